Context: an optimization exercise on an open-source flow, tuned for small area. The choices shown serve that exercise and are no tape-out recipe. Where RTL was checked, it was by simulation tests only, not by an equivalence proof against the original. Runs are listed by start time; runs that overlapped did not see each other's results, and the first one shown may already differ from the original design. Not every run is shown, and edits may drop behaviour that the tests do not exercise. Only the layout flow was run in run 10; the RTL was not checked for function there. The clock cells of runs 12 to 14 come from the design's own scripts or RTL, not from TritonCTS. The clock input has no modelled driver; a real chip could not lean on it and would need a root buffer or a full tree. Power and IR drop assume default switching activity.

===== design/flow/design.v =====
module baudrate_gen
	(
		input clk, rst,
		output tick,
		output bit_tick
	);
	reg [10:0] cnt;
	reg [1:0] sub;
	assign tick = cnt[10] & cnt[8];    
	always @(posedge clk, posedge rst)
		if (rst)
			cnt <= 11'd0;
		else if (tick)
			cnt <= 11'd0;
		else
			cnt <= cnt + 11'd1;
	always @(posedge clk, posedge rst)
		if (rst)
			sub <= 2'd0;
		else if (tick)
			sub <= sub + 2'd1;
	assign bit_tick = tick & (sub == 2'd3);
endmodule
module fifo
	#(parameter
		WORD = 8,
		SIZE = 8
	)
	(
		input clk, rst,
		input wr,                  
		input [WORD-1:0] wr_data,
		input rd,                  
		output [WORD-1:0] rd_data,
		output full, empty
	);
	reg [WORD-1:0] buf_r [0:SIZE-1];
	reg [SIZE-1:0] valid;
	reg [SIZE-1:0] move;     
	integer i;
	always @(*) begin
		move[0] = ~valid[0] | rd;
		for (i = 1; i < SIZE; i = i + 1)
			move[i] = ~valid[i] | move[i-1];
	end
	always @(posedge clk, posedge rst)
		if (rst)
			valid <= {SIZE{1'b0}};
		else begin
			for (i = 0; i < SIZE-1; i = i + 1)
				valid[i] <= move[i] ? valid[i+1] : 1'b1;
			valid[SIZE-1] <= move[SIZE-1] ? (wr & ~full) : 1'b1;
		end
	always @(posedge clk) begin
		for (i = 0; i < SIZE-1; i = i + 1)
			if (move[i])
				buf_r[i] <= buf_r[i+1];
		if (move[SIZE-1])
			buf_r[SIZE-1] <= wr_data;
	end
	assign rd_data = buf_r[0];
	assign full = &valid;
	assign empty = ~valid[0];
endmodule
module uart_rx
	(
		input clk, rst,
		input tick,
		input rx,
		output ready,
		output [7:0] rd_data
	);
	reg busy;
	reg [1:0] sub;
	reg [9:0] sh;
	wire sample = busy & tick & (sub == 2'd3);
	wire done = sample & ~sh[0];
	always @(posedge clk, posedge rst)
		if (rst) begin
			busy <= 1'b0;
			sub <= 2'd1;
		end else begin
			if (~busy)
				busy <= ~rx;
			else if (done)
				busy <= 1'b0;
			if (~busy)
				sub <= 2'd1;
			else if (tick)
				sub <= sub + 2'd1;
		end
	always @(posedge clk)
		if (~busy | sample)
			sh <= {rx, sh[9:1]};
	assign ready = done;
	assign rd_data = sh[9:2];
endmodule
module uart_tx
	(
		input clk, rst,
		input bit_tick,
		input avail,             
		input [7:0] data,
		output start,            
		output tx
	);
	reg [8:0] sh;
	reg line;
	wire idle = (sh == 9'd0);
	assign start = bit_tick & idle & avail;
	always @(posedge clk, posedge rst)
		if (rst) begin
			sh <= 9'd0;
			line <= 1'b1;
		end else if (bit_tick) begin
			if (idle) begin
				line <= ~avail;
				if (avail)
					sh <= {1'b1, data};
			end else begin
				line <= sh[0];
				sh <= {1'b0, sh[8:1]};
			end
		end
	assign tx = line;
endmodule
module uart
	(
		input clk, rst,
		output rx_ready,
		input rx,  
		output [7:0] rx_data,
		input uart_rx,	 
		input tx,
		input [7:0] tx_data,
		output tx_full,	 
		output uart_tx
	);
	wire tick, bit_tick;
	baudrate_gen baudrate_inst (
		.clk(clk), .rst(rst),
		.tick(tick), .bit_tick(bit_tick)
	);
	wire rx_done;
	wire [7:0] rx_byte;
	wire rx_empty, rx_full;
	uart_rx rx_inst (
		.clk(clk), .rst(rst),
		.tick(tick), .rx(uart_rx),
		.ready(rx_done), .rd_data(rx_byte)
	);
	fifo rx_fifo (
		.clk(clk), .rst(rst),
		.wr(rx_done), .wr_data(rx_byte),
		.rd(rx), .rd_data(rx_data),
		.full(rx_full), .empty(rx_empty)
	);
	assign rx_ready = ~rx_empty;
	wire tx_empty, tx_start;
	wire [7:0] tx_head;
	fifo tx_fifo (
		.clk(clk), .rst(rst),
		.wr(tx), .wr_data(tx_data),
		.rd(tx_start), .rd_data(tx_head),
		.full(tx_full), .empty(tx_empty)
	);
	uart_tx tx_inst (
		.clk(clk), .rst(rst),
		.bit_tick(bit_tick),
		.avail(~tx_empty), .data(tx_head),
		.start(tx_start), .tx(uart_tx)
	);
endmodule

===== design/flow/run.sh =====
#!/bin/bash
# synth_recipe.tcl (not shown) runs the flow's synth.tcl, then flattens the netlist and writes it again
# the make line also repeats each setting of config.mk as NAME=value (left out here)
make -C /OpenROAD-flow-scripts/flow DESIGN_CONFIG=/design/flow/config.mk WORK_HOME=/design/flow/orfs CLKGATE_MAP_FILE= SYNTH_SCRIPT=/design/flow/synth_recipe.tcl finish

===== design/flow/config.mk =====
export PLATFORM = sky130hd
export DESIGN_NAME = uart
export DESIGN_NICKNAME = uart
export VERILOG_FILES = /design/flow/design.v
export SDC_FILE = /design/flow/constraint.sdc
export NUM_CORES = 4
export LEC_CHECK = 0
export CAP_MARGIN = 20
export CORE_MARGIN = 2
export CORE_UTILIZATION = 40
export SLEW_MARGIN = 20

===== design/flow/constraint.sdc =====
create_clock -name core_clock -period 10.0 [get_ports {clk}]
set_input_delay 2.0000 -clock core_clock [delete_from_list [all_inputs] [get_ports {clk}]]
set_output_delay 2.0000 -clock core_clock [all_outputs]
set_load 0.01 [all_outputs]

==> notes.md, run 1 <==
FF+latch area: 5200 µm²
GRT Total Usage: 0.101
period utilisation layout: 0.419
Clock transition at path regs: 0.07 ns
final hold viol count: 0
FFs w/ async S/R, synth: 0.233
CP Launch Type: flip-flop
Clk Latency, worst-skew pair: 0.42 ns
Setup violations, final: 0
CP endpoint kind: output pin
maximum buffer depth of the clock tree: 2
Hold/Removal Path Class: reg -> reg
minimum clock period: 4.19 ns
Reg-to-Reg Start: baudrate_inst.sub[0]
die width: 128 µm
most used flip-flop cell after synthesis: edfxtp_1
crit path max fanout: 11
CP endpoint: tx_full
Worst-Margin Slew: 0.735 ns
max_cap viols: 0
total core area: 15100 µm²
first-pass GRT wire length: 12400 µm
Antenna Violating Nets Remaining: 0
layout filler cell count: 1265
Synth Area in Simple Gates: 0.0822
Final Wtd Congestion: 0.696
IO buf count: 23
vias per cell: 4.80
unrepaired setup endpoints after global routing: false
die area: 16300 µm²
Reg-to-Reg End: tx_fifo.buf_r[4][2]
postcts setup bufs: 0
Yosys reg bits: 180
Die H: 128 µm
total wire length: 7250 µm
Initial Utilization: 0.406
Syn. warnings: 5
mux contribution to synthesized area: 0.0117
Adder-Cell Fraction of Synth Area: 0.00613
1st-iter DRT viols: 194
Cells after Synth: 325
grt ovf: 0
fin. max-slew vios: 0
status: complete, no violations
Worst Skew: 0.00720 ns
H-tree Lvls: 4
FF-to-FF setup slack: 7.95 ns
boundary pin count: 24
CTS Buf Count: 17
drc violations: 0
kind of critical path: reg -> out
CTS tree: built
net count after synthesis: 341
crit path launch: tx_fifo.valid[0]
setup TNS: 0 ns
root buffer cell: clkbuf_16
Req. time, crit path: 8.00 ns
CTS sink count: 180
share of layout cells above drive strength 1: 0.125
largest net degree at the start of global routing: 43
Achievable Freq: 238 MHz
XOR/XNOR Fraction of Synth Area: 0.00716
worst r2r path cells: 4
Rows: 45
vias in the first global route: 2665
CTS Hold Buffers Added: 0
Nets: 378
relative slew slack: 0.510
antenna violations before repair: 0
Syn Std Cell Area: 6120 µm²
Avg WL per Cell: 12.9 µm
sequential element share of the synthesized area: 0.849
Avg Cell Area, Syn: 18.8 µm²
Worst Path Arrival: 2.19 ns
EDFF count, synth: 138
routed via count: 2705
Synth cell types: 43
largest family of logic cells by synthesized area: simple AND/OR/NAND/NOR gates
placed wire-length estimate: 4740 µm
DRT Pass-1 Iters: 4
area delta synth->final: 16.9%
CTS resizes: 0
Multi-input gate area: 872 µm²
# diodes: 0
Hold Startpoint: rx_fifo.buf_r[3][2]
post-synthesis compound-gate area fraction: 0.0354
## worst max-delay path: stages (launching register included)
cell and delay (ns):
dfrtp_1 0.54, and3_1 0.43, and3_1 0.26, clkdlybuf4s50_1 0.55
## synth_stat cells, drive strengths merged (3+ instances only)
cell    count  area (µm²)
edfxtp    138        4140
dfrtp      40        1000
nand2      24        90.1
nor2       13        48.8
nand3      12        65.1
o21ai       9        45.0
a21oi       7        35.0
nand2b      7        43.8
mux2i       6        60.1
nand4b      6        67.6
a31o        5        43.8
and3        5        32.5
inv         5        18.8
nand4       4        25.0
a211oi      3        22.5
a21o        3        22.5
buf         3        20.0
clkbuf      3        11.3
ha          3        37.5
or3         3        18.8
or4         3        22.5
xnor2       3        26.3
## worst min-delay path by stage
stage / depth (start not counted) / end
6_report: 0 / rx_fifo.buf_r[2][2]
3_5_place_dp: 0 / rx_fifo.buf_r[1][2]
2_1_floorplan: 0 / rx_fifo.buf_r[0][0]
5_1_grt: 0 / rx_fifo.buf_r[4][1]
4_1_cts: 0 / rx_fifo.buf_r[2][2]
3_3_place_gp: 0 / rx_fifo.buf_r[1][3]
## through the flow
| stage | setup slack [ns] | cell area, µm² | std cells | hold slack, ns | utilization |
|---|---|---|---|---|---|
| after floorplan | 6.76 | 6120 | 325 | 0.400 | - |
| after global placement | 6.05 | 6560 | 531 | 0.401 | 0.435 |
| after detailed placement | 5.99 | 6560 | 531 | 0.405 | 0.435 |
| after CTS | 5.80 | 7160 | 563 | 0.416 | 0.474 |
| after global routing | 5.63 | 7160 | 563 | 0.419 | 0.474 |
| final | 5.81 | 7160 | 563 | 0.414 | 0.474 |
## cell usage in the layout (no fill, tap or decap), drive strengths merged, types with 2 or more instances in the layout
cell / netlist / routed
xor2: 2 / 2
a211oi: 3 / 3
inv: 5 / 10
a21o: 3 / 3
o31ai: 2 / 2
clkinv: 0 / 5
clkbuf: 3 / 17
edfxtp: 138 / 138
xnor2: 3 / 3
nand4b: 6 / 6
nand4: 4 / 4
nand2: 24 / 24
or4: 3 / 3
ha: 3 / 3
bufinv: 0 / 2
clkinvlp: 0 / 3
nand3: 12 / 12
clkdlybuf4s50: 0 / 23
nor2: 13 / 13
nand2b: 7 / 7
a21oi: 7 / 7
and3: 5 / 5
dfrtp: 40 / 40
dfstp: 2 / 2
a31o: 5 / 5
o21ai: 9 / 9
or3: 3 / 3
mux2i: 6 / 6
nor4: 2 / 2
and2: 2 / 2
## area by class of cell
cell class | instances | area share
Clock inverter | 15 | 0.0238
Multi-Input combinational cell | 134 | 0.122
Clock buffer | 17 | 0.0594
Timing Repair Buffer | 24 | 0.0332
Inverter | 5 | 0.00262
Sequential cell | 180 | 0.726
Tap cell | 188 | 0.0329
## kinds of logic after synthesis
| family | after synthesis |
|---|---|
| muxes | 7 |
| and+or+nand+nor | 86 |
| buffers and inverters | 11 |
| xor gates and xnor gates | 5 |
| adders and majority gates | 3 |
| DFF | 180 |
| AOI/OAI and AO/OA | 33 |
## sequential cells by signal (all words and copies together), names as in the netlist, 2 cells and up
| register | flops |
|---|---|
| baudrate_inst.cnt | 11 |
| baudrate_inst.sub | 2 |
| rx_fifo.buf_r | 64 |
| rx_fifo.valid | 8 |
| rx_inst.sh | 10 |
| rx_inst.sub | 2 |
| tx_fifo.buf_r | 64 |
| tx_fifo.valid | 8 |
| tx_inst.sh | 9 |
## per-layer routing
metal | global-route usage | part of all wire | vias up
met5 | 0 | 0 | -
met4 | 0.0608 | 0.015 | 0
met3 | 0.0438 | 0.041 | 11
met2 | 0.159 | 0.50 | 51
met1 | 0.115 | 0.44 | 1325
li1 | - | - | 1318
Power of run 1 is not shown: the default activity estimate is doubtful for this run.
==> run 2: changes to the inputs <==
--- a/design/flow/config.mk
+++ b/design/flow/config.mk
@@ -9,3 +9,6 @@
 export CORE_MARGIN = 2
-export CORE_UTILIZATION = 40
+export CORE_UTILIZATION = 60
+export CTS_BUF_LIST = sky130_fd_sc_hd__clkbuf_8
+export CTS_CLUSTER_DIAMETER = 100
+export CTS_CLUSTER_SIZE = 40
 export SLEW_MARGIN = 20
==> notes.md, run 2 <==
CP endpoint kind: output pin
GRT Total Usage: 0.147 (+0.0461)
status: complete, no violations
postcts setup bufs: 0 (unchanged)
die width: 105 µm (-18%)
Hold/Removal Path Class: reg -> reg
antenna violations before repair: 0 (unchanged)
FF+latch area: 5200 µm² (unchanged)
root buffer cell: clkbuf_8
Worst Path Arrival: 2.27 ns (+0.08 ns)
Hold Slack: 0.420 ns (+0.00670 ns)
Worst-Margin Slew: 0.730 ns (-0.00450 ns)
Setup violations, final: 0 (unchanged)
cell with the most instances after synthesis: edfxtp_1
Clock transition at path regs: 0.10 ns (+0.03 ns)
first-pass GRT wire length: 12200 µm (-1.1%)
total core area: 9820 µm² (-35%)
Clk Latency, worst-skew pair: 0.44 ns (+0.02 ns)
leading cell type in the layout, fill and taps excluded: edfxtp_1
Hold Crit Depth: 0 (unchanged)
boundary pin count: 24 (unchanged)
placed wire-length estimate: 4710 µm (-0.63%)
vias per cell: 5.31 (+11%)
relative slew slack: 0.513 (+0.00300)
Final Wtd Congestion: 0.749 (+7.6%)
routed via count: 2700 (-0.18%)
kind of critical path: reg -> out
Syn Std Cell Area: 6120 µm² (unchanged)
Yosys reg bits: 180 (unchanged)
final hold viol count: 0 (unchanged)
met2 usage: 0.224 (+0.0647)
area delta synth->final: 12.7%
M3 GR Usage: 0.0543 (+0.0105)
die area: 11000 µm² (-32%)
max_cap viols: 0 (unchanged)
top cells by area, synth: edfxtp_1, dfrtp_1, nand2_1
worst r2r path cells: 4 (unchanged)
setup TNS: 0 ns (unchanged)
CP Launch Type: flip-flop
share of the synthesized area in the top cell type: 0.677 (unchanged)
Cells after Synth: 325 (unchanged)
layout filler cell count: 666 (-47%)
Avg Cell Area, Syn: 18.8 µm² (unchanged)
Rows: 36 (-20%)
total wire length: 7220 µm (-0.47%)
crit path max fanout: 11 (unchanged)
CTS Buf Count: 17 (unchanged)
drc violations: 0 (unchanged)
vias in the first global route: 2652 (-0.49%)
CTS sink count: 180 (unchanged)
share of layout cells above drive strength 1: 0.123 (-0.00267)
Synth top cells by count: edfxtp_1, dfrtp_1, nand2_1, nor2_1, nand3_1
period utilisation layout: 0.427 (+0.00749)
Worst Skew: 0.0179 ns (+0.0107 ns)
GRT met1 Usage: 0.191 (+0.0754)
CTS resizes: 0 (unchanged)
Syn. warnings: 5 (unchanged)
maximum buffer depth of the clock tree: 2 (unchanged)
DRT Pass-1 Iters: 4 (unchanged)
H-tree Lvls: 4 (unchanged)
unrepaired setup endpoints after global routing: false
CTS Hold Buffers Added: 0 (unchanged)
Initial Utilization: 0.623 (+0.218)
Req. time, crit path: 8.00 ns (about the same)
sequential element share of the synthesized area: 0.849 (unchanged)
CTS tree: built
Achievable Freq: 234 MHz (-1.8%)
Antenna Violating Nets Remaining: 0 (unchanged)
minimum clock period: 4.27 ns (+0.0749 ns)
# diodes: 0 (unchanged)
largest registers: rx_fifo.buf_r (64), tx_fifo.buf_r (64), baudrate_inst.cnt (11)
biggest area consumer among synthesized cells: edfxtp_1
grt ovf: 0 (unchanged)
IO buf count: 23 (unchanged)
EDFF count, synth: 138 (unchanged)
busiest grt layer: met2
Nets: 378 (unchanged)
Multi-input gate area: 872 µm² (unchanged)
Avg WL per Cell: 14.2 µm (+10%)
1st-iter DRT viols: 125 (-36%)
most used flip-flop cell after synthesis: edfxtp_1
commonest non-fill, non-tap cells in the layout: edfxtp_1, dfrtp_1, nand2_1, clkdlybuf4s50_1, clkbuf_8
FFs w/ async S/R, synth: 0.233 (unchanged)
largest net degree at the start of global routing: 43 (unchanged)
Die H: 105 µm (-18%)
fin. max-slew vios: 0 (unchanged)
Synth cell types: 43 (unchanged)
net count after synthesis: 341 (unchanged)
[run 2: per-layer routing]
layer	share of wire	wire length [µm]	up-vias
li1	-	-	1313
met1	0.45	3270	1323
met2	0.49	3510	48
met3	0.041	297	16
met4	0.019	135	0
met5	0	0	-
[run 2: area by class of cell]
cell class / instances / area share
inverters: 5 / 0.00272
repair buffers: 24 / 0.0345
well taps: 133 / 0.0241
multi-input cells: 134 / 0.126
flip-flops and latches: 180 / 0.753
clock buffers: 17 / 0.0339
clock inverters: 15 / 0.0249
[run 2: cell families after synthesis]
kind of cell,synth area share
XOR/XNOR,0.00716
AND/OR/NAND/NOR,0.0822
adder cells (fa/ha/maj),0.00613
flip-flops,0.849
AO/OA/AOI/OAI,0.0354
buffers and inverters,0.00818
multiplexers,0.0117
[run 2: final timing paths]
path / startpoint / endpoint / slack, ns
worst max-delay path: tx_fifo.valid[0] / tx_full / 5.73
worst min-delay path: tx_fifo.buf_r[6][3] / tx_fifo.buf_r[5][3] / 0.42
worst max register to register: baudrate_inst.sub[0] / tx_fifo.buf_r[4][4] / 7.94
worst min register to register: tx_fifo.buf_r[6][3] / tx_fifo.buf_r[5][3] / 0.42
max in group asynchronous: rst / tx_inst.line / 7.63
min in group asynchronous: rst / baudrate_inst.cnt[9] / 1.99
[run 2: worst max-delay path, cell delays in order, from the launching register on]
cell             delay [ns]
dfrtp_1                0.55
and3_1                 0.45
and3_1                 0.27
clkdlybuf4s50_1        0.55
[run 2: per-stage QoR]
step                 util  cells  instance area (µm²)  setup slack (ns)
CTS                 0.702    508                 6900              5.74
global placement    0.661    476                 6490              6.05
detailed placement  0.661    476                 6490              6.00
floorplan               -    325                 6120              6.76
global route        0.702    508                 6900              5.59
finish              0.702    508                 6900              5.73
Power of run 2 is not shown: the default activity estimate is doubtful for this run.
==> run 3: changes to the inputs <==
--- a/design/flow/design.v
+++ b/design/flow/design.v
@@ -6,18 +6,16 @@
 	);
-	reg [10:0] cnt;
-	reg [1:0] sub;
-	assign tick = cnt[10] & cnt[8];    
+	reg [9:0] lfsr;    
+	reg [2:0] sub;     
 	always @(posedge clk, posedge rst)
 		if (rst)
-			cnt <= 11'd0;
-		else if (tick)
-			cnt <= 11'd0;
+			lfsr <= 10'd1;
 		else
-			cnt <= cnt + 11'd1;
+			lfsr <= {lfsr[8:0], lfsr[9] ^ lfsr[6]};
+	assign tick = (lfsr == 10'd1);
 	always @(posedge clk, posedge rst)
 		if (rst)
-			sub <= 2'd0;
+			sub <= 3'b000;
 		else if (tick)
-			sub <= sub + 2'd1;
-	assign bit_tick = tick & (sub == 2'd3);
+			sub <= {sub[1:0], ~(sub[2] | sub[1])};
+	assign bit_tick = tick & sub[2] & ~sub[1];
 endmodule
@@ -73,5 +71,5 @@
 	reg busy;
-	reg [1:0] sub;
+	reg [2:0] sub;     
 	reg [9:0] sh;
-	wire sample = busy & tick & (sub == 2'd3);
+	wire sample = busy & tick & sub[2] & ~sub[1];
 	wire done = sample & ~sh[0];
@@ -80,3 +78,3 @@
 			busy <= 1'b0;
-			sub <= 2'd1;
+			sub <= 3'b001;
 		end else begin
@@ -87,5 +85,5 @@
 			if (~busy)
-				sub <= 2'd1;
+				sub <= 3'b001;
 			else if (tick)
-				sub <= sub + 2'd1;
+				sub <= {sub[1:0], ~(sub[2] | sub[1])};
 		end
@@ -106,19 +104,23 @@
 	);
+	reg busy, line;
 	reg [8:0] sh;
-	reg line;
-	wire idle = (sh == 9'd0);
-	assign start = bit_tick & idle & avail;
+	wire free = ~busy | ~|sh;
+	assign start = bit_tick & free & avail;
 	always @(posedge clk, posedge rst)
 		if (rst) begin
-			sh <= 9'd0;
+			busy <= 1'b0;
 			line <= 1'b1;
 		end else if (bit_tick) begin
-			if (idle) begin
+			if (free) begin
+				busy <= avail;
 				line <= ~avail;
-				if (avail)
-					sh <= {1'b1, data};
-			end else begin
+			end else
 				line <= sh[0];
+		end
+	always @(posedge clk)
+		if (bit_tick) begin
+			if (~free)
 				sh <= {1'b0, sh[8:1]};
-			end
+			else if (avail)
+				sh <= {1'b1, data};
 		end
==> design/flow/config.mk (replaced) <==
export PLATFORM = sky130hd
export DESIGN_NAME = uart
export DESIGN_NICKNAME = uart
export VERILOG_FILES = /design/flow/design.v
export SDC_FILE = /design/flow/constraint.sdc
export NUM_CORES = 4
export LEC_CHECK = 0
export CAP_MARGIN = 0
export CORE_MARGIN = 2
export CORE_UTILIZATION = 40
export CTS_BUF_LIST = sky130_fd_sc_hd__clkbuf_8
export SLEW_MARGIN = 0
==> notes.md, run 3 <==
most used flip-flop cell after synthesis: edfxtp_1
period utilisation layout: 0.426 (about the same)
root buffer cell: clkbuf_8
grt ovf: 0 (unchanged)
vias per cell: 4.51 (-15%)
first-pass GRT wire length: 11000 µm (-9.9%)
final instance area: 6780 µm² (-1.7%)
status: complete, no violations
drc violations: 0 (unchanged)
Syn Std Cell Area: 5920 µm² (-3.3%)
postcts setup bufs: 0 (unchanged)
placed wire-length estimate: 4160 µm (-12%)
CTS tree: built
Hold Path End: baudrate_inst.lfsr[2]
post-place setup slack: 6.03 ns (+0.0278 ns)
largest registers: rx_fifo.buf_r (64), tx_fifo.buf_r (64)
DRT Pass-1 Iters: 4 (unchanged)
# diodes: 0 (unchanged)
Achievable Freq: 235 MHz (about the same)
Antenna Violating Nets Remaining: 0 (unchanged)
FFs w/ async S/R, synth: 0.192 (-0.0410)
Nets: 334 (-12%)
Avg WL per Cell: 12.3 µm (-14%)
Initial Utilization: 0.409 (-0.215)
Setup violations, final: 0 (unchanged)
routed via count: 2337 (-13%)
net count after synthesis: 295 (-13%)
final hold viol count: 0 (unchanged)
maximum buffer depth of the clock tree: 2 (unchanged)
Hold Startpoint: baudrate_inst.lfsr[1]
FF-to-FF setup slack: 7.26 ns (-0.68 ns)
biggest area consumer among synthesized cells: edfxtp_1
sequential element share of the synthesized area: 0.895 (+0.0456)
Rows: 44 (+22%)
H-tree Lvls: 4 (unchanged)
Die H: 126 µm (+20%)
share of the synthesized area in the top cell type: 0.746 (+0.0690)
Clk Latency, worst-skew pair: 0.44 ns (about the same)
Layout Utilization: 0.468 (-0.234)
Avg Cell Area, Syn: 21.0 µm² (+11%)
CP cell instances: and4_1, and3_1, and3_1, clkdlybuf4s50_1
GRT Total Usage: 0.0912 (-0.0561)
die width: 126 µm (+20%)
Synth top cells by count: edfxtp_1, dfrtp_1, nand2_1, nand2b_1
CTS resizes: 0 (unchanged)
setup TNS: 0 ns (unchanged)
area delta synth->final: 14.6%
Synth cell types: 37 (-14%)
CTS Hold Buffers Added: 0 (unchanged)
leading cell type in the layout, fill and taps excluded: edfxtp_1
Reg-to-Reg End: tx_fifo.buf_r[2][3]
Syn. warnings: 5 (unchanged)
vias in the first global route: 2381 (-10%)
CP Launch Type: flip-flop
IO buf count: 23 (unchanged)
Worst-Margin Slew: 0.841 ns (+0.111 ns)
total wire length: 6360 µm (-12%)
CP most frequent cell: and3_1
CP endpoint kind: output pin
CTS sink count: 182 (+1.1%)
worst r2r path cells: 4 (unchanged)
placed cell areas: 6360 µm² (-2.0%)
minimum clock period: 4.26 ns (-0.00380 ns)
commonest non-fill, non-tap cells in the layout: edfxtp_1, dfrtp_1, nand2_1, clkdlybuf4s50_1, clkbuf_8
FF+latch area: 5290 µm² (+1.9%)
layout filler cell count: 1224 (+84%)
1st-iter DRT viols: 139 (+11%)
CTS Buf Count: 17 (unchanged)
Clock transition at path regs: 0.08 ns (-0.02 ns)
Cells after Synth: 282 (-13%)
cell with the most instances after synthesis: edfxtp_1
total core area: 14500 µm² (+47%)
max_cap viols: 0 (unchanged)
Yosys reg bits: 182 (+1.1%)
die area: 15800 µm² (+43%)
Req. time, crit path: 8.00 ns (about the same)
kind of critical path: reg -> out
Multi-input gate area: 572 µm² (-34%)
EDFF count, synth: 147 (+6.5%)
largest net degree at the start of global routing: 36 (-16%)
top cells by area, synth: edfxtp_1, dfrtp_1, nand2_1
Worst Skew: 0.0106 ns (-0.00731 ns)
share of layout cells above drive strength 1: 0.141 (+0.0181)
Worst Path Arrival: 2.26 ns (about the same)
critical path's largest stage delay: 0.55 ns (about the same)
Slowest cell on crit path: clkdlybuf4s50_1
Final Wtd Congestion: 0.697 (-6.9%)
Reg-to-Reg Start: tx_inst.sh[2]
unrepaired setup endpoints after global routing: false
Hold Crit Depth: 0 (unchanged)
antenna violations before repair: 0 (unchanged)
boundary pin count: 24 (unchanged)
relative slew slack: 0.440 (-0.0735)
Hold/Removal Path Class: reg -> reg
Worst Slack Setup Final: 5.74 ns (+0.00380 ns)
crit path max fanout: 8 (-3)
fin. max-slew vios: 0 (unchanged)
## run 3: worst max-delay path by stage
stage,startpoint,endpoint,slack [ns]
floorplan,tx_fifo.valid[0],tx_full,6.74
global placement,rx,rx_fifo.buf_r[6][3],6.16
detailed placement,rx,rx_fifo.buf_r[6][1],6.03
CTS,tx_fifo.valid[0],tx_full,5.69
global route,tx_fifo.valid[0],tx_full,5.52
finish,tx_fifo.valid[0],tx_full,5.74
## run 3: layout make-up
class                      count  area share
tap                          184      0.0339
sequential                   182       0.781
timing repair buffer          25      0.0362
inverter                       5     0.00277
clock buffer                  17      0.0345
multi-input combinational     90      0.0843
clock inverter                15      0.0277
## run 3: layer usage
layer | track usage | part of all wire | vias up
met5 | 0 | 0 | -
met4 | 0.0529 | 0.019 | 0
met3 | 0.0391 | 0.043 | 10
met2 | 0.141 | 0.50 | 40
met1 | 0.106 | 0.44 | 1136
li1 | - | - | 1151
## run 3: critical path, delay by kind of cell (launching register included)
family | cells | cell delay [ns]
buffers and inverters | 1 | 0.55
DFF | 1 | 0.47
and+or+nand+nor | 3 | 0.81
## run 3: per-stage QoR
stage	hold slack (ns)	cells
3_3_place_gp	0.362	486
2_1_floorplan	0.354	282
6_report	0.388	518
3_5_place_dp	0.366	486
5_1_grt	0.401	518
4_1_cts	0.384	518
## run 3: logic make-up after synthesis
family / synth area share
AO/OA/AOI/OAI: 0.0256
XOR/XNOR: 0.00148
multiplexers: 0.0146
buffers and inverters: 0.00846
flip-flops: 0.895
AND/OR/NAND/NOR: 0.0550
Power of run 3 is not shown: the default activity estimate is doubtful for this run.
==> run 4: changes to the inputs <==
--- a/design/flow/config.mk
+++ b/design/flow/config.mk
@@ -7,3 +7,3 @@
 export LEC_CHECK = 0
-export CAP_MARGIN = 0
+export CAP_MARGIN = 20
 export CORE_MARGIN = 2
@@ -11,2 +11,2 @@
 export CTS_BUF_LIST = sky130_fd_sc_hd__clkbuf_8
-export SLEW_MARGIN = 0
+export SLEW_MARGIN = 20
==> notes.md, run 4 <==
Nets: 334 (unchanged)
Worst Path Arrival: 2.26 ns (about the same)
net count after synthesis: 295 (unchanged)
Antenna Violating Nets Remaining: 0 (unchanged)
IO buf count: 23 (unchanged)
1st-iter DRT viols: 139 (unchanged)
biggest area consumer among synthesized cells: edfxtp_1
FF-to-FF setup slack: 7.26 ns (about the same)
leading cell type in the layout, fill and taps excluded: edfxtp_1
grt ovf: 0 (unchanged)
metal2 WL: 3170 µm (unchanged)
Slowest cell on crit path: clkdlybuf4s50_1
Synth top cells by count: edfxtp_1, dfrtp_1, nand2_1, nand2b_1
fin. max-slew vios: 0 (unchanged)
CTS sink count: 182 (unchanged)
Final Wtd Congestion: 0.697 (unchanged)
antenna violations before repair: 0 (unchanged)
CP most frequent cell: and3_1
WL met3: 271 µm (unchanged)
Rows: 44 (unchanged)
final hold viol count: 0 (unchanged)
CTS Hold Buffers Added: 0 (unchanged)
largest registers: rx_fifo.buf_r (64), tx_fifo.buf_r (64)
most used flip-flop cell after synthesis: edfxtp_1
Avg Cell Area, Syn: 21.0 µm² (unchanged)
CTS Buf Count: 17 (unchanged)
Hold/Removal Path Class: reg -> reg
# diodes: 0 (unchanged)
total wire length: 6360 µm (unchanged)
vias per cell: 4.51 (unchanged)
Avg WL per Cell: 12.3 µm (unchanged)
Die H: 126 µm (unchanged)
critical path's largest stage delay: 0.55 ns (about the same)
die width: 126 µm (unchanged)
wire length on met1: 2800 µm (unchanged)
setup TNS: 0 ns (unchanged)
kind of critical path: reg -> out
status: complete, no violations
layout filler cell count: 1224 (unchanged)
maximum buffer depth of the clock tree: 2 (unchanged)
cell with the most instances after synthesis: edfxtp_1
max_cap viols: 0 (unchanged)
root buffer cell: clkbuf_8
Initial Utilization: 0.409 (unchanged)
Setup violations, final: 0 (unchanged)
postcts setup bufs: 0 (unchanged)
die area: 15800 µm² (unchanged)
Yosys reg bits: 182 (unchanged)
CTS tree: built
Clock transition at path regs: 0.08 ns (about the same)
top sig layer: met4
total core area: 14500 µm² (unchanged)
Synth cell types: 37 (unchanged)
boundary pin count: 24 (unchanged)
share of the synthesized area in the top cell type: 0.746 (unchanged)
first-pass GRT wire length: 11000 µm (unchanged)
Achievable Freq: 235 MHz (unchanged)
relative slew slack: 0.440 (unchanged)
top cells by area, synth: edfxtp_1, dfrtp_1, nand2_1
routed via count: 2337 (unchanged)
Cells after Synth: 282 (unchanged)
Clk Latency, worst-skew pair: 0.44 ns (about the same)
DRT Pass-1 Iters: 4 (unchanged)
period utilisation layout: 0.426 (unchanged)
commonest non-fill, non-tap cells in the layout: edfxtp_1, dfrtp_1, nand2_1, clkdlybuf4s50_1, clkbuf_8
largest net degree at the start of global routing: 36 (unchanged)
Worst-Margin Slew: 0.841 ns (unchanged)
CP Launch Type: flip-flop
crit path max fanout: 8 (unchanged)
Worst Skew: 0.0106 ns (unchanged)
GRT Total Usage: 0.0912 (unchanged)
CP cell instances: and4_1, and3_1, and3_1, clkdlybuf4s50_1
H-tree Lvls: 4 (unchanged)
placed wire-length estimate: 4160 µm (unchanged)
Syn Std Cell Area: 5920 µm² (unchanged)
unrepaired setup endpoints after global routing: false
FFs w/ async S/R, synth: 0.192 (unchanged)
area delta synth->final: 14.6% (unchanged)
EDFF count, synth: 147 (unchanged)
CTS resizes: 0 (unchanged)
minimum clock period: 4.26 ns (unchanged)
Syn. warnings: 5 (unchanged)
vias in the first global route: 2381 (unchanged)
Req. time, crit path: 8.00 ns (about the same)
drc violations: 0 (unchanged)
CP endpoint kind: output pin
sequential element share of the synthesized area: 0.895 (unchanged)
share of layout cells above drive strength 1: 0.141 (unchanged)
[run 4: cell counts after synthesis]
Identical to the previous run, type by type.
[run 4: worst max-delay path, delay by kind of cell (launching register included)]
family                 cells  cell delay (ns)
AND/OR/NAND/NOR            3             0.81
buffers and inverters      1             0.55
flip-flops                 1             0.47
[run 4: metrics by stage]
stage | cell area, µm² | cells | hold slack, ns | setup slack [ns] | utilization
2_1_floorplan | 5920 | 282 | 0.354 | 6.74 | -
3_3_place_gp | 6360 | 486 | 0.362 | 6.16 | 0.439
3_5_place_dp | 6360 | 486 | 0.366 | 6.03 | 0.439
4_1_cts | 6780 | 518 | 0.384 | 5.69 | 0.468
5_1_grt | 6780 | 518 | 0.401 | 5.52 | 0.468
6_report | 6780 | 518 | 0.388 | 5.74 | 0.468
[run 4: worst paths after layout]
kind,start,endpoint,depth (start not counted)
max,tx_fifo.valid[0],tx_full,4
min,baudrate_inst.lfsr[1],baudrate_inst.lfsr[2],0
max reg2reg,tx_inst.sh[2],tx_fifo.buf_r[2][3],4
min reg2reg,baudrate_inst.lfsr[1],baudrate_inst.lfsr[2],0
max in group asynchronous,rst,tx_inst.line,3
min in group asynchronous,rst,tx_fifo.valid[7],3
[run 4: cell families (layout without fill, tap and decap cells)]
kind of cell    Yosys count  in the layout  synth area share
compound gates           18             18            0.0256
xor+xnor                  1              1           0.00148
buf+inv                  10             62           0.00846
flops                   182            182             0.895
mux                       8              8            0.0146
simple gates             63             63            0.0550
[run 4: cell type report]
type	count	area [µm²]	share of cell area
inverters	5	18.8	0.00277
clock inverters	15	188	0.0277
repair buffers	25	245	0.0362
clock buffers	17	234	0.0345
multi-input cells	90	572	0.0843
flip-flops and latches	182	5290	0.781
well taps	184	230	0.0339
[run 4: metal layers]
layer / GRT usage / vias up
li1: - / 1151
met1: 0.106 / 1136
met2: 0.141 / 40
met3: 0.0391 / 10
met4: 0.0529 / 0
met5: 0 / -
Power of run 4 is not shown: the default activity estimate is doubtful for this run.
==> run 5: changes to the inputs <==
==> design/flow/flow/run.sh (new file) <==
#!/bin/bash
# The standard layout, with two changes: ports are buffered with the smallest
# buffer, and clock tree synthesis adds no dummy loads.
set -euo pipefail
export BUFFER_PORTS_ARGS="-buffer_cell sky130_fd_sc_hd__buf_1"
export CTS_ARGS="-sink_clustering_enable -repair_clock_nets -buf_list sky130_fd_sc_hd__clkbuf_8 -dont_use_dummy_load"
bash standard.sh > standard.log 2>&1
==> design/flow/standard.sh (new file) <==
#!/bin/bash
# synth_recipe.tcl (not shown) runs the flow's synth.tcl, then flattens the netlist and writes it again
# the make line also repeats each setting of config.mk as NAME=value (left out here)
make -C /OpenROAD-flow-scripts/flow DESIGN_CONFIG=/design/flow/config.mk WORK_HOME=/design/flow/orfs CLKGATE_MAP_FILE= SYNTH_SCRIPT=/design/flow/synth_recipe.tcl "${@:-finish}"
removed: design/flow/run.sh
==> notes.md, run 5 <==
unrepaired setup endpoints after global routing: false
postcts setup bufs: 0 (unchanged)
worst r2r path cells: 4 (unchanged)
CP Launch Type: flip-flop
die width: 126 µm (unchanged)
Die H: 126 µm (unchanged)
Setup violations, final: 0 (unchanged)
GRT Total Usage: 0.0948 (+0.00366)
# diodes: 0 (unchanged)
CTS Hold Buffers Added: 0 (unchanged)
routed via count: 2339 (+0.086%)
WL met3: 327 µm (+21%)
top sig layer: met4
Req. time, crit path: 8.00 ns (about the same)
drc violations: 0 (unchanged)
final hold viol count: 0 (unchanged)
boundary pin count: 24 (unchanged)
DRT Pass-1 Iters: 4 (unchanged)
EDFF count, synth: 147 (unchanged)
Worst-Margin Slew: 0.840 ns (-0.000431 ns)
Clock transition at path regs: 0.08 ns (about the same)
largest net degree at the start of global routing: 36 (unchanged)
Achievable Freq: 257 MHz (+9.4%)
die area: 15800 µm² (unchanged)
maximum buffer depth of the clock tree: 2 (unchanged)
Antenna Violating Nets Remaining: 0 (unchanged)
Yosys reg bits: 182 (unchanged)
vias in the first global route: 2423 (+1.8%)
Reg-to-Reg Start: tx_inst.sh[2]
Cells after Synth: 282 (unchanged)
CTS tree: built
total core area: 14500 µm² (unchanged)
crit path launch: tx_fifo.valid[0]
crit path max fanout: 8 (unchanged)
Reg-to-Reg End: tx_fifo.buf_r[2][1]
relative slew slack: 0.440 (about the same)
Synth cell types: 37 (unchanged)
fin. max-slew vios: 0 (unchanged)
IO buf count: 23 (unchanged)
share of the synthesized area in the top cell type: 0.746 (unchanged)
max_cap viols: 0 (unchanged)
H-tree Lvls: 4 (unchanged)
Final Wtd Congestion: 0.720 (+3.2%)
status: complete, no violations
Hold Startpoint: baudrate_inst.lfsr[3]
share of layout cells above drive strength 1: 0.110 (-0.0310)
metal2 WL: 3100 µm (-2.3%)
FF-to-FF setup slack: 7.26 ns (about the same)
CTS Buf Count: 17 (unchanged)
Hold Crit Depth: 0 (unchanged)
wire length on met1: 2850 µm (+1.8%)
FFs w/ async S/R, synth: 0.192 (unchanged)
Worst Path Arrival: 1.90 ns (-0.36 ns)
commonest non-fill, non-tap cells in the layout: edfxtp_1, dfrtp_1, nand2_1, buf_1, clkbuf_8
Avg Cell Area, Syn: 21.0 µm² (unchanged)
cell with the most instances after synthesis: edfxtp_1
root buffer cell: clkbuf_8
Synth top cells by count: edfxtp_1, dfrtp_1, nand2_1, nand2b_1
Final Non-Filler Cells: 503 (-2.9%)
minimum clock period: 3.90 ns (-0.366 ns)
sequential element share of the synthesized area: 0.895 (unchanged)
Hold/Removal Path Class: reg -> reg
setup TNS: 0 ns (unchanged)
biggest area consumer among synthesized cells: edfxtp_1
net count after synthesis: 295 (unchanged)
Syn Std Cell Area: 5920 µm² (unchanged)
CTS sink count: 182 (unchanged)
Clk Latency, worst-skew pair: 0.45 ns (about the same)
placed insts: 486 (unchanged)
Worst Skew: 0.0211 ns (+0.0105 ns)
vias per cell: 4.65 (+3.1%)
Hold Path End: baudrate_inst.lfsr[4]
grt ovf: 0 (unchanged)
largest registers: rx_fifo.buf_r (64), tx_fifo.buf_r (64)
Rows: 44 (unchanged)
kind of critical path: reg -> out
area delta synth->final: 9.03%
period utilisation layout: 0.390 (-0.0366)
Nets: 334 (unchanged)
Syn. warnings: 5 (unchanged)
first-pass GRT wire length: 11300 µm (+2.1%)
leading cell type in the layout, fill and taps excluded: edfxtp_1
top cells by area, synth: edfxtp_1, dfrtp_1, nand2_1
most used flip-flop cell after synthesis: edfxtp_1
Avg WL per Cell: 12.8 µm (+4.0%)
CTS resizes: 0 (unchanged)
placed wire-length estimate: 4150 µm (about the same)
1st-iter DRT viols: 151 (+8.6%)
antenna violations before repair: 0 (unchanged)
CP endpoint kind: output pin
Initial Utilization: 0.409 (unchanged)
total wire length: 6430 µm (+1.0%)
-- run 5: changes by cell type in the layout (fill, tap and decap cells not counted), sizes merged --
cell,before,now
buf,2,25
clkdlybuf4s50,23,0
clkinv,5,0
clkinvlp,5,0
bufinv,4,0
inv,6,5
-- run 5: final cells by class --
cell class | count | area [µm²]
sequential | 182 | 5290
fill | 1231 | 8030
clock buffer | 17 | 234
timing repair buffer | 25 | 101
inverter | 5 | 18.8
multi-input combinational | 90 | 572
tap | 184 | 230
-- run 5: how the worst max path moves through the flow --
stage,end,slack [ns],depth (start not counted)
2_1_floorplan,tx_full,6.74,4
3_3_place_gp,rx_fifo.buf_r[6][2],6.48,5
3_5_place_dp,rx_fifo.buf_r[6][2],6.40,5
4_1_cts,tx_full,6.07,4
5_1_grt,tx_full,5.94,4
6_report,tx_full,6.10,4
-- run 5: metal layers --
layer | up-vias | GRT usage
met4 | 0 | 0.0549
met1 | 1148 | 0.108
li1 | 1134 | -
met2 | 44 | 0.145
met5 | - | 0
met3 | 13 | 0.0476
-- run 5: through the flow --
stage          utilization  hold slack, ns  setup WS (ns)  instance area, µm²
2_1_floorplan            -           0.354           6.74                5920
3_3_place_gp         0.429           0.363           6.48                6220
3_5_place_dp         0.429           0.362           6.40                6220
4_1_cts              0.445           0.375           6.07                6450
5_1_grt              0.445           0.377           5.94                6450
6_report             0.445           0.374           6.10                6450
-- run 5: cells by family (layout without fill, tap and decap cells) --
group                     after synthesis  after routing  share of synthesized area
and+or+nand+nor                        63             63                     0.0550
xor gates and xnor gates                1              1                    0.00148
muxes                                   8              8                     0.0146
buffers and inverters                  10             47                    0.00846
DFF                                   182            182                      0.895
AOI/OAI and AO/OA                      18             18                     0.0256
-- run 5: critical path: stages, from the launching register on --
cell	delay, ns
dfrtp_1	0.48
and4_1	0.33
and3_1	0.27
and3_1	0.22
buf_1	0.16
Power of run 5 is not shown: the default activity estimate is doubtful for this run.
==> run 6: changes to the inputs <==
--- a/design/flow/design.v
+++ b/design/flow/design.v
@@ -76,15 +76,13 @@
 	always @(posedge clk, posedge rst)
-		if (rst) begin
+		if (rst)
 			busy <= 1'b0;
+		else if (~busy)
+			busy <= ~rx;
+		else if (done)
+			busy <= 1'b0;
+	always @(posedge clk)
+		if (~busy)
 			sub <= 3'b001;
-		end else begin
-			if (~busy)
-				busy <= ~rx;
-			else if (done)
-				busy <= 1'b0;
-			if (~busy)
-				sub <= 3'b001;
-			else if (tick)
-				sub <= {sub[1:0], ~(sub[2] | sub[1])};
-		end
+		else if (tick)
+			sub <= {sub[1:0], ~(sub[2] | sub[1])};
 	always @(posedge clk)
==> design/flow/flow/run.sh (replaced) <==
#!/bin/bash
# The standard layout (standard.sh), with three changes:
#  - ports are buffered with the smallest buffer;
#  - clock tree synthesis adds no dummy loads and builds the tree from
#    clkbuf_4 under a clkbuf_8 root;
#  - after clock tree synthesis, flow/post_cts.tcl gives each clock buffer the
#    smallest size that keeps the clock slew at its flip-flops low enough.
# make's output goes to standard.log; each step's own log is under orfs/logs.
set -euo pipefail
here=$(pwd)
export BUFFER_PORTS_ARGS="-buffer_cell sky130_fd_sc_hd__buf_1"
export CTS_ARGS="-sink_clustering_enable -repair_clock_nets -buf_list sky130_fd_sc_hd__clkbuf_4 -root_buf sky130_fd_sc_hd__clkbuf_8 -dont_use_dummy_load"
export POST_CTS_TCL="$here/flow/post_cts.tcl"
bash standard.sh > standard.log 2>&1
==> design/flow/flow/post_cts.tcl (new file) <==
# Resize the leaf clock buffers: for each, the smallest clkbuf whose estimated
# slew at every flip-flop clock pin it drives stays under the limit.
set slew_limit 0.115
set sizes {sky130_fd_sc_hd__clkbuf_2 sky130_fd_sc_hd__clkbuf_4 sky130_fd_sc_hd__clkbuf_8 sky130_fd_sc_hd__clkbuf_16}

proc sink_slew { inst } {
  set out [get_pins -of_objects $inst -filter "direction==output"]
  set worst 0
  foreach p [get_pins -of_objects [get_nets -of_objects $out] -filter "direction==input"] {
    foreach a {max min} {
      foreach e {rise fall} {
        set s [get_property $p slew_${a}_$e]
        if {$s > $worst} { set worst $s }
      }
    }
  }
  return $worst
}

proc drives_registers { inst } {
  set out [get_pins -of_objects $inst -filter "direction==output"]
  foreach p [get_pins -of_objects [get_nets -of_objects $out] -filter "direction==input"] {
    if {[string match "*/CLK" [get_full_name $p]]} { return 1 }
  }
  return 0
}

estimate_parasitics -placement
set changed 0
foreach inst [get_cells clkbuf_*] {
  if {![drives_registers $inst]} { continue }
  set orig [get_property $inst ref_name]
  set chosen ""
  foreach m $sizes {
    replace_cell $inst $m
    estimate_parasitics -placement
    if {[sink_slew $inst] <= $slew_limit} { set chosen $m; break }
  }
  if {$chosen eq ""} { set chosen [lindex $sizes end]; replace_cell $inst $chosen }
  if {$chosen ne $orig} { incr changed }
  puts [format "post_cts: %s %s -> %s (%.1f ps)" [get_name $inst] $orig $chosen [expr {1000.0 * [sink_slew $inst]}]]
}
puts "post_cts: resized $changed clock buffers"
detailed_placement
check_placement -verbose
estimate_parasitics -placement
--- a/design/flow/config.mk
+++ b/design/flow/config.mk
@@ -9,3 +9,3 @@
 export CORE_MARGIN = 2
-export CORE_UTILIZATION = 40
+export CORE_UTILIZATION = 70
 export CTS_BUF_LIST = sky130_fd_sc_hd__clkbuf_8
==> notes.md, run 6 <==
share of layout cells above drive strength 1: 0.110 (unchanged)
CP cell instances: and4_1, and3_1, and3_1, buf_1
Final Wtd Congestion: 0.676 (-6.0%)
Syn Std Cell Area: 5910 µm² (about the same)
XOR/XNOR Fraction of Synth Area: 0.00148 (about the same)
placed wire-length estimate: 4200 µm (+1.2%)
fin. max-slew vios: 0 (unchanged)
layout filler cell count: 443 (-64%)
met2 usage: 0.237 (+0.0925)
FF-to-FF setup slack: 7.27 ns (about the same)
CP endpoint kind: output pin
CTS sink count: 182 (unchanged)
max_cap viols: 0 (unchanged)
CP most frequent cell: and3_1
Synth cell types: 37 (unchanged)
die area: 9200 µm² (-42%)
routed via count: 2337 (-0.086%)
first-pass GRT wire length: 9730 µm (-14%)
drc violations: 0 (unchanged)
vias in the first global route: 2193 (-9.5%)
CP Launch Type: flip-flop
Die H: 95.9 µm (-24%)
family with the most delay on the worst path: simple AND/OR/NAND/NOR gates
total wire length: 6160 µm (-4.2%)
IO buf count: 23 (unchanged)
# diodes: 0 (unchanged)
Clock transition at path regs: 0.10 ns (+0.02 ns)
Hold Startpoint: baudrate_inst.lfsr[3]
Hold Crit Depth: 0 (unchanged)
Final Non-Filler Cells: 424 (-16%)
Yosys reg bits: 182 (unchanged)
share of the synthesized area in the top cell type: 0.747 (about the same)
Req. time, crit path: 8.00 ns (about the same)
Rows: 33 (-25%)
Achievable Freq: 260 MHz (+1.4%)
commonest non-fill, non-tap cells in the layout: edfxtp_1, dfrtp_1, nand2_1, buf_1, clkbuf_4
Critical path buffers and inverters: 1 (unchanged)
CTS tree: built
cell with the most instances after synthesis: edfxtp_1
largest registers: rx_fifo.buf_r (64), tx_fifo.buf_r (64)
status: complete, no violations
EDFF count, synth: 147 (unchanged)
Reg-to-Reg Start: tx_inst.sh[4]
cell count along the critical path: 4 (unchanged)
Adder-Cell Fraction of Synth Area: 0 (unchanged)
critical path's largest stage delay: 0.47 ns (about the same)
FFs w/ async S/R, synth: 0.176 (-0.0165)
Antenna Violating Nets Remaining: 0 (unchanged)
sequential element share of the synthesized area: 0.893 (-0.00218)
vias per cell: 5.51 (+19%)
GRT Total Usage: 0.148 (+0.0537)
Hold/Removal Path Class: reg -> reg
final hold viol count: 0 (unchanged)
Clk Latency, worst-skew pair: 0.41 ns (-0.04 ns)
Cells after Synth: 282 (unchanged)
worst r2r path cells: 4 (unchanged)
GRT met1 Usage: 0.182 (+0.0741)
mux contribution to synthesized area: 0.0146 (about the same)
boundary pin count: 24 (unchanged)
Avg Cell Area, Syn: 21.0 µm² (about the same)
net count after synthesis: 295 (unchanged)
unrepaired setup endpoints after global routing: false
crit path launch: tx_fifo.valid[0]
DRT Pass-1 Iters: 6 (+2)
largest net degree at the start of global routing: 33 (-8.3%)
top cells by area, synth: edfxtp_1, dfrtp_1, nand2_1
post-synthesis compound-gate area fraction: 0.0256 (about the same)
1st-iter DRT viols: 95 (-37%)
Worst Skew: 0.0406 ns (+0.0195 ns)
Synth top cells by count: edfxtp_1, dfrtp_1, nand2_1, nand2b_1
grt ovf: 0 (unchanged)
placed insts: 407 (-16%)
area delta synth->final: 6.01%
largest family of logic cells by synthesized area: simple AND/OR/NAND/NOR gates
Avg WL per Cell: 14.5 µm (+14%)
total core area: 8220 µm² (-43%)
Syn. warnings: 5 (unchanged)
Worst-Margin Slew: 0.793 ns (-0.0472 ns)
period utilisation layout: 0.384 (-0.00541)
setup TNS: 0 ns (unchanged)
Synth Area in Simple Gates: 0.0561 (+0.00109)
biggest area consumer among synthesized cells: edfxtp_1
relative slew slack: 0.471 (+0.0315)
M3 GR Usage: 0.0587 (+0.0112)
Slowest cell on crit path: dfrtp_1
minimum clock period: 3.84 ns (-0.0541 ns)
most used flip-flop cell after synthesis: edfxtp_1
Worst Path Arrival: 1.84 ns (-0.06 ns)
crit path max fanout: 8 (unchanged)
leading cell type in the layout, fill and taps excluded: edfxtp_1
antenna violations before repair: 0 (unchanged)
Initial Utilization: 0.720 (+0.311)
busiest grt layer: met2
kind of critical path: reg -> out
die width: 95.9 µm (-24%)
Setup violations, final: 0 (unchanged)
Nets: 334 (unchanged)
run 6: changes by cell type after synthesis:
cell and delta:
nor4b_2 +1, buf_2 -1, dfxtp_1 +3, dfrtp_1 -2, nor4b_1 -1, buf_6 +1
dfstp_2 -1
run 6: final timing paths:
check | endpoint
max in group asynchronous | tx_inst.line
min reg2reg | baudrate_inst.lfsr[4]
max reg2reg | tx_fifo.buf_r[6][4]
min | baudrate_inst.lfsr[4]
min in group asynchronous | rx_inst.busy
max | tx_full
run 6: cell type report:
class | instances | area [µm²] | area share
Sequential cell | 182 | 5280 | 0.842
Multi-Input combinational cell | 90 | 578 | 0.0922
Clock buffer | 17 | 160 | 0.0256
Timing Repair Buffer | 25 | 101 | 0.0162
Inverter | 5 | 18.8 | 0.00299
Tap cell | 105 | 131 | 0.0210
run 6: cells by family (layout without fill, tap and decap cells):
kind of cell / Yosys count / count (layout)
simple gates: 63 / 63
flops: 182 / 182
xor+xnor: 1 / 1
buf+inv: 10 / 47
compound gates: 18 / 18
mux: 8 / 8
run 6: per-layer routing:
layer / part of all wire / wire [µm] / vias to the layer above
li1: - / - / 1145
met1: 0.45 / 2770 / 1142
met2: 0.50 / 3070 / 46
met3: 0.044 / 271 / 4
met4: 0.0083 / 51 / 0
met5: 0 / 0 / -
run 6: stage by stage:
step / worst slack [ns] / utilization / hold slack [ns] / instance area [µm²]
after floorplan: 6.74 / - / 0.354 / 5910
after global routing: 6.00 / 0.763 / 0.379 / 6270
after detailed placement: 6.40 / 0.743 / 0.361 / 6110
after global placement: 6.48 / 0.743 / 0.358 / 6110
final: 6.16 / 0.763 / 0.358 / 6270
Power of run 6 is not shown: the default activity estimate is doubtful for this run.
==> run 7: changes to the inputs <==
--- a/design/flow/flow/post_cts.tcl
+++ b/design/flow/flow/post_cts.tcl
@@ -2,4 +2,4 @@
 # slew at every flip-flop clock pin it drives stays under the limit.
-set slew_limit 0.115
-set sizes {sky130_fd_sc_hd__clkbuf_2 sky130_fd_sc_hd__clkbuf_4 sky130_fd_sc_hd__clkbuf_8 sky130_fd_sc_hd__clkbuf_16}
+set slew_limit 0.110
+set sizes {sky130_fd_sc_hd__clkbuf_4 sky130_fd_sc_hd__clkbuf_8 sky130_fd_sc_hd__clkbuf_16}
 
==> notes.md, run 7 <==
status: complete, no violations
vias in the first global route: 2195 (+0.091%)
Achievable Freq: 260 MHz (-0.14%)
Clock transition at path regs: 0.10 ns (about the same)
Clk Latency, worst-skew pair: 0.41 ns (about the same)
IO buf count: 23 (unchanged)
placed wire-length estimate: 4200 µm (unchanged)
die area: 9200 µm² (unchanged)
commonest non-fill, non-tap cells in the layout: edfxtp_1, dfrtp_1, nand2_1, buf_1, clkbuf_4
CP cell instances: and4_1, and3_1, and3_1, buf_1
CTS tree: built
share of the synthesized area in the top cell type: 0.747 (unchanged)
# diodes: 0 (unchanged)
top sig layer: met4
Final Wtd Congestion: 0.676 (unchanged)
1st-iter DRT viols: 84 (-12%)
period utilisation layout: 0.385 (+0.000524)
crit path max fanout: 8 (unchanged)
kind of critical path: reg -> out
Synth top cells by count: edfxtp_1, dfrtp_1, nand2_1, nand2b_1
largest registers: rx_fifo.buf_r (64), tx_fifo.buf_r (64)
Synth cell types: 37 (unchanged)
most used flip-flop cell after synthesis: edfxtp_1
Initial Utilization: 0.720 (unchanged)
die width: 95.9 µm (unchanged)
grt ovf: 0 (unchanged)
FFs w/ async S/R, synth: 0.176 (unchanged)
DRT Pass-1 Iters: 4 (-2)
Worst Path Arrival: 1.85 ns (about the same)
setup TNS: 0 ns (unchanged)
Nets: 334 (unchanged)
GRT Total Usage: 0.148 (-0.000175)
Worst Skew: 0.0278 ns (-0.0127 ns)
Reg-to-Reg Start: tx_inst.sh[4]
EDFF count, synth: 147 (unchanged)
Rows: 33 (unchanged)
cell with the most instances after synthesis: edfxtp_1
total core area: 8220 µm² (unchanged)
Slowest cell on crit path: dfrtp_1
share of layout cells above drive strength 1: 0.110 (unchanged)
crit path launch: tx_fifo.valid[0]
vias per cell: 5.53 (+0.34%)
first-pass GRT wire length: 9710 µm (-0.22%)
family with the most delay on the worst path: simple AND/OR/NAND/NOR gates
CP Launch Type: flip-flop
wire length on met1: 2760 µm (-0.36%)
Worst-Margin Slew: 0.793 ns (unchanged)
Critical path buffers and inverters: 1 (unchanged)
relative slew slack: 0.471 (unchanged)
antenna violations before repair: 0 (unchanged)
Antenna Violating Nets Remaining: 0 (unchanged)
sequential element share of the synthesized area: 0.893 (unchanged)
WL met3: 313 µm (+15%)
max_cap viols: 0 (unchanged)
largest net degree at the start of global routing: 33 (unchanged)
CP most frequent cell: and3_1
Req. time, crit path: 8.00 ns (about the same)
Die H: 95.9 µm (unchanged)
Hold Startpoint: baudrate_inst.lfsr[3]
Setup violations, final: 0 (unchanged)
area delta synth->final: 6.20%
Avg WL per Cell: 14.6 µm (+0.23%)
biggest area consumer among synthesized cells: edfxtp_1
Yosys reg bits: 182 (unchanged)
Hold/Removal Path Class: reg -> reg
CTS sink count: 182 (unchanged)
boundary pin count: 24 (unchanged)
minimum clock period: 3.85 ns (+0.00524 ns)
Syn Std Cell Area: 5910 µm² (unchanged)
fin. max-slew vios: 0 (unchanged)
top cells by area, synth: edfxtp_1, dfrtp_1, nand2_1
final hold viol count: 0 (unchanged)
unrepaired setup endpoints after global routing: false
total wire length: 6170 µm (+0.23%)
Cells after Synth: 282 (unchanged)
leading cell type in the layout, fill and taps excluded: edfxtp_1
Syn. warnings: 5 (unchanged)
metal2 WL: 3060 µm (-0.26%)
CP endpoint kind: output pin
Avg Cell Area, Syn: 21.0 µm² (unchanged)
routed via count: 2345 (+0.34%)
net count after synthesis: 295 (unchanged)
critical path's largest stage delay: 0.47 ns (about the same)
drc violations: 0 (unchanged)
[run 7: logic make-up (layout without fill, tap and decap cells)]
family                 count (synthesis)  in the layout  synth area share
buffers and inverters                 10             47           0.00952
AO/OA/AOI/OAI                         18             18            0.0256
multiplexers                           8              8            0.0146
flip-flops                           182            182             0.893
AND/OR/NAND/NOR                       63             63            0.0561
XOR/XNOR                               1              1           0.00148
[run 7: worst register-to-register path: stages, from the launching register on]
cell and delay [ns]:
edfxtp_1 0.42, or4_4 0.58, o31ai_4 0.49, nand2b_1 0.46, nand3_1 0.47
[run 7: metal layers]
layer	global-route usage	up-vias
met5	0	-
met4	0.0643	0
met3	0.0587	4
met2	0.238	49
met1	0.181	1145
li1	-	1147
[run 7: path summary, 6_finish.rpt]
| kind | end | slack [ns] | cells past startpoint |
|---|---|---|---|
| hold / removal | baudrate_inst.lfsr[4] | 0.35 | 0 |
| min in group asynchronous | tx_fifo.valid[7] | 1.62 | 3 |
| hold reg to reg | baudrate_inst.lfsr[4] | 0.35 | 0 |
| setup reg to reg | tx_fifo.buf_r[6][4] | 7.27 | 4 |
| max in group asynchronous | tx_inst.line | 8.06 | 3 |
| setup / recovery | tx_full | 6.15 | 4 |
[run 7: metrics by stage]
stage / hold slack [ns] / cells / worst slack (ns) / utilization / instance area (µm²)
finish: 0.354 / 424 / 6.15 / 0.764 / 6280
floorplan: 0.354 / 282 / 6.74 / - / 5910
detailed placement: 0.361 / 407 / 6.40 / 0.743 / 6110
global placement: 0.358 / 407 / 6.48 / 0.743 / 6110
global route: 0.360 / 424 / 6.00 / 0.764 / 6280
[run 7: final cells by class]
cell class | count | area [µm²]
well taps | 105 | 131
flip-flops and latches | 182 | 5280
fillers | 440 | 1940
multi-input cells | 90 | 578
clock buffers | 17 | 171
repair buffers | 25 | 101
inverters | 5 | 18.8
Power of run 7 is not shown: the default activity estimate is doubtful for this run.
==> run 8: changes to the inputs <==
--- a/design/flow/flow/run.sh
+++ b/design/flow/flow/run.sh
@@ -6,3 +6,4 @@
 #  - after clock tree synthesis, flow/post_cts.tcl gives each clock buffer the
-#    smallest size that keeps the clock slew at its flip-flops low enough.
+#    smallest size that keeps the clock slew at its flip-flops low enough, and
+#    each logic cell the smallest size that keeps timing, slew and load limits.
 # make's output goes to standard.log; each step's own log is under orfs/logs.
--- a/design/flow/flow/post_cts.tcl
+++ b/design/flow/flow/post_cts.tcl
@@ -46 +46,54 @@
 estimate_parasitics -placement
+
+# Downsize logic cells: give each non-register, non-clock cell the smallest
+# cell of the same function whose use adds no slew or capacitance violation
+# and keeps setup and hold slack.
+proc is_dont_use { name } {
+  if {![info exists ::env(DONT_USE_CELLS)]} { return 0 }
+  foreach pat $::env(DONT_USE_CELLS) {
+    if {[string match $pat $name]} { return 1 }
+  }
+  return 0
+}
+
+proc timing_ok { } {
+  if {[sta::max_slew_violation_count] > $::ds_slew0} { return 0 }
+  if {[sta::max_capacitance_violation_count] > $::ds_cap0} { return 0 }
+  if {[sta::worst_slack_cmd max] < 2.0e-9} { return 0 }
+  if {[sta::worst_slack_cmd min] < $::ds_hold0} { return 0 }
+  return 1
+}
+
+set ::ds_slew0 [sta::max_slew_violation_count]
+set ::ds_cap0 [sta::max_capacitance_violation_count]
+set ::ds_hold0 [expr {min(0.1e-9, [sta::worst_slack_cmd min])}]
+set saved 0.0
+foreach inst [get_cells *] {
+  set m [get_property $inst ref_name]
+  if {![regexp {^(sky130_fd_sc_hd__[a-z0-9]+)_([0-9]+)$} $m -> base drive]} { continue }
+  if {[regexp {df|dl|clk|tap|fill|decap|conb} $base]} { continue }
+  set cur_area [get_property [lindex [get_lib_cells */$m] 0] area]
+  set cands {}
+  foreach lc [get_lib_cells */${base}_*] {
+    set n [get_name $lc]
+    if {![regexp "^${base}_\[0-9\]+\$" $n]} { continue }
+    if {[is_dont_use $n]} { continue }
+    set a [get_property $lc area]
+    if {$a < $cur_area} { lappend cands [list $a $n] }
+  }
+  foreach c [lsort -real -index 0 $cands] {
+    replace_cell $inst [lindex $c 1]
+    estimate_parasitics -placement
+    if {[timing_ok]} {
+      set saved [expr {$saved + $cur_area - [lindex $c 0]}]
+      puts "post_cts: $inst $m -> [lindex $c 1]"
+      break
+    }
+    replace_cell $inst $m
+    estimate_parasitics -placement
+  }
+}
+puts [format "post_cts: downsizing saved %.1f um2" $saved]
+detailed_placement
+check_placement -verbose
+estimate_parasitics -placement
--- a/design/flow/config.mk
+++ b/design/flow/config.mk
@@ -9,3 +9,3 @@
 export CORE_MARGIN = 2
-export CORE_UTILIZATION = 70
+export CORE_UTILIZATION = 80
 export CTS_BUF_LIST = sky130_fd_sc_hd__clkbuf_8
==> notes.md, run 8 <==
status: complete, no violations
unrepaired setup endpoints after global routing: false
post-synthesis compound-gate area fraction: 0.0256 (unchanged)
net count after synthesis: 295 (unchanged)
Setup violations, final: 0 (unchanged)
Antenna Violating Nets Remaining: 0 (unchanged)
CP most frequent cell: and3_1
CP cell instances: and4_1, and3_1, and3_1, buf_1
commonest non-fill, non-tap cells in the layout: edfxtp_1, dfrtp_1, nand2_1, buf_1, clkbuf_4
cell with the most instances after synthesis: edfxtp_1
Layout Utilization: 0.865 (+0.101)
most used flip-flop cell after synthesis: edfxtp_1
Rows: 31 (-6.1%)
top cells by area, synth: edfxtp_1, dfrtp_1, nand2_1
Cells after Synth: 282 (unchanged)
Final Wtd Congestion: 0.689 (+1.8%)
CTS sink count: 182 (unchanged)
# diodes: 0 (unchanged)
FFs w/ async S/R, synth: 0.176 (unchanged)
GRT Total Usage: 0.234 (+0.0857)
Syn. warnings: 5 (unchanged)
period utilisation layout: 0.402 (+0.0174)
Synth Area in Simple Gates: 0.0561 (unchanged)
Worst Path Arrival: 2.02 ns (+0.17 ns)
die width: 90.0 µm (-6.2%)
Worst-Margin Slew: 0.878 ns (+0.0850 ns)
Initial Utilization: 0.819 (+0.100)
total wire length: 8510 µm (+38%)
total core area: 7210 µm² (-12%)
max_cap viols: 0 (unchanged)
CP endpoint kind: output pin
die area: 8090 µm² (-12%)
Avg Cell Area, Syn: 21.0 µm² (unchanged)
setup TNS: 0 ns (unchanged)
area delta synth->final: 5.57%
Adder-Cell Fraction of Synth Area: 0 (unchanged)
largest net degree at the start of global routing: 33 (unchanged)
IO buf count: 23 (unchanged)
Final Non-Filler Cells: 417 (-1.7%)
mux contribution to synthesized area: 0.0146 (unchanged)
fin. max-slew vios: 0 (unchanged)
largest family of logic cells by synthesized area: simple AND/OR/NAND/NOR gates
Yosys reg bits: 182 (unchanged)
share of layout cells above drive strength 1: 0.101 (-0.00909)
share of the synthesized area in the top cell type: 0.747 (unchanged)
routed via count: 2500 (+6.6%)
Clock transition at path regs: 0.11 ns (about the same)
Nets: 333 (-0.30%)
EDFF count, synth: 147 (unchanged)
drc violations: 0 (unchanged)
kind of critical path: reg -> out
boundary pin count: 24 (unchanged)
largest registers: rx_fifo.buf_r (64), tx_fifo.buf_r (64)
Critical path buffers and inverters: 1 (unchanged)
Req. time, crit path: 8.00 ns (about the same)
Synth cell types: 37 (unchanged)
CP Launch Type: flip-flop
sequential element share of the synthesized area: 0.893 (unchanged)
Slowest cell on crit path: dfrtp_1
Hold/Removal Path Class: reg -> reg
placed insts: 400 (-1.7%)
final hold viol count: 0 (unchanged)
first-pass GRT wire length: 13500 µm (+39%)
1st-iter DRT viols: 211 (+150%)
crit path max fanout: 8 (unchanged)
antenna violations before repair: 0 (unchanged)
family with the most delay on the worst path: simple AND/OR/NAND/NOR gates
biggest area consumer among synthesized cells: edfxtp_1
critical path's largest stage delay: 0.54 ns (+0.07 ns)
Avg WL per Cell: 20.4 µm (+40%)
minimum clock period: 4.02 ns (+0.174 ns)
Synth top cells by count: edfxtp_1, dfrtp_1, nand2_1, nand2b_1
Die H: 90.0 µm (-6.2%)
DRT Pass-1 Iters: 4 (unchanged)
CTS tree: built
Worst Skew: 0.0274 ns (-0.000383 ns)
vias per cell: 6.00 (+8.4%)
vias in the first global route: 2606 (+19%)
Clk Latency, worst-skew pair: 0.41 ns (about the same)
grt ovf: 0 (unchanged)
placed wire-length estimate: 5280 µm (+26%)
layout filler cell count: 286 (-35%)
relative slew slack: 0.411 (-0.0602)
Syn Std Cell Area: 5910 µm² (unchanged)
XOR/XNOR Fraction of Synth Area: 0.00148 (unchanged)
leading cell type in the layout, fill and taps excluded: edfxtp_1
Achievable Freq: 249 MHz (-4.3%)
-- run 8: cell counts after synthesis --
Identical to the previous run, type by type.
-- run 8: cell families (layout without fill, tap and decap cells) --
logic type                count (synthesis)  in the layout
buffers and inverters                    10             46
xor gates and xnor gates                  1              1
AOI/OAI and AO/OA                        18             18
and+or+nand+nor                          63             63
DFF                                     182            182
muxes                                     8              8
-- run 8: path summary, 6_finish.rpt --
check	from	depth (start not counted)	slack, ns	endpoint
worst max-delay path	tx_fifo.valid[0]	4	5.98	tx_full
worst min-delay path	rx_fifo.buf_r[7][2]	0	0.40	rx_fifo.buf_r[6][2]
worst max register to register	tx_inst.sh[4]	4	6.73	tx_fifo.buf_r[1][4]
worst min register to register	rx_fifo.buf_r[7][2]	0	0.40	rx_fifo.buf_r[6][2]
max in group asynchronous	rst	2	7.84	baudrate_inst.lfsr[3]
min in group asynchronous	rst	2	1.67	rx_fifo.valid[6]
-- run 8: routing by layer --
layer / part of all wire / GRT usage
met4: 0.022 / 0.114
met5: 0 / 0
met3: 0.046 / 0.0712
met2: 0.54 / 0.388
met1: 0.40 / 0.288
-- run 8: layout make-up --
type / count / area [µm²] / share of cell area
inverters: 5 / 18.8 / 0.00301
clock buffers: 17 / 171 / 0.0275
multi-input cells: 90 / 559 / 0.0896
repair buffers: 24 / 90.1 / 0.0144
flip-flops and latches: 182 / 5280 / 0.846
well taps: 99 / 124 / 0.0198
-- run 8: through the flow --
step / worst slack (ns) / hold WS (ns) / instance area [µm²]
global placement: 6.50 / 0.358 / 6090
global route: 5.85 / 0.399 / 6240
detailed placement: 6.36 / 0.390 / 6090
finish: 5.98 / 0.399 / 6240
floorplan: 6.74 / 0.354 / 5910
Power of run 8 is not shown: the default activity estimate is doubtful for this run.
==> run 9: changes to the inputs <==
--- a/design/flow/config.mk
+++ b/design/flow/config.mk
@@ -9,3 +9,3 @@
 export CORE_MARGIN = 2
-export CORE_UTILIZATION = 80
+export CORE_UTILIZATION = 70
 export CTS_BUF_LIST = sky130_fd_sc_hd__clkbuf_8
==> notes.md, run 9 <==
status: complete, no violations
first-pass GRT wire length: 9700 µm (-28%)
final instance area: 6250 µm² (+0.20%)
vias per cell: 5.53 (-7.8%)
Cells after Synth: 282 (unchanged)
cell with the most instances after synthesis: edfxtp_1
Rows: 33 (+6.5%)
share of layout cells above drive strength 1: 0.100 (-0.000315)
Nets: 334 (+0.30%)
family with the most delay on the worst path: simple AND/OR/NAND/NOR gates
CP most frequent cell: and3_1
Synth cell types: 37 (unchanged)
Hold Startpoint: baudrate_inst.lfsr[3]
Worst Skew: 0.0281 ns (+0.000631 ns)
kind of critical path: reg -> out
relative slew slack: 0.467 (+0.0555)
net count after synthesis: 295 (unchanged)
1st-iter DRT viols: 89 (-58%)
Yosys reg bits: 182 (unchanged)
IO buf count: 23 (unchanged)
crit path max fanout: 8 (unchanged)
# diodes: 0 (unchanged)
GRT Total Usage: 0.148 (-0.0859)
largest net degree at the start of global routing: 33 (unchanged)
Req. time, crit path: 8.00 ns (about the same)
Reg-to-Reg Start: tx_inst.sh[4]
antenna violations before repair: 0 (unchanged)
crit path launch: tx_fifo.valid[0]
Slowest cell on crit path: dfrtp_1
commonest non-fill, non-tap cells in the layout: edfxtp_1, dfrtp_1, nand2_1, buf_1, clkbuf_4
fin. max-slew vios: 0 (unchanged)
Final Wtd Congestion: 0.676 (-1.8%)
routed via count: 2344 (-6.2%)
CP Launch Type: flip-flop
CTS sink count: 182 (unchanged)
placed cell areas: 6110 µm² (+0.25%)
Initial Utilization: 0.720 (-0.100)
grt ovf: 0 (unchanged)
die area: 9200 µm² (+14%)
Layout Utilization: 0.761 (-0.104)
Hold/Removal Path Class: reg -> reg
Avg Cell Area, Syn: 21.0 µm² (unchanged)
largest registers: rx_fifo.buf_r (64), tx_fifo.buf_r (64)
Critical path buffers and inverters: 1 (unchanged)
max_cap viols: 0 (unchanged)
Avg WL per Cell: 14.5 µm (-29%)
EDFF count, synth: 147 (unchanged)
Worst-Margin Slew: 0.795 ns (-0.0828 ns)
Worst Path Arrival: 1.85 ns (-0.17 ns)
most used flip-flop cell after synthesis: edfxtp_1
CP cell instances: and4_1, and3_1, and3_1, buf_1
vias in the first global route: 2195 (-16%)
Clock transition at path regs: 0.10 ns (about the same)
Syn. warnings: 5 (unchanged)
biggest area consumer among synthesized cells: edfxtp_1
CTS tree: built
CP endpoint kind: output pin
leading cell type in the layout, fill and taps excluded: edfxtp_1
FFs w/ async S/R, synth: 0.176 (unchanged)
total core area: 8220 µm² (+14%)
top cells by area, synth: edfxtp_1, dfrtp_1, nand2_1
total wire length: 6160 µm (-28%)
minimum clock period: 3.85 ns (-0.174 ns)
Setup violations, final: 0 (unchanged)
Synth top cells by count: edfxtp_1, dfrtp_1, nand2_1, nand2b_1
period utilisation layout: 0.385 (-0.0174)
final hold viol count: 0 (unchanged)
layout filler cell count: 443 (+55%)
Syn Std Cell Area: 5910 µm² (unchanged)
sequential element share of the synthesized area: 0.893 (unchanged)
die width: 95.9 µm (+6.6%)
Antenna Violating Nets Remaining: 0 (unchanged)
setup TNS: 0 ns (unchanged)
Clk Latency, worst-skew pair: 0.41 ns (about the same)
placed wire-length estimate: 4200 µm (-20%)
area delta synth->final: 5.78%
share of the synthesized area in the top cell type: 0.747 (unchanged)
critical path's largest stage delay: 0.47 ns (-0.07 ns)
drc violations: 0 (unchanged)
DRT Pass-1 Iters: 4 (unchanged)
Die H: 95.9 µm (+6.6%)
unrepaired setup endpoints after global routing: false
boundary pin count: 24 (unchanged)
Achievable Freq: 260 MHz (+4.5%)
-- run 9: cell counts after synthesis --
Identical to the previous run, type by type.
-- run 9: layout make-up --
class	instances	area [µm²]	share of cell area
flip-flops and latches	182	5280	0.844
multi-input cells	90	559	0.0894
clock buffers	17	171	0.0274
inverters	5	18.8	0.00300
well taps	105	131	0.0210
repair buffers	25	95.1	0.0152
-- run 9: logic make-up after synthesis --
family / share of synthesized area
XOR/XNOR: 0.00148
flip-flops: 0.893
AO/OA/AOI/OAI: 0.0256
AND/OR/NAND/NOR: 0.0561
buffers and inverters: 0.00952
multiplexers: 0.0146
-- run 9: worst paths after layout --
check	endpoint	slack, ns	cells after the start
worst min-delay path	baudrate_inst.lfsr[4]	0.35	0
worst max register to register	tx_fifo.buf_r[6][4]	6.95	4
min in group asynchronous	tx_fifo.valid[7]	1.73	3
worst min register to register	baudrate_inst.lfsr[4]	0.35	0
worst max-delay path	tx_full	6.15	4
max in group asynchronous	baudrate_inst.lfsr[3]	7.80	3
-- run 9: per-stage QoR --
step / hold slack [ns] / instances / setup slack [ns]
global placement: 0.358 / 407 / 6.48
finish: 0.352 / 424 / 6.15
global route: 0.360 / 424 / 6.00
detailed placement: 0.361 / 407 / 6.40
floorplan: 0.354 / 282 / 6.74
-- run 9: worst register-to-register path: stages, from the launching register on --
cell and delay, ns:
edfxtp_1 0.42, or4_1 0.59, o31ai_2 0.71, nand2b_1 0.53, nand3_1 0.49
-- run 9: per-layer routing --
layer,vias up,share of wire,GRT usage
met2,50,0.50,0.237
met4,0,0.0075,0.0643
met5,-,0,0
li1,1147,-,-
met1,1142,0.44,0.181
met3,5,0.053,0.0587
Power of run 9 is not shown: the default activity estimate is doubtful for this run.
==> run 10: changes to the inputs <==
--- a/design/flow/design.v
+++ b/design/flow/design.v
@@ -104,3 +104,3 @@
 	reg [8:0] sh;
-	wire free = ~busy | ~|sh;
+	wire free = ~|sh;
 	assign start = bit_tick & free & avail;
@@ -118,8 +118,4 @@
 	always @(posedge clk)
-		if (bit_tick) begin
-			if (~free)
-				sh <= {1'b0, sh[8:1]};
-			else if (avail)
-				sh <= {1'b1, data};
-		end
+		if (bit_tick | ~busy)
+			sh <= {start, sh[8:1] | ({8{start}} & data)};
 	assign tx = line;
==> notes.md, run 10 <==
Worst-Margin Slew: 0.758 ns (-0.0369 ns)
routed via count: 2353 (+0.38%)
kind of critical path: reg -> out
status: complete, no violations
Reg-to-Reg End: tx_fifo.buf_r[4][0]
max_cap viols: 0 (unchanged)
largest net degree at the start of global routing: 33 (unchanged)
Clk Latency, worst-skew pair: 0.41 ns (about the same)
Nets: 324 (-3.0%)
EDFF count, synth: 147 (unchanged)
first-pass GRT wire length: 10200 µm (+5.5%)
Initial Utilization: 0.722 (+0.00241)
Hold Crit Depth: 0 (unchanged)
Die H: 95.8 µm (about the same)
CTS tree: built
Hold Slack: 0.367 ns (+0.0157 ns)
largest registers: rx_fifo.buf_r (64), tx_fifo.buf_r (64)
Avg WL per Cell: 15.4 µm (+5.8%)
Synth cell types: 39 (+5.4%)
area delta synth->final: 5.51%
most used flip-flop cell after synthesis: edfxtp_1
Synth top cells by count: edfxtp_1, dfrtp_1, nand2_1, a31o_2, nand2b_1
share of the synthesized area in the top cell type: 0.748 (+0.00127)
Syn. warnings: 5 (unchanged)
net count after synthesis: 286 (-3.1%)
Achievable Freq: 256 MHz (-1.6%)
Worst Slack Setup Final: 6.09 ns (-0.0614 ns)
vias in the first global route: 2266 (+3.2%)
metal2 WL: 3160 µm (+3.2%)
DRT Pass-1 Iters: 4 (unchanged)
die area: 9180 µm² (-0.17%)
crit path max fanout: 16 (+8)
worst r2r path cells: 4 (unchanged)
unrepaired setup endpoints after global routing: false
Yosys reg bits: 182 (unchanged)
Syn Std Cell Area: 5900 µm² (-0.17%)
total wire length: 6360 µm (+3.3%)
sequential element share of the synthesized area: 0.894 (+0.00151)
Final Wtd Congestion: 0.708 (+4.8%)
CTS sink count: 182 (unchanged)
final hold viol count: 0 (unchanged)
top cells by area, synth: edfxtp_1, dfrtp_1, a31o_2
die width: 95.8 µm (about the same)
wire length on met1: 2760 µm (+1.2%)
Rows: 33 (unchanged)
# diodes: 0 (unchanged)
Antenna Violating Nets Remaining: 0 (unchanged)
placed wire-length estimate: 4360 µm (+3.6%)
IO buf count: 23 (unchanged)
leading cell type in the layout, fill and taps excluded: edfxtp_1
FF-to-FF setup slack: 7.26 ns (+0.31 ns)
CP Launch Type: flip-flop
drc violations: 0 (unchanged)
Reg-to-Reg Start: baudrate_inst.lfsr[0]
grt ovf: 0 (unchanged)
cell with the most instances after synthesis: edfxtp_1
GRT Total Usage: 0.156 (+0.00827)
Worst Skew: 0.0352 ns (+0.00713 ns)
Hold Path End: baudrate_inst.lfsr[5]
Layout Utilization: 0.762 (about the same)
period utilisation layout: 0.391 (+0.00614)
setup TNS: 0 ns (unchanged)
relative slew slack: 0.491 (+0.0244)
minimum clock period: 3.91 ns (+0.0614 ns)
FFs w/ async S/R, synth: 0.176 (unchanged)
fin. max-slew vios: 0 (unchanged)
boundary pin count: 24 (unchanged)
WL met3: 360 µm (+10%)
Hold/Removal Path Class: reg -> reg
total core area: 8180 µm² (-0.50%)
biggest area consumer among synthesized cells: edfxtp_1
crit path launch: tx_fifo.valid[0]
antenna violations before repair: 0 (unchanged)
commonest non-fill, non-tap cells in the layout: edfxtp_1, dfrtp_1, buf_1, nand2_1, clkbuf_4
Worst Path Arrival: 1.91 ns (+0.06 ns)
Setup violations, final: 0 (unchanged)
vias per cell: 5.68 (+2.8%)
Req. time, crit path: 8.00 ns (about the same)
Clock transition at path regs: 0.11 ns (about the same)
Hold Startpoint: baudrate_inst.lfsr[4]
CP endpoint kind: output pin
Avg Cell Area, Syn: 21.6 µm² (+3.1%)
Cells after Synth: 273 (-3.2%)
share of layout cells above drive strength 1: 0.113 (+0.0130)
1st-iter DRT viols: 124 (+39%)
post-place setup slack: 6.39 ns (-0.00175 ns)
top sig layer: met4
layout filler cell count: 466 (+5.2%)
[run 10: cell types whose count changed after synthesis, moves of 2 or more]
cell,change
nand2_1,-15
nor2_1,+2
a31o_2,+7
nor4b_1,+2
a21oi_1,-2
[run 10: area by class of cell]
class	count	area [µm²]	share of cell area
multi-input cells	81	543	0.0872
clock buffers	17	165	0.0265
repair buffers	24	91.3	0.0147
inverters	5	18.8	0.00301
flip-flops and latches	182	5280	0.847
well taps	105	131	0.0211
[run 10: worst max path at each step]
| stage | slack (ns) | depth (start not counted) | end |
|---|---|---|---|
| 3_5_place_dp | 6.39 | 5 | rx_fifo.buf_r[6][4] |
| 3_3_place_gp | 6.49 | 5 | rx_fifo.buf_r[6][2] |
| 5_1_grt | 5.91 | 4 | tx_full |
| 6_report | 6.09 | 4 | tx_full |
| 2_1_floorplan | 6.81 | 4 | rx_fifo.buf_r[6][0] |
[run 10: cells by family after synthesis]
family                    share of synthesized area
DFF                                           0.894
AOI/OAI and AO/OA                            0.0301
and+or+nand+nor                              0.0524
xor gates and xnor gates                    0.00148
buffers and inverters                       0.00912
muxes                                        0.0127
[run 10: metal layers]
metal | up-vias | GRT usage
li1 | 1127 | -
met1 | 1155 | 0.204
met2 | 62 | 0.240
met3 | 9 | 0.0611
met4 | 0 | 0.0643
met5 | - | 0
[run 10: worst max-delay path, stage by stage, from the launching register on]
cell and delay, ns:
dfrtp_1 0.64, and3_1 0.43, nand2_1 0.09, nor2_1 0.18, buf_1 0.17
[run 10: per-stage QoR]
stage                     instances  instance area, µm²
after floorplan                 273                5900
after global placement          397                6090
after detailed placement        397                6090
after global routing            414                6230
final                           414                6230
Power of run 10 is not shown: the default activity estimate is doubtful for this run.
==> run 11: changes to the inputs <==
--- a/design/flow/design.v
+++ b/design/flow/design.v
@@ -13,3 +13,3 @@
 			lfsr <= {lfsr[8:0], lfsr[9] ^ lfsr[6]};
-	assign tick = (lfsr == 10'd1);
+	assign tick = ~|lfsr[9:1];    
 	always @(posedge clk, posedge rst)
==> notes.md, run 11 <==
Clock transition at path regs: 0.09 ns (-0.02 ns)
fin. max-slew vios: 0 (unchanged)
GRT Total Usage: 0.163 (+0.00644)
commonest non-fill, non-tap cells in the layout: edfxtp_1, dfrtp_1, buf_1, a31o_2
leading cell type in the layout, fill and taps excluded: edfxtp_1
routed via count: 2315 (-1.6%)
vias per cell: 5.61 (-1.4%)
1st-iter DRT viols: 135 (+8.9%)
largest registers: rx_fifo.buf_r (64), tx_fifo.buf_r (64)
cell leakage power: 2.23 nW
unrepaired setup endpoints after global routing: false
die area: 9160 µm² (-0.28%)
CTS tree: built
DRT Pass-1 Iters: 4 (unchanged)
FFs w/ async S/R, synth: 0.176 (unchanged)
area delta synth->final: 5.49% (about the same)
sequential element share of the synthesized area: 0.897 (+0.00266)
Die H: 95.7 µm (-0.14%)
period utilisation layout: 0.391 (about the same)
CP Launch Type: flip-flop
Synth top cells by count: edfxtp_1, dfrtp_1, a31o_2, nand2_1
Power Total: 1.45 mW
P_int: 1.16 mW
grt ovf: 0 (unchanged)
largest net degree at the start of global routing: 33 (unchanged)
Syn. warnings: 5 (unchanged)
placed cell areas: 6070 µm² (-0.29%)
Rows: 33 (unchanged)
top cells by area, synth: edfxtp_1, dfrtp_1, a31o_2
vias in the first global route: 2278 (+0.53%)
Achievable Freq: 256 MHz (about the same)
status: complete, no violations
Worst-Margin Slew: 0.729 ns (-0.0297 ns)
Avg WL per Cell: 16.0 µm (+4.1%)
Worst Path Arrival: 1.91 ns (about the same)
Hold/Removal Path Class: reg -> reg
IO buf count: 23 (unchanged)
P_sw: 0.285 mW
minimum clock period: 3.91 ns (+0.00150 ns)
Nets: 323 (-0.31%)
Yosys reg bits: 182 (unchanged)
Antenna Violating Nets Remaining: 0 (unchanged)
relative slew slack: 0.514 (+0.0232)
drc violations: 0 (unchanged)
P per Cell Area: 233 nW/µm²
die width: 95.7 µm (-0.14%)
placed wire-length estimate: 4550 µm (+4.3%)
Multi-input gate area: 517 µm² (-4.8%)
# diodes: 0 (unchanged)
sequential share of power: 0.752
final hold viol count: 0 (unchanged)
FF+latch area: 5280 µm² (unchanged)
Cells after Synth: 272 (-0.37%)
EDFF count, synth: 147 (unchanged)
kind of critical path: reg -> out
crit path max fanout: 15 (-1)
Clk Latency, worst-skew pair: 0.40 ns (about the same)
antenna violations before repair: 0 (unchanged)
share of the synthesized area in the top cell type: 0.750 (+0.00223)
maximum VDD drop: 0.169 mV
combinational cell fraction of total power: 0.044
max_cap viols: 0 (unchanged)
most used flip-flop cell after synthesis: edfxtp_1
final instance area: 6210 µm² (-0.32%)
setup TNS: 0 ns (unchanged)
Initial Utilization: 0.720 (-0.00214)
Clk pwr share: 0.204
first-pass GRT wire length: 10600 µm (+3.4%)
boundary pin count: 24 (unchanged)
share of layout cells above drive strength 1: 0.117 (+0.00361)
layout filler cell count: 459 (-1.5%)
total wire length: 6610 µm (+3.9%)
Setup violations, final: 0 (unchanged)
CTS sink count: 182 (unchanged)
total core area: 8180 µm² (unchanged)
Final Wtd Congestion: 0.688 (-2.9%)
CP endpoint kind: output pin
Avg Cell Area, Syn: 21.6 µm² (about the same)
net count after synthesis: 285 (-0.35%)
Syn Std Cell Area: 5880 µm² (-0.30%)
Worst Skew: 0.0209 ns (-0.0143 ns)
Layout Utilization: 0.759 (-0.00245)
biggest area consumer among synthesized cells: edfxtp_1
cell with the most instances after synthesis: edfxtp_1
Hold Slack: 0.379 ns (+0.0112 ns)
Synth cell types: 36 (-7.7%)
Switching Share: 0.197
Req. time, crit path: 8.00 ns (about the same)
[run 11: cell types whose count changed after synthesis, sizes merged, moves of 2 or more]
cell,change
nor2,+3
nor4b,-3
a21o,-2
a31o,+2
and3,+2
nor2b,-2
[run 11: critical path, cell delays in order (launching register included)]
cell	delay, ns
dfrtp_1	0.63
and3_1	0.45
and3_1	0.27
buf_1	0.17
[run 11: final cells by class]
class                   instances  share of cell area
well taps                     105              0.0212
repair buffers                 24              0.0147
inverters                       5             0.00302
clock buffers                  17              0.0276
multi-input cells              80              0.0832
flip-flops and latches        182               0.850
[run 11: stage by stage]
| step | setup slack (ns) | cells |
|---|---|---|
| floorplan | 6.81 | 272 |
| global placement | 6.49 | 396 |
| detailed placement | 6.37 | 396 |
| global route | 5.88 | 413 |
| finish | 6.09 | 413 |
[run 11: logic make-up after synthesis]
family	after synthesis	synth area share
AO/OA/AOI/OAI	22	0.0317
multiplexers	6	0.0108
XOR/XNOR	1	0.00149
buffers and inverters	10	0.00914
flip-flops	182	0.897
AND/OR/NAND/NOR	51	0.0500
[run 11: final timing paths]
check | from | end | slack, ns | cells past startpoint
max | tx_fifo.valid[0] | tx_full | 6.09 | 3
min | baudrate_inst.lfsr[4] | baudrate_inst.lfsr[5] | 0.38 | 0
max reg2reg | baudrate_inst.lfsr[1] | tx_fifo.buf_r[3][0] | 7.33 | 4
min reg2reg | baudrate_inst.lfsr[4] | baudrate_inst.lfsr[5] | 0.38 | 0
max in group asynchronous | rst | baudrate_inst.lfsr[3] | 7.75 | 3
min in group asynchronous | rst | rx_fifo.valid[0] | 1.77 | 3
[run 11: power by group through the flow]
stage / registers [mW] / logic (mW) / clock network, mW
final: 1.09 / 0.0635 / 0.295
after global placement: 1.09 / 0.0649 / 0
after detailed placement: 1.11 / 0.0684 / 0
after floorplan: 1.09 / 0.0352 / 0
after global routing: 1.11 / 0.0731 / 0.335
[run 11: layer usage]
metal,global-route usage,vias up,part of all wire
li1,-,1118,-
met5,0,-,0
met1,0.208,1142,0.44
met4,0.0643,0,0.0080
met2,0.263,51,0.51
met3,0.0545,4,0.039
==> run 12: changes to the inputs <==
--- a/design/flow/flow/run.sh
+++ b/design/flow/flow/run.sh
@@ -5,3 +5,5 @@
 #    clkbuf_4 under a clkbuf_8 root;
-#  - after clock tree synthesis, flow/post_cts.tcl gives each clock buffer the
+#  - after clock tree synthesis, flow/post_cts.tcl rebuilds the clock tree as
+#    one root buffer and 16 leaf buffers over equal groups of flip-flops
+#    (flow/manual_cts.tcl), then gives each clock buffer the
 #    smallest size that keeps the clock slew at its flip-flops low enough, and
==> design/flow/flow/manual_cts.tcl (new file) <==
# Replace the clock tree that CTS built by one level of buffers: the flip-flops
# are split into groups by placement (k-means), and each group is driven by
# one buffer placed at its centre and fed straight from the clock net.
proc mcts_build { nclusters bufmaster rootmaster } {
  set block [ord::get_db_block]
  set db [ord::get_db]
  set port_net [$block findNet clk]
  # sinks: clock pins of all flip-flops
  set sinks {}
  foreach inst [$block getInsts] {
    set it [$inst findITerm CLK]
    if {$it eq "NULL" || $it eq ""} { continue }
    set bb [$inst getBBox]
    lappend sinks [list $it [expr {([$bb xMin] + [$bb xMax]) / 2.0}] [expr {([$bb yMin] + [$bb yMax]) / 2.0}]]
  }
  set n [llength $sinks]
  # k-means, seeded along a diagonal sweep
  set sorted [lsort -real -index 1 $sinks]
  set cents {}
  for {set k 0} {$k < $nclusters} {incr k} {
    set s [lindex $sorted [expr {int(($k + 0.5) * $n / $nclusters)}]]
    lappend cents [list [lindex $s 1] [lindex $s 2]]
  }
  set cap [expr {int(ceil(double($n) / $nclusters))}]
  for {set iter 0} {$iter < 30} {incr iter} {
    # balanced assignment: sinks in order of their best distance, each to the
    # nearest centre that still has room
    set cand {}
    foreach s $sinks {
      set ds {}
      for {set k 0} {$k < $nclusters} {incr k} {
        set c [lindex $cents $k]
        lappend ds [list $k [expr {abs([lindex $s 1] - [lindex $c 0]) + abs([lindex $s 2] - [lindex $c 1])}]]
      }
      set ds [lsort -real -index 1 $ds]
      lappend cand [list $s $ds [lindex $ds 0 1]]
    }
    set cand [lsort -real -index 2 $cand]
    set count {}
    for {set k 0} {$k < $nclusters} {incr k} { lappend count 0 }
    set assign {}
    foreach c $cand {
      foreach kd [lindex $c 1] {
        set k [lindex $kd 0]
        if {[lindex $count $k] < $cap} {
          lset count $k [expr {[lindex $count $k] + 1}]
          lappend assign [list [lindex $c 0] $k]
          break
        }
      }
    }
    set sx {}; set sy {}
    for {set k 0} {$k < $nclusters} {incr k} { lappend sx 0.0; lappend sy 0.0 }
    foreach a $assign {
      set k [lindex $a 1]; set s [lindex $a 0]
      lset sx $k [expr {[lindex $sx $k] + [lindex $s 1]}]
      lset sy $k [expr {[lindex $sy $k] + [lindex $s 2]}]
    }
    set newc {}
    for {set k 0} {$k < $nclusters} {incr k} {
      set m [lindex $count $k]
      if {$m == 0} { lappend newc [lindex $cents $k] } else {
        lappend newc [list [expr {[lindex $sx $k] / $m}] [expr {[lindex $sy $k] / $m}]]
      }
    }
    set cents $newc
  }
  # remove the tree CTS built
  set old_insts {}
  set old_nets {}
  foreach inst [$block getInsts] {
    set name [$inst getName]
    if {[string match "clkbuf_*" $name] || [string match "clkload*" $name]} { lappend old_insts $inst }
  }
  foreach inst $old_insts {
    set out [$inst findITerm X]
    if {$out ne "NULL" && $out ne ""} {
      set net [$out getNet]
      if {$net ne "NULL" && $net ne "" && [$net getName] ne "clk"} { lappend old_nets $net }
    }
  }
  foreach a $assign { [lindex $a 0 0] disconnect }
  foreach inst $old_insts { odb::dbInst_destroy $inst }
  foreach net $old_nets { odb::dbNet_destroy $net }
  # a root buffer, so that the clock port drives one cell
  set root [odb::dbInst_create $block [$db findMaster $rootmaster] "clkbuf_root"]
  set root_net [odb::dbNet_create $block "clknet_root"]
  $root_net setSigType CLOCK
  [$root findITerm A] connect $port_net
  [$root findITerm X] connect $root_net
  set rx 0.0; set ry 0.0
  foreach c $cents { set rx [expr {$rx + [lindex $c 0]}]; set ry [expr {$ry + [lindex $c 1]}] }
  $root setLocation [expr {int($rx / $nclusters)}] [expr {int($ry / $nclusters)}]
  $root setPlacementStatus PLACED
  # the leaf buffers
  set master [$db findMaster $bufmaster]
  set bufs {}
  for {set k 0} {$k < $nclusters} {incr k} {
    set inst [odb::dbInst_create $block $master "clkbuf_leaf_$k"]
    set net [odb::dbNet_create $block "clknet_leaf_$k"]
    $net setSigType CLOCK
    [$inst findITerm A] connect $root_net
    [$inst findITerm X] connect $net
    set c [lindex $cents $k]
    $inst setLocation [expr {int([lindex $c 0])}] [expr {int([lindex $c 1])}]
    $inst setPlacementStatus PLACED
    lappend bufs $inst
  }
  foreach a $assign {
    set k [lindex $a 1]
    [lindex $a 0 0] connect [$block findNet "clknet_leaf_$k"]
  }
  puts "mcts: $n sinks in $nclusters groups of [join $count { }]"
  return $bufs
}
--- a/design/flow/flow/post_cts.tcl
+++ b/design/flow/flow/post_cts.tcl
@@ -1 +1,8 @@
+# Rebuild the clock tree as a clkbuf_8 root feeding 16 clkbuf_4 leaves, each
+# driving an equal share of the flip-flops grouped by placement.
+source [file join [file dirname [info script]] manual_cts.tcl]
+mcts_build 16 sky130_fd_sc_hd__clkbuf_4 sky130_fd_sc_hd__clkbuf_8
+detailed_placement
+check_placement -verbose
+
 # Resize the leaf clock buffers: for each, the smallest clkbuf whose estimated
==> notes.md, run 12 <==
maximum VDD drop: 0.157 mV (-7.2%)
top cells by area, synth: edfxtp_1, dfrtp_1, a31o_2
Worst-Margin Slew: 0.726 ns (-0.00294 ns)
Clock transition at path regs: 0.11 ns (+0.02 ns)
first-pass GRT wire length: 10600 µm (unchanged)
status: complete, no violations
crit path max fanout: 15 (unchanged)
cell leakage power: 2.23 nW (-0.12%)
Avg WL per Cell: 16.2 µm (+1.3%)
antenna violations before repair: 0 (unchanged)
sequential element share of the synthesized area: 0.897 (unchanged)
Synth cell types: 36 (unchanged)
P per Cell Area: 233 nW/µm² (about the same)
Die H: 95.7 µm (unchanged)
final hold viol count: 0 (unchanged)
CP Launch Type: flip-flop
unrepaired setup endpoints after global routing: false
largest registers: rx_fifo.buf_r (64), tx_fifo.buf_r (64)
largest net degree at the start of global routing: 33 (unchanged)
Syn Std Cell Area: 5880 µm² (unchanged)
FFs w/ async S/R, synth: 0.176 (unchanged)
Worst Path Arrival: 1.97 ns (+0.06 ns)
Req. time, crit path: 8.00 ns (about the same)
GRT Total Usage: 0.153 (-0.00990)
1st-iter DRT viols: 100 (-26%)
DRT Pass-1 Iters: 4 (unchanged)
FF-to-FF setup slack: 7.29 ns (-0.04 ns)
leading cell type in the layout, fill and taps excluded: edfxtp_1
Final Wtd Congestion: 0.688 (unchanged)
drc violations: 0 (unchanged)
# diodes: 0 (unchanged)
Initial Utilization: 0.720 (unchanged)
net count after synthesis: 285 (unchanged)
CP endpoint kind: output pin
total core area: 8180 µm² (unchanged)
Syn. warnings: 5 (unchanged)
Cells after Synth: 272 (unchanged)
EDFF count, synth: 147 (unchanged)
Setup violations, final: 0 (unchanged)
kind of critical path: reg -> out
share of layout cells above drive strength 1: 0.117 (unchanged)
vias in the first global route: 2271 (-0.31%)
Synth top cells by count: edfxtp_1, dfrtp_1, a31o_2, nand2_1
placed wire-length estimate: 4550 µm (unchanged)
vias per cell: 5.61 (about the same)
minimum clock period: 3.97 ns (+0.0552 ns)
period utilisation layout: 0.397 (+0.00552)
CTS sink count: 182 (unchanged)
Yosys reg bits: 182 (unchanged)
routed via count: 2316 (+0.043%)
setup TNS: 0 ns (unchanged)
commonest non-fill, non-tap cells in the layout: edfxtp_1, dfrtp_1, buf_1, a31o_2, clkbuf_4
die area: 9160 µm² (unchanged)
IO buf count: 23 (unchanged)
Worst Skew: 0.0403 ns (+0.0194 ns)
biggest area consumer among synthesized cells: edfxtp_1
fin. max-slew vios: 0 (unchanged)
Clk Latency, worst-skew pair: 0.44 ns (+0.04 ns)
most used flip-flop cell after synthesis: edfxtp_1
Achievable Freq: 252 MHz (-1.4%)
max_cap viols: 0 (unchanged)
share of the synthesized area in the top cell type: 0.750 (unchanged)
boundary pin count: 24 (unchanged)
Hold/Removal Path Class: reg -> reg
Rows: 33 (unchanged)
area delta synth->final: 5.38%
Layout Utilization: 0.758 (-0.000765)
die width: 95.7 µm (unchanged)
total wire length: 6700 µm (+1.3%)
Antenna Violating Nets Remaining: 0 (unchanged)
Power Total: 1.44 mW (about the same)
cell with the most instances after synthesis: edfxtp_1
Nets: 323 (unchanged)
relative slew slack: 0.516 (+0.00196)
grt ovf: 0 (unchanged)
Avg Cell Area, Syn: 21.6 µm² (unchanged)
run 12: cells by family after synthesis:
family          share of synthesized area
xor+xnor                          0.00149
flops                               0.897
compound gates                     0.0317
mux                                0.0108
simple gates                       0.0500
buf+inv                           0.00914
run 12: worst max-delay path: stages (launching register included):
cell and delay [ns]:
dfrtp_1 0.63, and3_1 0.46, and3_1 0.27, buf_1 0.17
run 12: final cells by class:
class                      instances  area [µm²]
sequential                       182        5280
tap                              105         131
fill                             456        1970
inverter                           5        18.8
timing repair buffer              24        91.3
multi-input combinational         80         517
buffer                            17         165
run 12: power breakdown:
part | leakage (nW) | switching (mW) | internal, mW
Sequential | 1.85 | 0.0571 | 1.03
Clock | 0.0937 | 0.190 | 0.104
Combinational | 0.284 | 0.0415 | 0.0217
Total | 2.23 | 0.288 | 1.16
run 12: routing by layer:
layer / wire [µm] / vias up / part of all wire / track usage
met1: 2890 / 1150 / 0.43 / 0.201
met2: 3430 / 41 / 0.51 / 0.264
met5: 0 / - / 0 / 0
li1: - / 1116 / - / -
met3: 280 / 9 / 0.042 / 0.0356
met4: 94 / 0 / 0.014 / 0.0369
run 12: per-stage QoR:
step           area, µm²  hold slack (ns)  cells  setup slack (ns)
2_1_floorplan       5880            0.354    272              6.81
3_3_place_gp        6070            0.363    396              6.49
3_5_place_dp        6070            0.387    396              6.37
5_1_grt             6200            0.381    413              5.82
6_report            6200            0.380    413              6.03
run 12: path summary, 6_finish.rpt:
check | from | endpoint | cells after the start
min in group asynchronous | rst | tx_fifo.valid[7] | 3
setup / recovery | tx_fifo.valid[0] | tx_full | 3
setup reg to reg | baudrate_inst.lfsr[1] | tx_fifo.buf_r[3][4] | 4
max in group asynchronous | rst | rx_fifo.valid[3] | 3
hold / removal | tx_fifo.buf_r[6][6] | tx_fifo.buf_r[5][6] | 0
hold reg to reg | tx_fifo.buf_r[6][6] | tx_fifo.buf_r[5][6] | 0
==> run 13: changes to the inputs <==
--- a/design/flow/flow/run.sh
+++ b/design/flow/flow/run.sh
@@ -6,3 +6,3 @@
 #  - after clock tree synthesis, flow/post_cts.tcl rebuilds the clock tree as
-#    one root buffer and 16 leaf buffers over equal groups of flip-flops
+#    one root buffer and 18 leaf buffers over equal groups of flip-flops
 #    (flow/manual_cts.tcl), then gives each clock buffer the
--- a/design/flow/flow/post_cts.tcl
+++ b/design/flow/flow/post_cts.tcl
@@ -1,5 +1,5 @@
-# Rebuild the clock tree as a clkbuf_8 root feeding 16 clkbuf_4 leaves, each
+# Rebuild the clock tree as a clkbuf_8 root feeding 18 clkbuf_4 leaves, each
 # driving an equal share of the flip-flops grouped by placement.
 source [file join [file dirname [info script]] manual_cts.tcl]
-mcts_build 16 sky130_fd_sc_hd__clkbuf_4 sky130_fd_sc_hd__clkbuf_8
+mcts_build 18 sky130_fd_sc_hd__clkbuf_4 sky130_fd_sc_hd__clkbuf_8
 detailed_placement
==> notes.md, run 13 <==
top cells by area, synth: edfxtp_1, dfrtp_1, a31o_2
Synth top cells by count: edfxtp_1, dfrtp_1, a31o_2, nand2_1
P_int: 1.14 mW (-1.1%)
Worst Skew: 0.0273 ns (-0.0130 ns)
# diodes: 0 (unchanged)
final instance area: 6180 µm² (-0.26%)
P_sw: 0.288 mW (about the same)
GRT Total Usage: 0.154 (+0.000881)
max_cap viols: 0 (unchanged)
share of layout cells above drive strength 1: 0.123 (+0.00570)
net count after synthesis: 285 (unchanged)
biggest area consumer among synthesized cells: edfxtp_1
Nets: 325 (+0.62%)
1st-iter DRT viols: 92 (-8.0%)
die width: 95.7 µm (unchanged)
placed cell areas: 6070 µm² (unchanged)
Req. time, crit path: 8.00 ns (about the same)
status: complete, no violations
sequential element share of the synthesized area: 0.897 (unchanged)
Worst-Margin Slew: 0.716 ns (-0.00982 ns)
FF+latch area: 5280 µm² (unchanged)
vias in the first global route: 2285 (+0.62%)
total core area: 8180 µm² (unchanged)
Avg WL per Cell: 16.2 µm (-0.38%)
cell with the most instances after synthesis: edfxtp_1
placed insts: 396 (unchanged)
Syn Std Cell Area: 5880 µm² (unchanged)
vias per cell: 5.64 (+0.59%)
Achievable Freq: 253 MHz (+0.20%)
most used flip-flop cell after synthesis: edfxtp_1
Setup violations, final: 0 (unchanged)
FF-to-FF setup slack: 7.30 ns (about the same)
P per Cell Area: 232 nW/µm² (-0.58%)
Avg Cell Area, Syn: 21.6 µm² (unchanged)
grt ovf: 0 (unchanged)
IO buf count: 23 (unchanged)
sequential share of power: 0.759 (+0.006)
Hold/Removal Path Class: reg -> reg
largest registers: rx_fifo.buf_r (64), tx_fifo.buf_r (64)
crit path max fanout: 15 (unchanged)
Hold Slack: 0.384 ns (+0.00403 ns)
cell leakage power: 2.22 nW (-0.17%)
share of the synthesized area in the top cell type: 0.750 (unchanged)
area delta synth->final: 5.10%
Worst Path Arrival: 1.96 ns (about the same)
largest net degree at the start of global routing: 33 (unchanged)
total wire length: 6710 µm (+0.10%)
relative slew slack: 0.523 (+0.00654)
DRT Pass-1 Iters: 4 (unchanged)
EDFF count, synth: 147 (unchanged)
Yosys reg bits: 182 (unchanged)
Hold Startpoint: baudrate_inst.lfsr[4]
Rows: 33 (unchanged)
Power Total: 1.43 mW (-0.84%)
Final Wtd Congestion: 0.688 (unchanged)
Clk Latency, worst-skew pair: 0.43 ns (about the same)
Hold Path End: baudrate_inst.lfsr[5]
maximum VDD drop: 0.169 mV (+7.6%)
crit path launch: tx_fifo.valid[0]
setup TNS: 0 ns (unchanged)
commonest non-fill, non-tap cells in the layout: edfxtp_1, dfrtp_1, buf_1, clkbuf_4, a31o_2
Clock transition at path regs: 0.10 ns (about the same)
unrepaired setup endpoints after global routing: false
drc violations: 0 (unchanged)
Reg-to-Reg End: tx_fifo.buf_r[3][4]
die area: 9160 µm² (unchanged)
Synth cell types: 36 (unchanged)
minimum clock period: 3.96 ns (-0.00782 ns)
final hold viol count: 0 (unchanged)
Cells after Synth: 272 (unchanged)
first-pass GRT wire length: 10600 µm (+0.33%)
FFs w/ async S/R, synth: 0.176 (unchanged)
worst r2r path cells: 4 (unchanged)
Die H: 95.7 µm (unchanged)
Multi-input gate area: 517 µm² (unchanged)
post-place setup slack: 6.37 ns (unchanged)
combinational cell fraction of total power: 0.044 (about the same)
Worst Slack Setup Final: 6.04 ns (+0.00782 ns)
Syn. warnings: 5 (unchanged)
CP Launch Type: flip-flop
fin. max-slew vios: 0 (unchanged)
layout filler cell count: 460 (+0.88%)
Layout Utilization: 0.757 (-0.00199)
routed via count: 2341 (+1.1%)
Reg-to-Reg Start: baudrate_inst.lfsr[1]
Final Non-Filler Cells: 415 (+0.48%)
leading cell type in the layout, fill and taps excluded: edfxtp_1
Clk pwr share: 0.197 (-0.007)
Switching Share: 0.201 (+0.00181)
kind of critical path: reg -> out
Initial Utilization: 0.720 (unchanged)
Antenna Violating Nets Remaining: 0 (unchanged)
placed wire-length estimate: 4550 µm (unchanged)
CTS sink count: 182 (unchanged)
period utilisation layout: 0.396 (-0.000782)
CP endpoint kind: output pin
boundary pin count: 24 (unchanged)
Hold Crit Depth: 0 (unchanged)
antenna violations before repair: 0 (unchanged)
[run 13: power by group through the flow]
stage | Sequential (mW) | Clock, mW | Combinational (mW)
2_1_floorplan | 1.09 | 0 | 0.0352
3_3_place_gp | 1.09 | 0 | 0.0649
3_5_place_dp | 1.11 | 0 | 0.0684
5_1_grt | 1.11 | 0.321 | 0.0731
6_report | 1.09 | 0.281 | 0.0634
[run 13: worst max-delay path, cell delays in order (launching register included)]
cell and delay [ns]:
dfrtp_1 0.63, and3_1 0.46, and3_1 0.27, buf_1 0.17
[run 13: worst max path at each step]
| stage | end | slack (ns) | cells after the start |
|---|---|---|---|
| 2_1_floorplan | rx_fifo.buf_r[6][0] | 6.81 | 4 |
| 3_3_place_gp | rx_fifo.buf_r[6][2] | 6.49 | 5 |
| 3_5_place_dp | rx_fifo.buf_r[6][4] | 6.37 | 5 |
| 5_1_grt | tx_full | 5.83 | 3 |
| 6_report | tx_full | 6.04 | 3 |
[run 13: cell type report]
class,instances,area share
Tap cell,105,0.0212
Inverter,5,0.00303
Buffer,19,0.0241
Multi-Input combinational cell,80,0.0836
Sequential cell,182,0.853
Timing Repair Buffer,24,0.0148
[run 13: kinds of logic after synthesis]
family          after synthesis  synth area share
xor+xnor                      1           0.00149
flops                       182             0.897
mux                           6            0.0108
simple gates                 51            0.0500
compound gates               22            0.0317
buf+inv                      10           0.00914
[run 13: routing by layer]
layer  share of wire  track usage  up-vias
li1                -            -     1124
met1            0.42        0.203     1138
met4           0.014       0.0381        0
met5               0            0        -
met2            0.51        0.261       66
met3           0.052       0.0395       13
==> run 14: changes to the inputs <==
--- a/design/flow/config.mk
+++ b/design/flow/config.mk
@@ -9,3 +9,3 @@
 export CORE_MARGIN = 2
-export CORE_UTILIZATION = 70
+export CORE_UTILIZATION = 80
 export CTS_BUF_LIST = sky130_fd_sc_hd__clkbuf_8
==> notes.md, run 14 <==
status: complete, no violations
drc violations: 0 (unchanged)
Worst Slack Setup Final: 5.94 ns (-0.103 ns)
cell with the most instances after synthesis: edfxtp_1
Clock transition at path regs: 0.11 ns (about the same)
1st-iter DRT viols: 110 (+20%)
Critical path buffers and inverters: 1 (unchanged)
family with the most delay on the worst path: simple AND/OR/NAND/NOR gates
Setup violations, final: 0 (unchanged)
maximum VDD drop: 0.175 mV (+3.5%)
biggest area consumer among synthesized cells: edfxtp_1
FF+latch area: 5280 µm² (unchanged)
kind of critical path: reg -> out
P per Cell Area: 233 nW/µm² (+0.57%)
die area: 8060 µm² (-12%)
Clk Latency, worst-skew pair: 0.43 ns (about the same)
commonest non-fill, non-tap cells in the layout: edfxtp_1, dfrtp_1, buf_1, clkbuf_4, a31o_2
CP Launch Type: flip-flop
Hold/Removal Path Class: reg -> reg
fin. max-slew vios: 0 (unchanged)
share of the synthesized area in the top cell type: 0.750 (unchanged)
period utilisation layout: 0.406 (+0.0103)
CP most frequent cell: and3_1
total core area: 7180 µm² (-12%)
IO buf count: 23 (unchanged)
Yosys reg bits: 182 (unchanged)
first-pass GRT wire length: 12600 µm (+18%)
share of layout cells above drive strength 1: 0.123 (unchanged)
Avg WL per Cell: 19.4 µm (+20%)
largest registers: rx_fifo.buf_r (64), tx_fifo.buf_r (64)
# diodes: 0 (unchanged)
Cells after Synth: 272 (unchanged)
Worst Path Arrival: 2.06 ns (+0.10 ns)
Final Wtd Congestion: 0.728 (+5.8%)
Nets: 325 (unchanged)
cell leakage power: 2.22 nW (unchanged)
Worst-Margin Slew: 0.722 ns (+0.00594 ns)
routed via count: 2458 (+5.0%)
critical path's largest stage delay: 0.69 ns (+0.06 ns)
crit path max fanout: 15 (unchanged)
most used flip-flop cell after synthesis: edfxtp_1
CTS sink count: 182 (unchanged)
FFs w/ async S/R, synth: 0.176 (unchanged)
relative slew slack: 0.519 (-0.00396)
largest net degree at the start of global routing: 33 (unchanged)
EDFF count, synth: 147 (unchanged)
grt ovf: 0 (unchanged)
Synth top cells by count: edfxtp_1, dfrtp_1, a31o_2, nand2_1
top cells by area, synth: edfxtp_1, dfrtp_1, a31o_2
placed wire-length estimate: 5540 µm (+22%)
post-place setup slack: 6.35 ns (-0.0191 ns)
Worst Skew: 0.0230 ns (-0.00431 ns)
total wire length: 7920 µm (+18%)
CP endpoint kind: output pin
Die H: 89.8 µm (-6.2%)
sequential element share of the synthesized area: 0.897 (unchanged)
die width: 89.8 µm (-6.2%)
GRT Total Usage: 0.204 (+0.0502)
Syn Std Cell Area: 5880 µm² (unchanged)
unrepaired setup endpoints after global routing: false
Achievable Freq: 246 MHz (-2.5%)
final hold viol count: 0 (unchanged)
vias per cell: 6.01 (+6.5%)
Initial Utilization: 0.820 (+0.100)
Rows: 31 (-6.1%)
layout filler cell count: 302 (-34%)
vias in the first global route: 2541 (+11%)
DRT Pass-1 Iters: 4 (unchanged)
CP cell instances: and3_1, and3_1, buf_1
boundary pin count: 24 (unchanged)
max_cap viols: 0 (unchanged)
Slowest cell on crit path: dfrtp_1
Avg Cell Area, Syn: 21.6 µm² (unchanged)
Antenna Violating Nets Remaining: 0 (unchanged)
Syn. warnings: 5 (unchanged)
setup TNS: 0 ns (unchanged)
Synth cell types: 36 (unchanged)
area delta synth->final: 4.98%
antenna violations before repair: 0 (unchanged)
leading cell type in the layout, fill and taps excluded: edfxtp_1
net count after synthesis: 285 (unchanged)
Req. time, crit path: 8.00 ns (about the same)
minimum clock period: 4.06 ns (+0.103 ns)
Multi-input gate area: 517 µm² (unchanged)
==> run 14: logic make-up after synthesis <==
kind of cell           after synthesis  synth area share
AO/OA/AOI/OAI                       22            0.0317
buffers and inverters               10           0.00914
AND/OR/NAND/NOR                     51            0.0500
multiplexers                         6            0.0108
XOR/XNOR                             1           0.00149
flip-flops                         182             0.897
==> run 14: cell type report <==
cell class | instances | share of cell area
Multi-Input combinational cell | 80 | 0.0837
Tap cell | 99 | 0.0201
Buffer | 19 | 0.0241
Timing Repair Buffer | 24 | 0.0148
Inverter | 5 | 0.00304
Sequential cell | 182 | 0.854
==> run 14: final timing paths <==
kind | endpoint | slack [ns] | cells after the start | startpoint
setup / recovery | tx_full | 5.94 | 3 | tx_fifo.valid[0]
hold / removal | baudrate_inst.lfsr[9] | 0.40 | 0 | baudrate_inst.lfsr[8]
setup reg to reg | tx_fifo.buf_r[3][2] | 7.07 | 4 | baudrate_inst.lfsr[1]
hold reg to reg | baudrate_inst.lfsr[9] | 0.40 | 0 | baudrate_inst.lfsr[8]
max in group asynchronous | rx_fifo.valid[4] | 7.77 | 3 | rst
min in group asynchronous | tx_fifo.valid[7] | 1.75 | 3 | rst
==> run 14: per-stage QoR <==
stage	utilization	area, µm²	total power [mW]	hold slack (ns)	instances
floorplan	-	5880	1.13	0.354	272
global placement	0.846	6070	1.15	0.357	390
detailed placement	0.846	6070	1.18	0.385	390
global route	0.861	6180	1.50	0.412	409
finish	0.861	6180	1.44	0.396	409
==> run 14: power by group <==
group	internal [mW]	leakage (nW)	total, mW	switching, mW
clock	0.0926	0.0900	0.281	0.188
sequential	1.03	1.85	1.09	0.0630
combinational	0.0218	0.284	0.0649	0.0431
total	1.14	2.22	1.44	0.294
==> run 14: routing by layer <==
layer  GRT usage  vias up  wire length [µm]  share of wire
li1            -     1123                 -              -
met1       0.246     1230              2980           0.38
met2       0.375       89              4350           0.55
met3      0.0344       16               412          0.052
met4      0.0756        0               168          0.021
met5           0        -                 0              0
==> run 14: worst register-to-register path, cell delays in order, from the launching register on <==
cell and delay [ns]:
dfrtp_1 0.43, nor4_1 0.51, nand3_1 0.55, or2_1 0.65, nand3_1 0.45

==> port drivers added, routing unchanged <==
Ports are ideal in the flow. The routed layouts listed here were re-timed in OpenROAD. Step 1: set_driving_cell puts a clkbuf_16 on clk and a buf_2 on each other input, an assumption about the parent block. Step 2 moves the port delays by t, midway between the first and last clock arrival at a register: inputs arrive t later, outputs are due t later. That takes back most of the time a late clock gives input paths. Three values: no drivers, after step 1, after step 2; two values: the first two.
run | t (ns) | slack for setup (ns) | slew at the worst register clock pin (ns) | worst slew at a driven data input, ns
run 1 | 0.452 | 5.807 / 5.770 / 5.955 | 0.07 / 0.07 | 0.03
run 2 | 0.467 | 5.732 / 5.698 / 5.990 | 0.10 / 0.10 | 0.03
run 3 | 0.468 | 5.736 / 5.700 / 6.074 | 0.09 / 0.09 | 0.03
run 4 | 0.468 | 5.736 / 5.700 / 6.074 | 0.09 / 0.09 | 0.03
run 5 | 0.470 | 6.102 / 6.069 / 6.429 | 0.08 / 0.08 | 0.03
run 6 | 0.424 | 6.156 / 6.125 / 6.391 | 0.12 / 0.12 | 0.03
run 7 | 0.428 | 6.151 / 6.120 / 6.401 | 0.10 / 0.10 | 0.03
run 8 | 0.431 | 5.977 / 5.944 / 6.302 | 0.11 / 0.11 | 0.03
run 9 | 0.429 | 6.151 / 6.120 / 6.408 | 0.10 / 0.10 | 0.03
run 10 | 0.426 | 6.089 / 6.059 / 6.386 | 0.11 / 0.11 | 0.03
run 11 | 0.418 | 6.088 / 6.058 / 6.365 | 0.10 / 0.10 | 0.04
run 12 | 0.447 | 6.033 / 6.002 / 6.355 | 0.11 / 0.11 | 0.03
run 13 | 0.451 | 6.040 / 6.010 / 6.369 | 0.11 / 0.11 | 0.03
run 14 | 0.451 | 5.937 / 5.904 / 6.331 | 0.11 / 0.11 | 0.03
After both steps setup and hold are still met in every run listed.
